Background: an optimization exercise with open tools, aiming at a short achievable clock period and few clock cycles. Do not read the settings as production practice.
At most, simulation tests tie the RTL to the original design; equivalence was not proved.
Runs are listed by start time; runs that overlapped did not see each other's results, and the first one shown may already differ from the original design.
Not every run is shown, and edits may drop behaviour that the tests do not exercise.
The RTL of runs 2 and 3 was laid out without a check of its function.
The clock cells of runs 6 to 9 come from the design's own scripts or RTL, not from TritonCTS.
The clock port is modelled as an ideal driver, which makes a skipped or thinned clock tree look cheaper than it is; a real chip needs a root buffer or a tree.

==> design.v <==
module ALU(in1,
				in2, 
				op, 
				result);
	output reg [31:0] result;
	input [31:0] in1, in2;
	input [3:0] op;  
	always @(*) begin
		case(op)
			4'b0001 : begin  
				result = in1 & in2;
			end
			4'b0010 : begin  
				result = in1 | in2;
			end
			4'b0011 : begin  
				result = in1 ^ in2;
			end
			4'b0100 : begin  
				result = in1 + in2;
			end
			4'b0101 : begin 
				result = in1 - in2;
			end
			4'b0110 : begin  
				result = in1 >> in2[4:0];
			end
			4'b0111 : begin  
				result = in1 << in2[4:0];
			end
			4'b1000 : begin  
				result = $signed(in1) >>> in2[4:0];
			end
			4'b1001 : begin  
				result = in1 <<< in2[4:0];
			end
			4'b1010 : begin  
				result = in1 + in2;
			end
			4'b1011 : begin  
				result = {31'b0, $signed(in1) < $signed(in2)};
			end
			4'b1100 : begin  
				result = {31'b0, in1 < in2};
			end
			default : begin 
				result = 32'b0;
			end
		endcase
	end
endmodule
module BCompare(input [31:0] op1, input [31:0] op2, input BrUn, output reg BEQ, output reg BLT);
	always@(*)begin
		BEQ = 1'b0;
		BLT = 1'b0;
		if(~BrUn)begin 
			if(op1 == op2) begin
				BEQ = 1'b1;
			end
			if($signed(op1) < $signed(op2)) begin
				BLT = 1'b1;
			end
		end
		else begin
			if({1'b0, op1} == {1'b0, op2}) begin
				BEQ = 1'b1;
			end
			if({1'b0,op1} < {1'b0, op2}) begin
				BLT = 1'b1;
			end
		end
	end
endmodule
module ControlUnit(IWord, PCSelect, RegWEn, ImmSel, BrUn, BEQ, BLT, BSel, ASel, ALUOP, WBSel, MemRW);
input [31:0] IWord;
input BEQ, BLT;
output reg PCSelect, RegWEn, ImmSel, BSel, ASel, WBSel, MemRW, BrUn;
output reg [3:0] ALUOP;
always@(*) begin
	PCSelect = 1'b0;
	RegWEn = 1'b0;
	ImmSel = 1'b0;
	BSel = 1'b0;
	ASel = 1'b0;
	MemRW = 1'b0;
	WBSel = 1'b1;
	BrUn = 1'b0;
	ALUOP = 4'h4;
	case(IWord[6:0])
		7'b0110011: begin  
			PCSelect = 1'b0;
			RegWEn = 1'b1;
			ImmSel = 1'b0;
			BSel = 1'b0;
			ASel = 1'b0;
			MemRW = 1'b0;
			WBSel = 1'b1;
			BrUn = 1'b0;
			case(IWord[14:12])
				3'h0 : begin
					case(IWord[30])
						 1'b0 : begin  
							ALUOP = 4'h4;
						 end
						 1'b1 : begin  
							ALUOP = 4'h5;
						end
					endcase
				end
				3'h1 : begin  
					ALUOP = 4'h7;
				end
				3'h2 : begin  
					ALUOP = 4'hb;
				end
				3'h3 : begin  
					ALUOP = 4'hc;
				end
				3'h4 : begin  
					ALUOP = 4'h3;
				end
				3'h5 : begin 
					case(IWord[30]) 
						1'b1: begin  
							ALUOP = 4'h8;
						end
						1'b0:begin  
							ALUOP = 4'h6;
						end
					endcase
				end
				3'h6 : begin  
					ALUOP = 4'h2;
				end
				3'h7 : begin  
					ALUOP = 4'h1;
				end
			endcase
		end
		7'b0010011 : begin  
			PCSelect = 1'b0;
			RegWEn = 1'b1;
			ImmSel = 1'b1;
			BSel = 1'b1;
			ASel = 1'b0;
			MemRW = 1'b0;
			WBSel = 1'b1;
			BrUn = 1'b0;
			case(IWord[14:12])
					3'h0 : begin  
							ALUOP = 4'h4;
					end
					3'h1 : begin  
						ALUOP = 4'h7;
					end
					3'h2 : begin  
						ALUOP = 4'hb;
					end
					3'h3 : begin  
						ALUOP = 4'hc;
					end
					3'h4 : begin  
						ALUOP = 4'h3;
					end
					3'h5 : begin 
						case(IWord[30])
							1'b0 : begin
								ALUOP = 4'h6;
							end
							1'b1 : begin
								ALUOP = 4'h8;
							end
						endcase
					end
					3'h6 : begin  
						ALUOP = 4'h2;
					end
					3'h7 : begin  
						ALUOP = 4'h1;
					end
			endcase
		end
		7'b0000011 : begin  
			PCSelect = 1'b0;
			RegWEn = 1'b1;
			ImmSel = 1'b1;
			BSel = 1'b1;
			ASel = 1'b0;
			ALUOP = 4'h4;
			MemRW = 1'b0;
			WBSel = 1'b0;
			BrUn = 1'b0;
		end
		7'b0100011 : begin  
			PCSelect = 1'b0;
			RegWEn = 1'b0;
			ImmSel = 1'b1;
			BSel = 1'b1;
			ASel = 1'b0;
			ALUOP = 4'h4;
			MemRW = 1'b1;
			WBSel = 1'b1;
		end
		7'b1100011 : begin  
			RegWEn = 1'b0;
			ImmSel = 1'b1;
			case(IWord[14:12]) 
				3'h0 : begin
					BrUn = 1'b0;
					PCSelect = BEQ;
				end
				3'h1 : begin
					BrUn = 1'b0;
					PCSelect = ~BEQ;
				end
				3'h4 : begin
					BrUn = 1'b0;
					PCSelect = BLT;
				end
				3'h5 : begin
					BrUn = 1'b0;
					PCSelect = BEQ | ~BLT;
				end
				3'h6 : begin
					BrUn = 1'b1;
					PCSelect = BLT;
				end
				3'h7 : begin
					BrUn = 1'b1;
					PCSelect = BEQ | ~BLT;
				end
				default:
				;
			endcase
			BSel = 1'b1;
			ASel = 1'b1;
			ALUOP = 4'h4;
			MemRW = 1'b0;
			WBSel = 1'b1;
		end
		default:
		;
	endcase
end
endmodule
module ImmExtend(input [12:0] imm, output reg [31:0] extend);
	always @(*) begin
		extend = {{19{imm[12]}}, imm};
	end
endmodule
module PC(input PCSel, input [31:0] branchVal, input clk, input reset, output reg [31:0] PCVal);
	always @(posedge clk) begin
		if(reset) begin
			PCVal <= 32'b0;
		end
		else if(PCSel) begin
			PCVal <= branchVal;
		end
		else begin
			PCVal <= PCVal + 3'b100;
		end
	end
endmodule
module RegFile(rs1, rs2, rd, din, out1, out2, clk, reset, enable, rw);
reg [31:0] steve [31:0];
integer i;
input [4:0] rd, rs1, rs2;
input clk, reset, enable, rw;
input [31:0] din;
output reg [31:0] out1, out2;
	always @(posedge clk) begin
		if (enable) begin
			if(reset) begin
				for( i = 0; i <= 31; i = i + 1 ) begin 
					steve[i] <= 32'b0;	
				end
			end
			else if(rw && rd != 5'd0) begin
				steve[rd] <= din; 
			end
		end
	end
	always @(*) begin
		out1 = 32'b0;
		out2 = 32'b0;
		if(enable) begin
			out1 = (rs1 == 5'd0) ? 32'b0 : steve[rs1];
			out2 = (rs2 == 5'd0) ? 32'b0 : steve[rs2];
		end
	end
endmodule
module Datapath(input clk,
					input reset,
					output [31:0] imem_addr,
					input [31:0] imem_rdata,
					output [31:0] dmem_addr,
					output [31:0] dmem_wdata,
					output dmem_we,
					input [31:0] dmem_rdata,
					output wb_valid,
					output [4:0] wb_rd,
					output [31:0] wb_data);
reg [31:0] WB;
wire PCSelect, RegWEn, ImmSel, BrUn, BEQ, BLT, BSel, ASel, WBSel, MemRW;
wire [3:0] ALUOP;
wire [31:0] longImm, IWord, data1Val, data2Val, result, PCVal, DmemOut;
reg [31:0] alu1, alu2;
reg [12:0] imm;
reg [4:0] rs1, rs2, rd;
assign IWord = imem_rdata;
assign imem_addr = PCVal;
RegFile regs(IWord[19:15], IWord[24:20], IWord[11:7], WB, data1Val, data2Val, clk, reset, 1'b1 , RegWEn);
BCompare compare(data1Val, data2Val, BrUn, BEQ, BLT);
ControlUnit cu(IWord, PCSelect, RegWEn, ImmSel, BrUn, BEQ, BLT, BSel, ASel, ALUOP, WBSel, MemRW);
PC pc(PCSelect, WB, clk, reset, PCVal);
ImmExtend longBoi(imm, longImm);
ALU alu(alu1, alu2, ALUOP, result);
assign dmem_addr = result;
assign dmem_wdata = data2Val;
assign dmem_we = MemRW & ~reset;
assign DmemOut = dmem_rdata;
assign wb_valid = RegWEn & (rd != 5'd0) & ~reset;
assign wb_rd = rd;
assign wb_data = WB;
	always@(*) begin
		if(ASel) begin
			alu1 = PCVal;
		end
		else begin
			alu1 = data1Val;
		end
		if(BSel) begin
			alu2 = longImm;
		end
		else begin
			alu2 = data2Val;
		end
		if(WBSel) begin
			WB = result;
		end
		else begin
			WB = DmemOut;
		end
		if(IWord[6:0] == 7'b1100011)begin  
			imm = {IWord[31], IWord[7], IWord[30:25], IWord[11:8], 1'b0};
		end
		else if(IWord[6:0] == 7'b0100011)begin  
			imm = {IWord[31], IWord[31:25], IWord[11:7]};
		end
		else begin
			imm = {IWord[31], IWord[31:20]};
		end
		rs1 = IWord[19:15];
		rs2 = IWord[24:20];
		rd = IWord[11:7];
	end
endmodule
==> run.sh <==
#!/bin/bash
# synth_recipe.tcl (not shown) runs the flow's synth.tcl, then flattens the netlist and writes it again
# the make line also repeats each setting of config.mk as NAME=value (left out here)
make -C /OpenROAD-flow-scripts/flow DESIGN_CONFIG=/design/flow/config.mk WORK_HOME=/design/flow/orfs CLKGATE_MAP_FILE= SYNTH_SCRIPT=/design/flow/synth_recipe.tcl finish
==> config.mk <==
export PLATFORM = sky130hd
export DESIGN_NAME = Datapath
export DESIGN_NICKNAME = Datapath
export VERILOG_FILES = /design/flow/design.v
export SDC_FILE = /design/flow/constraint.sdc
export NUM_CORES = 4
export LEC_CHECK = 0
export CAP_MARGIN = 20
export CORE_MARGIN = 2
export CORE_UTILIZATION = 40
export PLACE_DENSITY = 0.6
export SLEW_MARGIN = 20
==> constraint.sdc <==
create_clock -name core_clock -period 14.0 [get_ports {clk}]
set_input_delay 2.8000 -clock core_clock [delete_from_list [all_inputs] [get_ports {clk}]]
set_output_delay 2.8000 -clock core_clock [all_outputs]
set_load 0.01 [all_outputs]
==> results of run 1 <==
[worst max-delay path, stage by stage]
cell and delay, ns:
clkdlybuf4s50_1 0.91, and2_2 0.55, nor2b_2 0.21, buf_4 0.22, a221oi_1 0.52, or4b_2 0.78
o21ai_0 0.80, ha_1 0.49, nor4_1 0.54, nand3_1 0.15, a21o_1 0.18, a21oi_1 0.43
o211ai_1 0.23, a211oi_1 0.32, mux2i_1 0.20, o21ai_0 0.19, o31ai_4 0.29, buf_4 0.28
inv_1 0.13, clkdlybuf4s50_1 0.50
[stage by stage]
| stage | hold WS [ns] | instances | cell area, µm² |
|---|---|---|---|
| floorplan | 0.5317 | 6107 | 67430 |
| global placement | 0.6351 | 8267 | 73000 |
| detailed placement | 0.6370 | 8267 | 73010 |
| CTS | 0.6458 | 8461 | 76400 |
| global route | 0.6807 | 8464 | 76410 |
| finish | 0.6563 | 8466 | 76420 |
[registers in the layout, summed over array words and instances, names as in the netlist]
register    flops
regs.steve   1024
pc.PCVal       32
[per-layer routing]
| metal | vias up | global-route usage |
|---|---|---|
| li1 | 23443 | - |
| met1 | 29335 | 0.4714 |
| met2 | 4299 | 0.5910 |
| met3 | 926 | 0.09687 |
| met4 | 38 | 0.2610 |
| met5 | - | 0 |
[final cells by class]
cell class | instances | area (µm²)
antenna | 5 | 12.51
sequential | 1056 | 31390
inverter | 167 | 631.9
fill | 15480 | 90810
clock inverter | 60 | 569.3
tap | 2204 | 2758
clock buffer | 134 | 2821
timing repair buffer | 553 | 4977
multi-input combinational | 4287 | 33260
[cell usage in the layout, fill, tap and decap left out, types with 27 or more instances in the layout]
| cell type | instances |
|---|---|
| buf_4 | 329 |
| nand2b_2 | 30 |
| clkinv_1 | 29 |
| mux2_2 | 97 |
| inv_1 | 154 |
| nor2_1 | 1001 |
| a21oi_1 | 313 |
| nand2_1 | 162 |
| nor3_1 | 272 |
| or4_1 | 27 |
| or3_1 | 41 |
| mux4_2 | 296 |
| o21ai_0 | 123 |
| a21o_1 | 38 |
| edfxtp_1 | 1024 |
| clkbuf_16 | 109 |
| mux2i_1 | 492 |
| o211ai_1 | 28 |
| nand2_2 | 33 |
| clkdlybuf4s50_1 | 193 |
| ha_1 | 130 |
| conb_1 | 32 |
| nor4_1 | 31 |
| o31ai_1 | 48 |
| a22oi_1 | 209 |
| nand3_1 | 75 |
| dfxtp_1 | 32 |
| a221o_1 | 38 |
| and2_1 | 27 |
| o22ai_1 | 58 |
| a211oi_1 | 152 |
[worst paths after layout]
kind,slack (ns),startpoint,endpoint,cells after the start
setup / recovery,0.41,imem_rdata[15],wb_data[29],20
hold / removal,0.66,pc.PCVal[1]$_SDFFE_PP0P_,pc.PCVal[1]$_SDFFE_PP0P_,2
setup reg to reg,7.05,regs.steve[30][18]$_SDFFCE_PN0P_,regs.steve[25][0]$_SDFFCE_PN0P_,17
hold reg to reg,0.66,pc.PCVal[1]$_SDFFE_PP0P_,pc.PCVal[1]$_SDFFE_PP0P_,2
[cells by family after synthesis]
family | share of synthesized area
simple gates | 0.1293
compound gates | 0.1341
flops | 0.4664
mux | 0.1884
buf+inv | 0.05218
fa+ha+maj | 0.02476
xor+xnor | 0.004814
other cells | 0.00005571
[Yosys cell counts (all sizes together), types with 41 or more instances]
cell | n | area (µm²)
a211oi | 156 | 1186
a21oi | 316 | 1585
a22oi | 209 | 1569
buf | 235 | 1524
clkbuf | 362 | 1359
edfxtp | 1024 | 30750
ha | 130 | 1627
inv | 165 | 621.8
mux2 | 97 | 1092
mux2i | 492 | 4925
mux4 | 296 | 6666
nand2 | 195 | 732.0
nand2b | 48 | 300.3
nand3 | 75 | 375.4
nor2 | 1014 | 3819
nor3 | 281 | 1436
o21ai | 131 | 655.6
o22ai | 64 | 400.4
o31ai | 56 | 425.4
or3 | 41 | 256.5
==> flow_metrics.tcl, run 1 <==
set metrics [dict create \
    clk_pin_slew_ns 0.08 \
    clock_path_buffers 3 \
    cts.sinks 1056 \
    totalWireLength_mm 336.8 \
    nets 6372 \
    cp.required_ns 11.20 \
    initial_core_util 0.4025 \
    syn_area_per_cell_um2 11.08 \
    period_share 0.9708 \
    worst_ep_arrival_time_ns 10.79 \
    cts_hold_buf 0 \
    maxCapViolCount 0 \
    drt.antenna.violating_nets 0 \
    grt_pass1_wl_mm 459.7 \
    cts_resized 0 \
    grt_max_degree 92 \
    hp-class "reg2reg" \
    fin_tns_setup_ns 0 \
    rsz0062_at_grt "false" \
    synth_seq_cells 1056 \
    dp_slack_ns 0.4886 \
    die-area_um2 171600 \
    dr_wl_met2_mm 150.0 \
    wl_per_cell_um 39.78 \
    die_h_um 414.2 \
    utilization 0.4570 \
    path_max_fanout 15 \
    grt_overflow 0 \
    drt_iter0_drc 9045 \
    drive_gt1_frac 0.1756 \
    dr.pass1.iters 6 \
    final.setup.worst_slack_ns 0.4086 \
    cts_max_level 3 \
    via_count 58041 \
    drt-met1-wl_mm 120.5 \
    async_flop_share 0 \
    via_per_inst 6.856 \
    dp_hpwl_mm 237.7 \
    ys.flop_type "edfxtp_1" \
    core_um2 167200 \
    drcViolationCount 0 \
    postCtsSetupRepairBufs 0 \
    slew_headroom 0.2151 \
    max_freq_mhz 73.58 \
    die_w_um 414.2 \
    fin_skew_ns 0.04647 \
    path_class "in2out" \
    cts_tree "yes" \
    routed-wl-met3_mm 38.20 \
    synth-edff-count 1024 \
    status "timing/DRC/antenna clean" \
    end_kind "output port" \
    yosys.cell_types.count 110 \
    maxSlewViolCount 0 \
    worstMarginPinSlew_ns 1.170 \
    grt_usage 0.3823 \
    clk_latency_ns 0.77 \
    gp_congestion 1.008 \
    setup_violations 0 \
    yosysWarnings 7 \
    ys_seq_area_frac 0.4664 \
    period_needed_ns 13.59 \
    cts_buffers 109 \
    cts-root-buf "clkbuf_16" \
    area_growth_pct 13.53 \
    grt_antenna_before_repair 30 \
    io_buffers 200 \
    grt_pass1_vias 55306 \
    synth_cells 6076 \
    maxUsedRoutingLayer "met5" \
    core.rowCount 150 \
    ios 201 \
    critPathLaunchType "input pin" \
    hold_viol_final 0 \
    syn_area_um2 67310 \
]
Testbench counts, summed over its fixed seeds: cycles 54,582.
Power of run 1 is not shown: the default activity estimate is doubtful for this run.
==> inputs of run 2 (changes only) <==
==> design.v (replaced) <==
module ALU(input [31:0] a, input [31:0] b, input sub, input f0, input arith,
           input [5:0] sel, output [31:0] result);
	wire [31:0] sum = a + (sub ? ~b : b) + {31'd0, sub};
	wire lt = f0 ? (a < b) : ($signed(a) < $signed(b));
	wire [31:0] sll = a << b[4:0];
	wire [32:0] sra = $signed({arith & a[31], a}) >>> b[4:0];
	wire [31:0] x = a ^ b;
	wire [31:0] oa = f0 ? (a & b) : (a | b);
	assign result = ({32{sel[0]}} & sum)
	              | ({32{sel[1]}} & sll)
	              | {31'd0, sel[2] & lt}
	              | ({32{sel[3]}} & x)
	              | ({32{sel[4]}} & sra[31:0])
	              | ({32{sel[5]}} & oa);
endmodule
module BCompare(input [31:0] a, input [31:0] b, input [2:0] f3, output taken);
	wire eq = (a == b);
	wire lt = f3[1] ? (a < b) : ($signed(a) < $signed(b));
	assign taken = f3[2] ? (lt ^ f3[0]) : (eq ^ f3[0]);
endmodule
module ControlUnit(input [31:0] IWord,
                   output wr, output ld, output st, output br,
                   output use1, output use2, output isimm, output sub, output bun,
                   output known, output kval, output f0, output arith,
                   output [5:0] sel);
	wire [6:0] opc = IWord[6:0];
	wire [2:0] f3 = IWord[14:12];
	wire is_r  = (opc == 7'b0110011);
	wire is_i  = (opc == 7'b0010011);
	wire is_ld = (opc == 7'b0000011);
	wire is_st = (opc == 7'b0100011);
	wire is_b  = (opc == 7'b1100011);
	wire is_op = is_r | is_i;
	wire rdnz  = (IWord[11:7] != 5'd0);
	wire same  = (IWord[19:15] == IWord[24:20]);
	wire rs2z  = (IWord[24:20] == 5'd0);
	assign wr   = (is_op | is_ld) & rdnz;
	assign ld   = is_ld;
	assign st   = is_st;
	assign br   = is_b & (f3[2] | ~f3[1]);
	assign use1 = is_op | is_ld | is_st | br;
	assign use2 = is_r | is_st | br;
	assign isimm = ~is_r;
	assign f0 = f3[0];
	assign arith = IWord[30];
	assign sub  = is_r & (f3 == 3'd0) & IWord[30];
	assign bun  = f3[1];
	assign known = same | (rs2z & f3[2] & f3[1]);
	assign kval  = (f3 == 3'd0) | (f3[2] & f3[0]);
	assign sel[0] = ~is_op | (f3 == 3'd0);
	assign sel[1] = is_op & (f3 == 3'd1);
	assign sel[2] = is_op & (f3[2:1] == 2'b01);
	assign sel[3] = is_op & (f3 == 3'd4);
	assign sel[4] = is_op & (f3 == 3'd5);
	assign sel[5] = is_op & (f3[2:1] == 2'b11);
endmodule
module ImmExtend(input [31:0] IWord, output [31:0] imm, output [31:0] bimm);
	wire st = (IWord[6:0] == 7'b0100011);
	assign imm  = {{20{IWord[31]}}, IWord[31:25], st ? IWord[11:7] : IWord[24:20]};
	assign bimm = {{20{IWord[31]}}, IWord[7], IWord[30:25], IWord[11:8], 1'b0};
endmodule
module PC(input [31:0] pc, output [31:0] pc4);
	assign pc4 = pc + 32'd4;
endmodule
module RegFile(input clk, input clr, input [4:0] rs1, input [4:0] rs2,
               input we, input [4:0] rd, input [31:0] din,
               output [31:0] out1, output [31:0] out2);
	reg [31:0] r [1:31];
	integer i;
	always @(posedge clk) begin
		if (clr) begin
			for (i = 1; i <= 31; i = i + 1)
				r[i] <= 32'd0;
		end else if (we && rd != 5'd0) begin
			r[rd] <= din;
		end
	end
	assign out1 = (rs1 == 5'd0) ? 32'd0 : r[rs1];
	assign out2 = (rs2 == 5'd0) ? 32'd0 : r[rs2];
endmodule
module Datapath(input clk,
					input reset,
					output [31:0] imem_addr,
					input [31:0] imem_rdata,
					output [31:0] dmem_addr,
					output [31:0] dmem_wdata,
					output dmem_we,
					input [31:0] dmem_rdata,
					output wb_valid,
					output [4:0] wb_rd,
					output [31:0] wb_data);
reg  [31:0] pc_f;
reg         valid_d;
reg  [31:0] ir_d, pc_d;
reg         f0_e, arith_e, valid_e, wr_e, ld_e, st_e, br_e, pred_e, sub_e, bun_e;
reg  [2:0]  bf3_e;
reg  [5:0]  sel_e;
reg  [4:0]  rd_e;
reg  [31:0] a_e, b_e, s_e, alt_e;
reg         wr_m, ld_m, st_m;
reg  [4:0]  rd_m;
reg  [31:0] res_m, sd_m;
reg         wr_w;
reg  [4:0]  rd_w;
reg  [31:0] data_w;
reg         reset_q;
wire        d_f0, d_arith, d_wr, d_ld, d_st, d_br, d_use1, d_use2, d_isimm, d_sub, d_bun, d_known, d_kval;
wire [5:0]  d_sel;
wire [31:0] d_imm, d_bimm;
wire [4:0]  rs1 = ir_d[19:15];
wire [4:0]  rs2 = ir_d[24:20];
wire [4:0]  rd  = ir_d[11:7];
ControlUnit cu(.IWord(ir_d), .wr(d_wr), .ld(d_ld), .st(d_st), .br(d_br),
               .use1(d_use1), .use2(d_use2), .isimm(d_isimm), .sub(d_sub),
               .bun(d_bun), .known(d_known), .kval(d_kval), .f0(d_f0), .arith(d_arith), .sel(d_sel));
ImmExtend ie(.IWord(ir_d), .imm(d_imm), .bimm(d_bimm));
wire [31:0] rf1, rf2;
RegFile regs(.clk(clk), .clr(reset_q), .rs1(rs1), .rs2(rs2),
             .we(wr_w), .rd(rd_w), .din(data_w), .out1(rf1), .out2(rf2));
wire [31:0] alu_res;
wire        taken;
wire [31:0] m_val = ld_m ? dmem_rdata : res_m;
wire e1 = wr_e & (rd_e == rs1);
wire m1 = wr_m & (rd_m == rs1);
wire w1 = wr_w & (rd_w == rs1);
wire e2 = wr_e & (rd_e == rs2);
wire m2 = wr_m & (rd_m == rs2);
wire w2 = wr_w & (rd_w == rs2);
wire [31:0] fwd1 = e1 ? alu_res : m1 ? m_val : w1 ? data_w : rf1;
wire [31:0] fwd2 = e2 ? alu_res : m2 ? m_val : w2 ? data_w : rf2;
wire stall = valid_d & ld_e & ((d_use1 & e1) | (d_use2 & e2));
wire d_pred = d_br & (d_known ? d_kval : d_bimm[31]);
wire [31:0] d_target = pc_d + d_bimm;
wire [31:0] d_pc4 = pc_d + 32'd4;
wire mispred = valid_e & br_e & (taken ^ pred_e);
wire d_go = valid_d & ~stall & ~mispred;
wire redirect_d = d_go & d_pred;
assign imem_addr = pc_f;
wire [31:0] f_pc4;
PC pcinc(.pc(pc_f), .pc4(f_pc4));
always @(posedge clk) begin
	reset_q <= reset;
	if (reset) begin
		pc_f <= 32'd0;
		valid_d <= 1'b0;
	end else if (mispred) begin
		pc_f <= alt_e;
		valid_d <= 1'b0;
	end else if (!stall) begin
		pc_f <= redirect_d ? d_target : f_pc4;
		valid_d <= ~redirect_d;
	end
	if (!stall) begin
		ir_d <= imem_rdata;
		pc_d <= pc_f;
	end
end
always @(posedge clk) begin
	if (reset) begin
		valid_e <= 1'b0;
		wr_e <= 1'b0;
		ld_e <= 1'b0;
		st_e <= 1'b0;
		br_e <= 1'b0;
	end else begin
		valid_e <= d_go;
		wr_e <= d_go & d_wr;
		ld_e <= d_go & d_ld;
		st_e <= d_go & d_st;
		br_e <= d_go & d_br;
	end
	pred_e <= d_pred;
	sub_e <= d_sub;
	f0_e <= d_f0;
	arith_e <= d_arith;
	bun_e <= d_bun;
	bf3_e <= ir_d[14:12];
	sel_e <= d_sel;
	rd_e <= rd;
	a_e <= fwd1;
	b_e <= d_isimm ? d_imm : fwd2;
	s_e <= fwd2;
	alt_e <= d_pred ? d_pc4 : d_target;
end
ALU alu(.a(a_e), .b(b_e), .sub(sub_e), .f0(f0_e), .arith(arith_e), .sel(sel_e), .result(alu_res));
BCompare bc(.a(a_e), .b(s_e), .f3(bf3_e), .taken(taken));
always @(posedge clk) begin
	if (reset) begin
		wr_m <= 1'b0;
		ld_m <= 1'b0;
		st_m <= 1'b0;
	end else begin
		wr_m <= wr_e;
		ld_m <= ld_e;
		st_m <= st_e;
	end
	rd_m <= rd_e;
	res_m <= alu_res;
	sd_m <= s_e;
end
assign dmem_addr = res_m;
assign dmem_wdata = sd_m;
assign dmem_we = st_m;
always @(posedge clk) begin
	if (reset)
		wr_w <= 1'b0;
	else
		wr_w <= wr_m;
	rd_w <= rd_m;
	data_w <= m_val;
end
assign wb_valid = wr_w;
assign wb_rd = rd_w;
assign wb_data = data_w;
endmodule
==> run 2 against run 1 <==
Compared with the run above:
- worst setup slack improved by 8.4 ns
- via count decreased by 7.5%
- flip-flop and latch count increased by 336
- non-clock buffer count decreased by 186
- critical path type is now reg2reg
==> flow_metrics.tcl, run 2 <==
set metrics [dict create \
    via_per_inst 6.135 \
    grt_antenna_before_repair 21 \
    period_share 0.3697 \
    utilization 0.4539 \
    hp-class "reg2reg" \
    cpMaxStageDelayCell "buf_4" \
    yosys.cell_types.count 103 \
    synth_seq_cells 1392 \
    cts_buffers 154 \
    path_max_fanout 88 \
    synth_top_area_frac 0.4163 \
    worstMarginPinSlew_ns 1.107 \
    max_stage_delay_ns 0.81 \
    cts_hold_buf 0 \
    cp.required_ns 14.74 \
    fin_tns_setup_ns 0 \
    gp_congestion 0.9423 \
    cts_resized 0 \
    cts-root-buf "clkbuf_16" \
    layout_commonest_cell "edfxtp_1" \
    cts.sinks 1392 \
    max_freq_mhz 193.2 \
    dr.pass1.iters 6 \
    die_h_um 447.0 \
    clk_latency_ns 0.84 \
    totalWireLength_mm 282.4 \
    via_count 53659 \
    top_register "regs.r" \
    area_growth_pct 12.77 \
    die-area_um2 199800 \
    ios 201 \
    grt_pass1_wl_mm 399.9 \
    fillers 17518 \
    yosysMostFrequentCell "edfxtp_1" \
    maxCapViolCount 0 \
    cts_max_level 4 \
    ys_seq_area_frac 0.4938 \
    layout_common_cells "1,088 x edfxtp_1, 1,005 x and2_1, 699 x mux4_2" \
    dp_hpwl_mm 176.3 \
    initial_core_util 0.4025 \
    core.rowCount 162 \
    slew_headroom 0.2607 \
    end_kind "flip-flop" \
    synth_common_cells "1,088 x edfxtp_1, 1,005 x and2_1, 699 x mux4_2" \
    drt.antenna.violating_nets 0 \
    critPathLaunchType "flip-flop" \
    postCtsSetupRepairBufs 0 \
    core_um2 195000 \
    synthTopCellsByArea "edfxtp_1 42%, mux4_2 20%, and2_1 8.0%" \
    nets 6246 \
    wl_per_cell_um 32.29 \
    die_w_um 447.0 \
    clock_path_buffers 3 \
    grt_pass1_vias 53718 \
    holdWs_ns 0.3591 \
    drt_iter0_drc 6862 \
    worst_ep_arrival_time_ns 5.91 \
    rsz0062_at_grt "false" \
    syn_area_per_cell_um2 13.19 \
    grt_max_degree 127 \
    grt_overflow 0 \
    fin_skew_ns 0.03316 \
    hold_viol_final 0 \
    crit_path_cell_trace "buf_4 -> buf_12 -> buf_4 -> mux4_2 -> mux4_2 -> mux2_2 -> a221oi_1 -> a211oi_1 -> a21o_1" \
    maxSlewViolCount 0 \
    drive_gt1_frac 0.2114 \
    synth_cells 5950 \
    path_class "reg2reg" \
    setup_violations 0 \
    ys.flop_type "edfxtp_1" \
    async_flop_share 0 \
    syn_area_um2 78480 \
    status "timing/DRC/antenna clean" \
    clk_pin_slew_ns 0.06 \
    grt_usage 0.2809 \
    synth_area_leader_cell "edfxtp_1" \
    io_buffers 200 \
    largest_register_ffs 1024 \
    drcViolationCount 0 \
    yosysWarnings 2 \
    cts_tree "yes" \
    period_needed_ns 5.176 \
    synth-edff-count 1088 \
]
[run 2: cell count changes after synthesis, sizes merged, moves of 64 or more]
cell,delta
o21ai,+76
dfxtp,+272
edfxtp,+64
xor2,+77
mux4,+405
nor3,-231
a22oi,-194
mux2i,-389
nor2,-754
and2,+977
buf,-81
a211oi,-102
a21oi,-105
[run 2: kinds of logic (layout without fill, tap and decap cells)]
family / count (synthesis) / in the layout / synth area share
xor+xnor: 144 / 144 / 0.01607
fa+ha+maj: 193 / 193 / 0.03096
mux: 881 / 881 / 0.2255
flops: 1392 / 1392 / 0.4938
buf+inv: 702 / 838 / 0.03684
compound gates: 795 / 795 / 0.06659
other cells: 1 / 37 / 0.00004778
simple gates: 1842 / 1842 / 0.1301
[run 2: area by class of cell]
class	instances	area (µm²)	share of cell area
well taps	2624	3283	0.03709
multi-input cells	3887	37250	0.4209
flip-flops and latches	1392	38800	0.4383
clock inverters	74	711.9	0.008044
diodes	5	12.51	0.0001414
repair buffers	367	3318	0.03749
clock buffers	212	4434	0.05010
inverters	185	701.9	0.007931
[run 2: final timing paths]
check	from	to	slack, ns	cells past startpoint
setup / recovery	flip-flop	a_e[1]$_DFF_P_	8.82	9
hold / removal	s_e[26]$_DFF_P_	sd_m[26]$_DFF_P_	0.36	0
setup reg to reg	flip-flop	a_e[1]$_DFF_P_	8.82	9
hold reg to reg	s_e[26]$_DFF_P_	sd_m[26]$_DFF_P_	0.36	0
[run 2: routing by layer]
metal,track usage,part of all wire,vias up
met4,0.1434,0.057,6
met3,0.06453,0.097,644
met2,0.4578,0.48,2910
met1,0.3499,0.37,27575
met5,0,0.00013,-
li1,-,-,22524
[run 2: per-stage QoR]
stage                     std cells  setup WS, ns  instance area [µm²]
final                          8746         8.824                88510
after detailed placement       8455         8.729                83350
after CTS                      8741         8.719                88490
after global placement         8454         8.739                83320
after global routing           8742         8.382                88500
after floorplan                5981         9.723                78600
[run 2: worst max-delay path: cells and delay by family, from the launching register on]
kind	cells	cell delay (ns)
buffers and inverters	3	2.09
muxes	3	1.48
AOI/OAI and AO/OA	3	0.63
DFF	1	0.57
Power of run 2 is not shown: the default activity estimate is doubtful for this run.
==> inputs of run 3 (changes only) <==
--- a/design.v
+++ b/design.v
@@ -64,14 +64,14 @@
 endmodule
 module RegFile(input clk, input clr, input [4:0] rs1, input [4:0] rs2,
-               input we, input [4:0] rd, input [31:0] din,
+               input [31:1] wen, input [31:0] din,
                output [31:0] out1, output [31:0] out2);
 	reg [31:0] r [1:31];
 	integer i;
 	always @(posedge clk) begin
-		if (clr) begin
-			for (i = 1; i <= 31; i = i + 1)
+		for (i = 1; i <= 31; i = i + 1) begin
+			if (clr)
 				r[i] <= 32'd0;
-		end else if (we && rd != 5'd0) begin
-			r[rd] <= din;
+			else if (wen[i])
+				r[i] <= din;
 		end
 	end
@@ -92,10 +92,15 @@
 reg  [31:0] pc_f;
 reg         valid_d;
-reg  [31:0] ir_d, pc_d;
-reg         f0_e, arith_e, valid_e, wr_e, ld_e, st_e, br_e, pred_e, sub_e, bun_e;
+reg  [31:0] ir_d, pc_d, bt_d;
+reg         bp_d, bh_d;
+reg  [1:0]  ctr_d;
+reg         known_e, hint_e;
+reg  [5:0]  bidx_e;
+reg  [1:0]  ctr_e;
+reg         tbad_e, f0_e, arith_e, valid_e, wr_e, ld_e, st_e, br_e, pred_e, sub_e, bun_e;
 reg  [2:0]  bf3_e;
 reg  [5:0]  sel_e;
 reg  [4:0]  rd_e;
-reg  [31:0] a_e, b_e, s_e, alt_e;
+reg  [31:0] a_e, b_e, s_e, alt_e, tgt_e;
 reg         wr_m, ld_m, st_m;
 reg  [4:0]  rd_m;
@@ -104,4 +109,6 @@
 reg  [4:0]  rd_w;
 reg  [31:0] data_w;
+reg  [31:1] wen_w;
+reg  [31:0] daddr_q, wbd_q;
 reg         reset_q;
 wire        d_f0, d_arith, d_wr, d_ld, d_st, d_br, d_use1, d_use2, d_isimm, d_sub, d_bun, d_known, d_kval;
@@ -117,5 +124,5 @@
 wire [31:0] rf1, rf2;
 RegFile regs(.clk(clk), .clr(reset_q), .rs1(rs1), .rs2(rs2),
-             .we(wr_w), .rd(rd_w), .din(data_w), .out1(rf1), .out2(rf2));
+             .wen(wen_w), .din(data_w), .out1(rf1), .out2(rf2));
 wire [31:0] alu_res;
 wire        taken;
@@ -130,11 +137,42 @@
 wire [31:0] fwd2 = e2 ? alu_res : m2 ? m_val : w2 ? data_w : rf2;
 wire stall = valid_d & ld_e & ((d_use1 & e1) | (d_use2 & e2));
-wire d_pred = d_br & (d_known ? d_kval : d_bimm[31]);
+wire d_pred = d_br & (d_known ? d_kval : d_bimm[31] ^ ctr_d[1]);
 wire [31:0] d_target = pc_d + d_bimm;
 wire [31:0] d_pc4 = pc_d + 32'd4;
-wire mispred = valid_e & br_e & (taken ^ pred_e);
+wire wrongdir = taken ^ pred_e;
+wire mispred = br_e & (wrongdir | tbad_e);
+wire [31:0] e_newpc = wrongdir ? alt_e : tgt_e;
 wire d_go = valid_d & ~stall & ~mispred;
-wire redirect_d = d_go & d_pred;
+wire redirect_d = d_go & (d_pred ^ bp_d);
 assign imem_addr = pc_f;
+localparam NB = 4;
+reg  [NB-1:0] bv;
+reg  [9:0]    btag [0:NB-1];
+reg  [31:0]   btgt [0:NB-1];
+reg  [NB-1:0] bknown, bhnt;
+reg  [1:0]    bptr;
+reg  [NB-1:0] bhit;
+reg  [31:0]   f_btgt;
+integer k;
+always @(*) begin
+	f_btgt = 32'd0;
+	for (k = 0; k < NB; k = k + 1) begin
+		bhit[k] = bv[k] & (btag[k] == pc_f[11:2]);
+		f_btgt = f_btgt | ({32{bhit[k]}} & btgt[k]);
+	end
+end
+wire f_bh = |bhit;
+reg  f_bk, f_bhint;
+always @(*) begin
+	f_bk = 1'b0;
+	f_bhint = 1'b0;
+	for (k = 0; k < NB; k = k + 1) begin
+		f_bk = f_bk | (bhit[k] & bknown[k]);
+		f_bhint = f_bhint | (bhit[k] & bhnt[k]);
+	end
+end
+reg  [1:0] bht [0:63];
+wire [1:0] f_ctr = bht[pc_f[7:2]];
+wire f_bp = f_bh & (f_bk | (f_bhint ^ f_ctr[1]));
 wire [31:0] f_pc4;
 PC pcinc(.pc(pc_f), .pc4(f_pc4));
@@ -145,8 +183,8 @@
 		valid_d <= 1'b0;
 	end else if (mispred) begin
-		pc_f <= alt_e;
+		pc_f <= e_newpc;
 		valid_d <= 1'b0;
 	end else if (!stall) begin
-		pc_f <= redirect_d ? d_target : f_pc4;
+		pc_f <= redirect_d ? (d_pred ? d_target : d_pc4) : f_bp ? f_btgt : f_pc4;
 		valid_d <= ~redirect_d;
 	end
@@ -154,4 +192,24 @@
 		ir_d <= imem_rdata;
 		pc_d <= pc_f;
+		bp_d <= f_bp;
+		bh_d <= f_bh;
+		bt_d <= f_btgt;
+		ctr_d <= f_ctr;
+	end
+end
+wire btb_ins = valid_d & ~stall & d_pred & ~bh_d;
+always @(posedge clk) begin
+	if (reset) begin
+		bv <= {NB{1'b0}};
+		bptr <= 2'd0;
+	end else if (btb_ins) begin
+		bv[bptr] <= 1'b1;
+		bptr <= bptr + 2'd1;
+	end
+	if (btb_ins) begin
+		btag[bptr] <= pc_d[11:2];
+		btgt[bptr] <= d_target;
+		bknown[bptr] <= d_known;
+		bhnt[bptr] <= d_bimm[31];
 	end
 end
@@ -171,4 +229,9 @@
 	end
 	pred_e <= d_pred;
+	known_e <= d_known;
+	hint_e <= d_bimm[31];
+	bidx_e <= pc_d[7:2];
+	ctr_e <= ctr_d;
+	tbad_e <= d_pred & bp_d & (bt_d != d_target);
 	sub_e <= d_sub;
 	f0_e <= d_f0;
@@ -182,4 +245,5 @@
 	s_e <= fwd2;
 	alt_e <= d_pred ? d_pc4 : d_target;
+	tgt_e <= d_target;
 end
 ALU alu(.a(a_e), .b(b_e), .sub(sub_e), .f0(f0_e), .arith(arith_e), .sel(sel_e), .result(alu_res));
@@ -197,19 +261,40 @@
 	rd_m <= rd_e;
 	res_m <= alu_res;
+	if (ld_e | st_e)
+		daddr_q <= alu_res;
 	sd_m <= s_e;
 end
-assign dmem_addr = res_m;
+wire agree = (taken == hint_e);
+always @(posedge clk) begin
+	if (reset) begin
+		for (k = 0; k < 64; k = k + 1)
+			bht[k] <= 2'd0;
+	end else if (br_e & ~known_e) begin
+		if (agree) begin
+			if (ctr_e != 2'd0) bht[bidx_e] <= ctr_e - 2'd1;
+		end else begin
+			if (ctr_e != 2'd3) bht[bidx_e] <= ctr_e + 2'd1;
+		end
+	end
+end
+assign dmem_addr = daddr_q;
 assign dmem_wdata = sd_m;
 assign dmem_we = st_m;
 always @(posedge clk) begin
-	if (reset)
+	if (reset) begin
 		wr_w <= 1'b0;
-	else
+		wen_w <= 31'd0;
+	end else begin
 		wr_w <= wr_m;
+		for (k = 1; k < 32; k = k + 1)
+			wen_w[k] <= wr_m & (rd_m == k);
+	end
 	rd_w <= rd_m;
 	data_w <= m_val;
+	if (wr_m)
+		wbd_q <= m_val;
 end
 assign wb_valid = wr_w;
 assign wb_rd = rd_w;
-assign wb_data = data_w;
-endmodule
+assign wb_data = wbd_q;
+endmodule
==> flow/run.sh (new file) <==
#!/bin/bash
cp standard.sh standard.sh.log
export SETUP_SLACK_MARGIN=${SETUP_SLACK_MARGIN_OVERRIDE:-10}
bash standard.sh > standard.log 2>&1
==> standard.sh (new file) <==
#!/bin/bash
# synth_recipe.tcl (not shown) runs the flow's synth.tcl, then flattens the netlist and writes it again
# the make line also repeats each setting of config.mk as NAME=value (left out here)
make -C /OpenROAD-flow-scripts/flow DESIGN_CONFIG=/design/flow/config.mk WORK_HOME=/design/flow/orfs CLKGATE_MAP_FILE= SYNTH_SCRIPT=/design/flow/synth_recipe.tcl "${@:-finish}"
--- a/config.mk
+++ b/config.mk
@@ -6,4 +6,5 @@
 export NUM_CORES = 4
 export LEC_CHECK = 0
+export ABC_CLOCK_PERIOD_IN_PS = 3500
 export CAP_MARGIN = 20
 export CORE_MARGIN = 2
removed: run.sh
==> run 3 against run 2 <==
Compared with the run above:
- final area grew 21%
- sequential share of layout area shrank 4.7 points
- routed wire length grew 50%
- register-to-register slack gained 0.96 ns
- still clean on timing, DRC and antenna
==> flow_metrics.tcl, run 3 <==
set metrics [dict create \
    cts_tree "yes" \
    die_h_um 480.3 \
    synthTopCellsByArea "dfxtp_1 30%, edfxtp_1 15%, mux2i_1 13%" \
    cp_top_family "flip-flops" \
    area_growth_pct 17.93 \
    cpMaxStageDelayCell "edfxtp_1" \
    layout_common_cells "1,352 x nor2_1, 1,214 x dfxtp_1, 1,135 x mux2i_1" \
    met3_usage 0.1202 \
    yosys.cell_types.count 91 \
    async_flop_share 0 \
    synth_seq_cells 1838 \
    setup_violations 0 \
    status "timing/DRC/antenna clean" \
    cts.sinks 1838 \
    clk_latency_ns 0.90 \
    core.rowCount 174 \
    ios 201 \
    period_share 0.3116 \
    io_buffers 200 \
    yosysWarnings 35 \
    drcViolationCount 0 \
    clock_path_buffers 3 \
    grtUsageMet2 0.5004 \
    cts_hold_buf 0 \
    synth_cells 9353 \
    ys.flop_type "dfxtp_1" \
    via_per_inst 6.702 \
    path_max_fanout 1 \
    crit_buf_inv 1 \
    die_w_um 480.3 \
    drive_gt1_frac 0.1706 \
    grt_pass1_vias 78154 \
    dr.pass1.iters 14 \
    synth_area_leader_cell "dfxtp_1" \
    grt_overflow 0 \
    dp_hpwl_mm 250.3 \
    cp.required_ns 11.20 \
    grt_pass1_wl_mm 582.9 \
    hold_viol_final 0 \
    maxCapViolCount 0 \
    via_count 83795 \
    period_needed_ns 4.362 \
    synth_top_area_frac 0.3022 \
    drt.antenna.violating_nets 0 \
    ys_seq_area_frac 0.4571 \
    largest_register_ffs 992 \
    synth-edff-count 468 \
    cts_max_level 4 \
    max_stage_delay_ns 0.51 \
    top_register "regs.r" \
    hp-class "reg2reg" \
    max_freq_mhz 229.3 \
    fin_tns_setup_ns 0 \
    grt_usage 0.3492 \
    layout_commonest_cell "nor2_1" \
    syn_area_per_cell_um2 9.702 \
    die-area_um2 230700 \
    slew_headroom 0.09245 \
    wl_per_cell_um 33.97 \
    largestRegisters "regs.r: 992 flops, bht: 128 flops, btgt: 128 flops" \
    crit_path_cell_trace "buf_2" \
    cts-root-buf "clkbuf_16" \
    gp_congestion 0.9664 \
    core_um2 225100 \
    end_kind "output port" \
    synth_common_cells "1,428 x nor2_1, 1,370 x dfxtp_1, 1,138 x mux2i_1" \
    grt_antenna_before_repair 15 \
    grt_max_degree 193 \
    cts_buffers 196 \
    maxSlewViolCount 0 \
    totalWireLength_mm 424.8 \
    yosysMostFrequentCell "nor2_1" \
    worst_ep_arrival_time_ns 1.56 \
    path_class "reg2out" \
    initial_core_util 0.4031 \
    rsz0062_at_grt "true" \
    critPathLaunchType "flip-flop" \
    syn_area_um2 90740 \
    drt_iter0_drc 15339 \
    nets 9594 \
    grt-busiest-layer "met2" \
    worstMarginPinSlew_ns 1.361 \
    fin_skew_ns 0.06686 \
    clk_pin_slew_ns 0.06 \
    met1_usage 0.4444 \
]
-- run 3: cell families after synthesis --
kind of cell	count (synthesis)	synth area share
mux	1304	0.1580
compound gates	1976	0.1538
simple gates	2775	0.1367
xor+xnor	224	0.02253
fa+ha+maj	199	0.02760
buf+inv	1037	0.04423
flops	1838	0.4571
-- run 3: worst reg2reg max path, stage by stage, from the launching register on --
cell      delay (ns)
dfxtp_4         0.40
ha_1            0.34
and4_4          0.27
and4bb_4        0.32
nand3_4         0.10
and3_4          0.18
a221o_2         0.46
or4_4           0.57
and2_4          0.20
mux2_4          0.31
a21oi_4         0.27
buf_6           0.20
buf_12          0.18
nor3_2          0.08
-- run 3: metal layers --
layer / up-vias / wire length [µm]
li1: 34205 / -
met1: 40514 / 155300
met2: 7059 / 172500
met3: 2003 / 61360
met4: 14 / 35440
met5: - / 191
-- run 3: path summary, 6_finish.rpt --
| path | cells after the start | slack (ns) | start | endpoint |
|---|---|---|---|---|
| max | 1 | 9.64 | wbd_q[31]$_DFFE_PP_ | wb_data[31] |
| min | 0 | 0.33 | s_e[19]$_DFF_P_ | sd_m[19]$_DFF_P_ |
| max reg2reg | 13 | 9.78 | a_e[23]$_DFF_P_ | bht[12][1]$_SDFFCE_PN0P_ |
| min reg2reg | 0 | 0.33 | s_e[19]$_DFF_P_ | sd_m[19]$_DFF_P_ |
-- run 3: final cells by class --
type,count,area [µm²]
inverter,197,744.5
timing repair buffer,610,5594
fill,20724,118100
clock buffer,285,5769
antenna,11,27.53
tap,2992,3744
clock inverter,84,1186
sequential,1838,41900
multi-input combinational,6486,48050
-- run 3: through the flow --
step                instances  setup WS [ns]  hold WS, ns  instance area, µm²    util
finish                  12503          9.638       0.3258              107000  0.4754
global route            12494          9.635       0.3380              107000  0.4753
CTS                     12412          9.608       0.3239              104500  0.4643
detailed placement      11933          8.352       0.3393               95620  0.4248
global placement        11932          8.371       0.3308               95600  0.4247
floorplan                9353          9.957       0.3233               90850       -
-- run 3: timing repair --
item                                    in CTS  in global routing
pin swaps                                   30                136
buffers inserted                           100                 68
gates cloned                                10                 11
endpoints found under the setup margin     772                881
resized for setup                          974                366
Power of run 3 is not shown: the default activity estimate is doubtful for this run.
==> inputs of run 4 (changes only) <==
--- a/design.v
+++ b/design.v
@@ -64,14 +64,14 @@
 endmodule
 module RegFile(input clk, input clr, input [4:0] rs1, input [4:0] rs2,
-               input [31:1] wen, input [31:0] din,
+               input we, input [4:0] rd, input [31:0] din,
                output [31:0] out1, output [31:0] out2);
 	reg [31:0] r [1:31];
 	integer i;
 	always @(posedge clk) begin
-		for (i = 1; i <= 31; i = i + 1) begin
-			if (clr)
+		if (clr) begin
+			for (i = 1; i <= 31; i = i + 1)
 				r[i] <= 32'd0;
-			else if (wen[i])
-				r[i] <= din;
+		end else if (we && rd != 5'd0) begin
+			r[rd] <= din;
 		end
 	end
@@ -109,6 +109,4 @@
 reg  [4:0]  rd_w;
 reg  [31:0] data_w;
-reg  [31:1] wen_w;
-reg  [31:0] daddr_q, wbd_q;
 reg         reset_q;
 wire        d_f0, d_arith, d_wr, d_ld, d_st, d_br, d_use1, d_use2, d_isimm, d_sub, d_bun, d_known, d_kval;
@@ -124,5 +122,5 @@
 wire [31:0] rf1, rf2;
 RegFile regs(.clk(clk), .clr(reset_q), .rs1(rs1), .rs2(rs2),
-             .wen(wen_w), .din(data_w), .out1(rf1), .out2(rf2));
+             .we(wr_w), .rd(rd_w), .din(data_w), .out1(rf1), .out2(rf2));
 wire [31:0] alu_res;
 wire        taken;
@@ -198,5 +196,5 @@
 	end
 end
-wire btb_ins = valid_d & ~stall & d_pred & ~bh_d;
+wire btb_ins = d_go & d_pred & ~bh_d;
 always @(posedge clk) begin
 	if (reset) begin
@@ -261,6 +259,4 @@
 	rd_m <= rd_e;
 	res_m <= alu_res;
-	if (ld_e | st_e)
-		daddr_q <= alu_res;
 	sd_m <= s_e;
 end
@@ -278,23 +274,17 @@
 	end
 end
-assign dmem_addr = daddr_q;
+assign dmem_addr = res_m;
 assign dmem_wdata = sd_m;
 assign dmem_we = st_m;
 always @(posedge clk) begin
-	if (reset) begin
+	if (reset)
 		wr_w <= 1'b0;
-		wen_w <= 31'd0;
-	end else begin
+	else
 		wr_w <= wr_m;
-		for (k = 1; k < 32; k = k + 1)
-			wen_w[k] <= wr_m & (rd_m == k);
-	end
 	rd_w <= rd_m;
 	data_w <= m_val;
-	if (wr_m)
-		wbd_q <= m_val;
 end
 assign wb_valid = wr_w;
 assign wb_rd = rd_w;
-assign wb_data = wbd_q;
-endmodule
+assign wb_data = data_w;
+endmodule
==> run 4 against run 3 <==
Compared with the run above:
- worst setup slack worse by 0.022 ns
- fmax down 0.51%
- critical path type is now reg2reg
- clock skew up 0.013 ns
- flip-flop and latch count down 53
- worst hold slack worse by 0.0079 ns
- via count down 18%
- still clean
- final area up 8.3%
- sequential share of layout area up 4.4 points
- area after synthesis up 4.1%
==> flow_metrics.tcl, run 4 <==
set metrics [dict create \
    grt_max_degree 88 \
    grt_antenna_before_repair 24 \
    syn_area_um2 94470 \
    cts.sinks 1785 \
    worst_ep_arrival_time_ns 4.92 \
    maxSlewViolCount 0 \
    multi_input_area_um2 44870 \
    path_max_fanout 8 \
    core_um2 235000 \
    maxCapViolCount 0 \
    drt.antenna.violating_nets 0 \
    ff_latch_area_um2 50540 \
    die-area_um2 240100 \
    initial_core_util 0.4021 \
    layout_commonest_cell "edfxtp_1" \
    synth_fa_ha_area_frac 0.02652 \
    grtUsageMet2 0.4365 \
    rsz0062_at_grt "true" \
    die_w_um 490.0 \
    met1_usage 0.4005 \
    synth_common_cells "1,428 x edfxtp_1, 1,004 x and2_1, 738 x mux4_2" \
    synth_top_area_frac 0.4539 \
    worstMarginPinSlew_ns 1.141 \
    ys_seq_area_frac 0.5296 \
    synth_xor_area_frac 0.02338 \
    layout_common_cells "1,428 x edfxtp_1, 1,000 x and2_1, 738 x mux4_2" \
    max_stage_delay_ns 0.61 \
    yosysMostFrequentCell "edfxtp_1" \
    via_per_inst 6.291 \
    synth_compound_area_frac 0.06769 \
    period_share 0.3132 \
    dp.cells 10105 \
    grt_overflow 0 \
    cpMaxStageDelayCell "or4_4" \
    wl_per_cell_um 33.46 \
    largestRegisters "regs.r: 1024 flops, bht: 128 flops, btgt: 128 flops" \
    end_kind "flip-flop" \
    hp-class "reg2reg" \
    cts_tree "yes" \
    grt_pass1_wl_mm 504.6 \
    dr.pass1.iters 8 \
    clk_latency_ns 0.88 \
    fillers 19607 \
    grt-busiest-layer "met2" \
    synth-edff-count 1428 \
    setup_violations 0 \
    status "timing/DRC/antenna clean" \
    clock_path_buffers 3 \
    final-instance-count-excl-fill 10908 \
    yosys.cell_types.count 90 \
    path_class "reg2reg" \
    drive_gt1_frac 0.3201 \
    hold_viol_final 0 \
    synth_cells 7135 \
    max_freq_mhz 228.1 \
    nets 7855 \
    gp_congestion 0.9534 \
    critPathLaunchType "flip-flop" \
    syn_area_per_cell_um2 13.24 \
    totalWireLength_mm 365.0 \
    synthMuxAreaShare 0.1965 \
    dp_hpwl_mm 200.1 \
    slew_headroom 0.2376 \
    synthTopCellsByArea "edfxtp_1 45%, mux4_2 18%, dfxtp_1 7.6%" \
    async_flop_share 0 \
    cts-root-buf "clkbuf_16" \
    cts_hold_buf 0 \
    fin_tns_setup_ns 0 \
    yosysWarnings 2 \
    clk_pin_slew_ns 0.06 \
    top_register "regs.r" \
    fin_skew_ns 0.08017 \
    synth_top_family_by_area "multiplexers" \
    crit_path_cell_trace "inv_1 -> ha_4 -> nand4_1 -> or4_4 -> nor4_4 -> o31ai_2 -> a31oi_4 -> buf_12 -> buf_8 -> xnor2_4 -> buf_12 -> xor2_4 -> buf_6 -> mux2_4 -> nand3_4 -> buf_6 -> o21ai_2" \
    die_h_um 490.0 \
    core.rowCount 178 \
    largest_register_ffs 1024 \
    utilization 0.4935 \
    cts_buffers 193 \
    drt_iter0_drc 9959 \
    grt_usage 0.2938 \
    io_buffers 200 \
    cts_max_level 4 \
    period_needed_ns 4.384 \
    via_count 68617 \
    grt_pass1_vias 66369 \
    area_growth_pct 22.73 \
    synth_seq_cells 1785 \
    synth-simple-area-share 0.1240 \
    met3_usage 0.09632 \
    drcViolationCount 0 \
    ys.flop_type "edfxtp_1" \
    cp.required_ns 14.54 \
    synth_area_leader_cell "edfxtp_1" \
    ios 201 \
]
run 4: cell types whose count changed after synthesis, sizes merged, moves of 798 or more:
cell    before   now
mux2i     1138   102
nor2      1430   394
dfxtp     1370   357
and2        37  1005
edfxtp     468  1428
a22oi      886    88
run 4: worst max-delay path: cells and delay by family, from the launching register on:
kind / cells / cell delay (ns)
fa+ha+maj: 1 / 0.26
buf+inv: 6 / 0.88
compound gates: 3 / 0.56
xor+xnor: 2 / 0.37
simple gates: 4 / 1.35
flops: 1 / 0.34
mux: 1 / 0.26
run 4: logic make-up (layout without fill, tap and decap cells):
family	Yosys count	in the layout
AOI/OAI and AO/OA	996	996
xor gates and xnor gates	249	250
adders and majority gates	199	199
buffers and inverters	792	1348
DFF	1785	1785
muxes	922	922
other	1	37
and+or+nand+nor	2191	2221
run 4: path summary, 6_finish.rpt:
kind	from	end	slack (ns)	cells past startpoint
setup / recovery	s_e[21]$_DFF_P_	bht[18][1]$_SDFFCE_PN0P_	9.62	17
hold / removal	s_e[14]$_DFF_P_	sd_m[14]$_DFF_P_	0.32	0
setup reg to reg	s_e[21]$_DFF_P_	bht[18][1]$_SDFFCE_PN0P_	9.62	17
hold reg to reg	s_e[14]$_DFF_P_	sd_m[14]$_DFF_P_	0.32	0
run 4: layout make-up:
cell class / count / area share
multi-input combinational: 4620 / 0.3870
timing repair inverter: 2 / 0.0002806
sequential: 1785 / 0.4359
clock inverter: 111 / 0.008827
timing repair buffer: 798 / 0.08198
antenna: 5 / 0.0001079
inverter: 190 / 0.006421
tap: 3150 / 0.03399
clock buffer: 247 / 0.04553
run 4: timing repair:
item / 4_1_cts / 5_1_grt
endpoints found under the setup margin: 913 / 761
gates cloned: 76 / 7
pin swaps: 89 / 110
gates resized for setup: 1527 / 269
setup buffers: 284 / 73
endpoints found under the hold margin: 0 / 0
run 4: per-stage QoR:
| step | hold slack, ns | setup slack (ns) | instance area [µm²] |
|---|---|---|---|
| 6_report | 0.3179 | 9.616 | 115900 |
| 5_1_grt | 0.3224 | 9.543 | 115900 |
| 4_1_cts | 0.3164 | 9.626 | 113900 |
| 3_5_place_dp | 0.3325 | 7.849 | 100400 |
| 3_3_place_gp | 0.3318 | 7.882 | 100400 |
| 2_1_floorplan | 0.3233 | 9.674 | 95020 |
run 4: routing by layer:
layer / routed length [µm] / up-vias
li1: - / 27863
met1: 139200 / 35346
met2: 160500 / 4616
met3: 49360 / 786
met4: 15860 / 6
met5: 90 / -
Testbench counts for the RTL of run 4, summed over its fixed seeds: cycles 58,953.
Power of run 4 is not shown: the default activity estimate is doubtful for this run.
==> inputs of run 5 (changes only) <==
--- a/design.v
+++ b/design.v
@@ -2,5 +2,6 @@
            input [5:0] sel, output [31:0] result);
 	wire [31:0] sum = a + (sub ? ~b : b) + {31'd0, sub};
-	wire lt = f0 ? (a < b) : ($signed(a) < $signed(b));
+	wire lt, eq;
+	LtTree cmp(.a(a), .b(b), .sgn(~f0), .lt(lt), .eq(eq));
 	wire [31:0] sll = a << b[4:0];
 	wire [32:0] sra = $signed({arith & a[31], a}) >>> b[4:0];
@@ -15,8 +16,39 @@
 endmodule
 module BCompare(input [31:0] a, input [31:0] b, input [2:0] f3, output taken);
-	wire eq = (a == b);
-	wire lt = f3[1] ? (a < b) : ($signed(a) < $signed(b));
+	wire eq, lt;
+	LtTree cmp(.a(a), .b(b), .sgn(~f3[1]), .lt(lt), .eq(eq));
 	assign taken = f3[2] ? (lt ^ f3[0]) : (eq ^ f3[0]);
 endmodule
+module LtTree(input [31:0] a, input [31:0] b, input sgn, output lt, output eq);
+	wire [31:0] aa = {a[31] ^ sgn, a[30:0]};
+	wire [31:0] bb = {b[31] ^ sgn, b[30:0]};
+	wire [31:0] g0 = ~aa & bb;
+	wire [31:0] e0 = ~(aa ^ bb);
+	wire [15:0] g1, e1;
+	wire [7:0]  g2, e2;
+	wire [3:0]  g3, e3;
+	wire [1:0]  g4, e4;
+	genvar i;
+	generate
+		for (i = 0; i < 16; i = i + 1) begin : l1
+			assign g1[i] = g0[2*i+1] | (e0[2*i+1] & g0[2*i]);
+			assign e1[i] = e0[2*i+1] & e0[2*i];
+		end
+		for (i = 0; i < 8; i = i + 1) begin : l2
+			assign g2[i] = g1[2*i+1] | (e1[2*i+1] & g1[2*i]);
+			assign e2[i] = e1[2*i+1] & e1[2*i];
+		end
+		for (i = 0; i < 4; i = i + 1) begin : l3
+			assign g3[i] = g2[2*i+1] | (e2[2*i+1] & g2[2*i]);
+			assign e3[i] = e2[2*i+1] & e2[2*i];
+		end
+		for (i = 0; i < 2; i = i + 1) begin : l4
+			assign g4[i] = g3[2*i+1] | (e3[2*i+1] & g3[2*i]);
+			assign e4[i] = e3[2*i+1] & e3[2*i];
+		end
+	endgenerate
+	assign lt = g4[1] | (e4[1] & g4[0]);
+	assign eq = e4[1] & e4[0];
+endmodule
 module ControlUnit(input [31:0] IWord,
                    output wr, output ld, output st, output br,
@@ -64,14 +96,14 @@
 endmodule
 module RegFile(input clk, input clr, input [4:0] rs1, input [4:0] rs2,
-               input we, input [4:0] rd, input [31:0] din,
+               input [31:1] wen, input [31:0] din,
                output [31:0] out1, output [31:0] out2);
 	reg [31:0] r [1:31];
 	integer i;
 	always @(posedge clk) begin
-		if (clr) begin
-			for (i = 1; i <= 31; i = i + 1)
+		for (i = 1; i <= 31; i = i + 1) begin
+			if (clr)
 				r[i] <= 32'd0;
-		end else if (we && rd != 5'd0) begin
-			r[rd] <= din;
+			else if (wen[i])
+				r[i] <= din;
 		end
 	end
@@ -91,7 +123,9 @@
 					output [31:0] wb_data);
 reg  [31:0] pc_f;
+reg  [31:2] pcx;
 reg         valid_d;
-reg  [31:0] ir_d, pc_d, bt_d;
+reg  [31:0] ir_d, pc_d;
 reg         bp_d, bh_d;
+reg  [12:1] bi_d;
 reg  [1:0]  ctr_d;
 reg         known_e, hint_e;
@@ -102,5 +136,5 @@
 reg  [5:0]  sel_e;
 reg  [4:0]  rd_e;
-reg  [31:0] a_e, b_e, s_e, alt_e, tgt_e;
+reg  [31:0] a_e, b_e, s_e, alt_e;
 reg         wr_m, ld_m, st_m;
 reg  [4:0]  rd_m;
@@ -109,4 +143,6 @@
 reg  [4:0]  rd_w;
 reg  [31:0] data_w;
+reg  [31:1] wen_w;
+reg  [31:0] daddr_q, wbd_q;
 reg         reset_q;
 wire        d_f0, d_arith, d_wr, d_ld, d_st, d_br, d_use1, d_use2, d_isimm, d_sub, d_bun, d_known, d_kval;
@@ -122,5 +158,5 @@
 wire [31:0] rf1, rf2;
 RegFile regs(.clk(clk), .clr(reset_q), .rs1(rs1), .rs2(rs2),
-             .we(wr_w), .rd(rd_w), .din(data_w), .out1(rf1), .out2(rf2));
+             .wen(wen_w), .din(data_w), .out1(rf1), .out2(rf2));
 wire [31:0] alu_res;
 wire        taken;
@@ -138,13 +174,17 @@
 wire [31:0] d_target = pc_d + d_bimm;
 wire [31:0] d_pc4 = pc_d + 32'd4;
-wire wrongdir = taken ^ pred_e;
-wire mispred = br_e & (wrongdir | tbad_e);
-wire [31:0] e_newpc = wrongdir ? alt_e : tgt_e;
+wire mispred = br_e & ((taken ^ pred_e) | tbad_e);
 wire d_go = valid_d & ~stall & ~mispred;
-wire redirect_d = d_go & (d_pred ^ bp_d);
+wire d_tbad = d_pred & bp_d & (bi_d != d_bimm[12:1]);
+wire [31:0] zs = a_e ^ b_e ^ {a_e[30:0] | b_e[30:0], 1'b0};
+wire e_sumz = ~|zs;
+wire d_fuse = e1 & wr_e & ~ld_e & sel_e[0] & ~sub_e & (rs2 == 5'd0) & (ir_d[14:13] == 2'b00);
+wire d_final = ~d_br ? 1'b0 : d_fuse ? (e_sumz ^ ir_d[12]) : d_pred;
+wire redirect_d = d_go & (d_final ^ bp_d);
 assign imem_addr = pc_f;
 localparam NB = 4;
 reg  [NB-1:0] bv;
-reg  [9:0]    btag [0:NB-1];
+reg  [31:2]   btag [0:NB-1];
+reg  [12:1]   bimm [0:NB-1];
 reg  [31:0]   btgt [0:NB-1];
 reg  [NB-1:0] bknown, bhnt;
@@ -152,10 +192,13 @@
 reg  [NB-1:0] bhit;
 reg  [31:0]   f_btgt;
+reg  [12:1]   f_bimm;
 integer k;
 always @(*) begin
 	f_btgt = 32'd0;
+	f_bimm = 12'd0;
 	for (k = 0; k < NB; k = k + 1) begin
-		bhit[k] = bv[k] & (btag[k] == pc_f[11:2]);
+		bhit[k] = bv[k] & (btag[k] == pcx);
 		f_btgt = f_btgt | ({32{bhit[k]}} & btgt[k]);
+		f_bimm = f_bimm | ({12{bhit[k]}} & bimm[k]);
 	end
 end
@@ -171,8 +214,9 @@
 end
 reg  [1:0] bht [0:63];
-wire [1:0] f_ctr = bht[pc_f[7:2]];
+wire [1:0] f_ctr = bht[pcx[7:2]];
 wire f_bp = f_bh & (f_bk | (f_bhint ^ f_ctr[1]));
 wire [31:0] f_pc4;
 PC pcinc(.pc(pc_f), .pc4(f_pc4));
+wire [31:0] f_next = redirect_d ? (bp_d ? d_pc4 : d_target) : f_bp ? f_btgt : f_pc4;
 always @(posedge clk) begin
 	reset_q <= reset;
@@ -181,10 +225,14 @@
 		valid_d <= 1'b0;
 	end else if (mispred) begin
-		pc_f <= e_newpc;
+		pc_f <= alt_e;
 		valid_d <= 1'b0;
 	end else if (!stall) begin
-		pc_f <= redirect_d ? (d_pred ? d_target : d_pc4) : f_bp ? f_btgt : f_pc4;
+		pc_f <= f_next;
 		valid_d <= ~redirect_d;
 	end
+	if (mispred)
+		pcx <= alt_e[31:2];
+	else if (!stall)
+		pcx <= f_next[31:2];
 	if (!stall) begin
 		ir_d <= imem_rdata;
@@ -192,22 +240,36 @@
 		bp_d <= f_bp;
 		bh_d <= f_bh;
-		bt_d <= f_btgt;
+		bi_d <= f_bimm;
 		ctr_d <= f_ctr;
 	end
 end
-wire btb_ins = d_go & d_pred & ~bh_d;
+wire btb_ins = valid_d & ~stall & d_final & ~bh_d;
+reg        ins_q;
+reg [31:2] ins_tag;
+reg [12:1] ins_imm;
+reg        ins_known, ins_hint;
+reg [31:0] ins_tgt;
 always @(posedge clk) begin
-	if (reset) begin
+	ins_q <= btb_ins;
+	ins_tag <= pc_d[31:2];
+	ins_imm <= d_bimm[12:1];
+	ins_tgt <= d_target;
+	ins_known <= d_known;
+	ins_hint <= d_bimm[31];
+end
+always @(posedge clk) begin
+	if (reset_q | (br_e & tbad_e)) begin
 		bv <= {NB{1'b0}};
 		bptr <= 2'd0;
-	end else if (btb_ins) begin
+	end else if (ins_q) begin
 		bv[bptr] <= 1'b1;
 		bptr <= bptr + 2'd1;
 	end
-	if (btb_ins) begin
-		btag[bptr] <= pc_d[11:2];
-		btgt[bptr] <= d_target;
-		bknown[bptr] <= d_known;
-		bhnt[bptr] <= d_bimm[31];
+	if (ins_q) begin
+		btag[bptr] <= ins_tag;
+		bimm[bptr] <= ins_imm;
+		btgt[bptr] <= ins_tgt;
+		bknown[bptr] <= ins_known;
+		bhnt[bptr] <= ins_hint;
 	end
 end
@@ -226,10 +288,10 @@
 		br_e <= d_go & d_br;
 	end
-	pred_e <= d_pred;
+	pred_e <= d_final;
 	known_e <= d_known;
 	hint_e <= d_bimm[31];
 	bidx_e <= pc_d[7:2];
 	ctr_e <= ctr_d;
-	tbad_e <= d_pred & bp_d & (bt_d != d_target);
+	tbad_e <= d_tbad;
 	sub_e <= d_sub;
 	f0_e <= d_f0;
@@ -242,6 +304,5 @@
 	b_e <= d_isimm ? d_imm : fwd2;
 	s_e <= fwd2;
-	alt_e <= d_pred ? d_pc4 : d_target;
-	tgt_e <= d_target;
+	alt_e <= d_tbad ? pc_d : d_pred ? d_pc4 : d_target;
 end
 ALU alu(.a(a_e), .b(b_e), .sub(sub_e), .f0(f0_e), .arith(arith_e), .sel(sel_e), .result(alu_res));
@@ -259,9 +320,10 @@
 	rd_m <= rd_e;
 	res_m <= alu_res;
+	daddr_q <= alu_res & {32{ld_e | st_e}};
 	sd_m <= s_e;
 end
 wire agree = (taken == hint_e);
 always @(posedge clk) begin
-	if (reset) begin
+	if (reset_q) begin
 		for (k = 0; k < 64; k = k + 1)
 			bht[k] <= 2'd0;
@@ -274,17 +336,22 @@
 	end
 end
-assign dmem_addr = res_m;
+assign dmem_addr = daddr_q;
 assign dmem_wdata = sd_m;
 assign dmem_we = st_m;
 always @(posedge clk) begin
-	if (reset)
+	if (reset) begin
 		wr_w <= 1'b0;
-	else
+		wen_w <= 31'd0;
+	end else begin
 		wr_w <= wr_m;
+		for (k = 1; k < 32; k = k + 1)
+			wen_w[k] <= wr_m & (rd_m == k);
+	end
 	rd_w <= rd_m;
 	data_w <= m_val;
+	wbd_q <= m_val & {32{wr_m}};
 end
 assign wb_valid = wr_w;
 assign wb_rd = rd_w;
-assign wb_data = data_w;
+assign wb_data = wbd_q;
 endmodule
--- a/config.mk
+++ b/config.mk
@@ -9,5 +9,5 @@
 export CAP_MARGIN = 20
 export CORE_MARGIN = 2
-export CORE_UTILIZATION = 40
-export PLACE_DENSITY = 0.6
+export CORE_UTILIZATION = 55
+export PLACE_DENSITY = 0.7
 export SLEW_MARGIN = 20
==> run 5 against run 4 <==
Compared with the run above:
- critical endpoint is now a_e[23]$_DFF_P_
- critical path depth decreased by 4
- core utilization increased by 15 points
- die area decreased by 26%
- global-route usage increased by 18 points
- worst hold slack improved by 0.024 ns
- register-to-register slack about the same
- synthesized cell count increased by 34%
- clock-buffer cell count increased by 39
- final cell count increased by 11%
- final area decreased by 4.3%
- sequential share of layout area decreased by 2.1 points
==> flow_metrics.tcl, run 5 <==
set metrics [dict create \
    grt_overflow 0 \
    synth_seq_cells 2006 \
    largestRegisters "regs.r: 992 flops, bht: 128 flops, btgt: 128 flops" \
    period_needed_ns 4.386 \
    startpoint "ir_d[15]$_DFFE_PN_" \
    ys_seq_area_frac 0.4788 \
    rsz0062_at_grt "true" \
    grt_pass1_vias 79115 \
    synth_area_leader_cell "dfxtp_1" \
    min-delay-start "ctr_d[0]$_DFFE_PN_" \
    synth-simple-area-share 0.1270 \
    via_count 86918 \
    dp_hpwl_mm 261.7 \
    syn_area_per_cell_um2 9.950 \
    max_freq_mhz 228.0 \
    die_h_um 420.1 \
    initial_core_util 0.5544 \
    async_flop_share 0 \
    end_kind "flip-flop" \
    path_class "reg2reg" \
    cts-root-buf "clkbuf_16" \
    regToRegStartpoint "ir_d[15]$_DFFE_PN_" \
    grt_antenna_before_repair 24 \
    cp.required_ns 14.75 \
    critPathLaunchType "flip-flop" \
    layout_common_cells "1,396 x nor2_1, 1,280 x dfxtp_1, 1,090 x mux2i_1" \
    worst_ep_arrival_time_ns 5.13 \
    largest_register_ffs 992 \
    slew_headroom 0.09576 \
    synthTopCellsByArea "dfxtp_1 31%, edfxtp_1 17%, mux2i_1 11%" \
    io_buffers 200 \
    gp_congestion 1.010 \
    synth_cells 9569 \
    drt_iter0_drc 18339 \
    area_growth_pct 16.53 \
    synth_compound_area_frac 0.1488 \
    multi_input_area_um2 47500 \
    ff_latch_area_um2 46010 \
    drt.antenna.violating_nets 0 \
    die-area_um2 176500 \
    core_um2 171700 \
    clk_pin_slew_ns 0.07 \
    ys.flop_type "dfxtp_1" \
    wl_per_cell_um 36.02 \
    yosysWarnings 35 \
    via_per_inst 7.163 \
    status "timing/DRC/antenna clean" \
    fillers 13707 \
    syn_area_um2 95210 \
    hold_viol_final 0 \
    period_share 0.3133 \
    grt_pass1_wl_mm 595.6 \
    path_max_fanout 22 \
    core.rowCount 152 \
    maxSlewViolCount 0 \
    totalWireLength_mm 437.1 \
    synth_top_area_frac 0.3078 \
    cts_buffers 202 \
    synthMuxAreaShare 0.1445 \
    clk_latency_ns 0.89 \
    hp-class "reg2reg" \
    synth_common_cells "1,464 x dfxtp_1, 1,456 x nor2_1, 1,093 x mux2i_1" \
    grt_max_degree 238 \
    yosysMostFrequentCell "dfxtp_1" \
    cts.sinks 2006 \
    synth_top_family_by_area "compound AO/OA/AOI/OAI gates" \
    yosys.cell_types.count 91 \
    cts_tree "yes" \
    grt_usage 0.4743 \
    cts_max_level 4 \
    die_w_um 420.1 \
    maxCapViolCount 0 \
    worstMarginPinSlew_ns 1.356 \
    synth_xor_area_frac 0.03367 \
    synth_fa_ha_area_frac 0.02644 \
    ios 201 \
    drive_gt1_frac 0.1627 \
    clock_path_buffers 3 \
    dr.pass1.iters 14 \
    fin_tns_setup_ns 0 \
    fin_skew_ns 0.09530 \
    synth-edff-count 542 \
    cts_hold_buf 0 \
    nets 9905 \
    setup_violations 0 \
    top_register "regs.r" \
    drcViolationCount 0 \
    layout_commonest_cell "nor2_1" \
    rrSetupSlack_ns 9.61 \
]
-- run 5: changes by cell type after synthesis, moves of 127 or more --
cell	change
mux4_2	-642
and2_1	-965
clkbuf_1	+205
nand4_1	+131
dfxtp_1	+1107
mux2i_1	+991
edfxtp_1	-886
a22oi_1	+638
xnor2_1	+127
nor2_1	+1064
-- run 5: final timing paths --
kind	endpoint	cells after the start
hold / removal	ctr_e[0]$_DFF_P_	0
setup / recovery	a_e[23]$_DFF_P_	13
hold reg to reg	ctr_e[0]$_DFF_P_	0
setup reg to reg	a_e[23]$_DFF_P_	13
-- run 5: kinds of logic (layout without fill, tap and decap cells) --
kind of cell,after synthesis,in the layout
flops,2006,2006
other cells,0,14
simple gates,2739,2741
fa+ha+maj,200,200
xor+xnor,366,366
mux,1247,1247
compound gates,1990,1990
buf+inv,1021,1260
-- run 5: layout make-up --
type | instances | area share
Antenna cell | 14 | 0.0003158
Tap cell | 2310 | 0.02605
Sequential cell | 2006 | 0.4147
Clock buffer | 286 | 0.05288
Inverter | 171 | 0.006326
Clock inverter | 89 | 0.01106
Timing Repair Buffer | 711 | 0.06040
Timing Repair inverter | 3 | 0.0002255
Multi-Input combinational cell | 6544 | 0.4281
-- run 5: through the flow --
step	setup WS [ns]	util	hold WS (ns)	cells	cell area [µm²]
2_1_floorplan	10.00	-	0.3233	9569	95250
3_3_place_gp	8.194	0.5781	0.3500	11465	99290
3_5_place_dp	8.114	0.5785	0.3387	11470	99350
4_1_cts	9.718	0.6329	0.3544	11978	108700
5_1_grt	9.725	0.6459	0.3618	12122	110900
6_report	9.614	0.6461	0.3418	12134	111000
-- run 5: what timing repair did --
| item | in CTS | in global routing |
|---|---|---|
| pin swaps | 34 | 62 |
| setup endpoints to repair | 629 | 499 |
| gates cloned | 9 | 9 |
| buffers inserted | 124 | 131 |
| gates resized for setup | 995 | 215 |
-- run 5: per-layer routing --
| layer | GRT usage | share of wire | vias up |
|---|---|---|---|
| li1 | - | - | 35013 |
| met1 | 0.6203 | 0.36 | 41480 |
| met2 | 0.6342 | 0.38 | 7945 |
| met3 | 0.2039 | 0.17 | 2444 |
| met4 | 0.3036 | 0.088 | 36 |
| met5 | 0.009447 | 0.0014 | - |
-- run 5: worst max-delay path, cell delays in order (launching register included) --
cell and delay, ns:
edfxtp_1 0.37, buf_4 0.27, nand2_2 0.41, nor2_4 0.03, buf_4 0.29, buf_4 0.39, a22o_1 0.30, a221oi_1 0.25
nand4_1 0.17, nor3_2 0.45, nor3_1 0.13, a211oi_2 0.56, a21oi_1 0.21, mux2_2 0.35
Testbench counts for the RTL of run 5, summed over its fixed seeds: cycles 58,268.
Power of run 5 is not shown: the default activity estimate is doubtful for this run.
==> inputs of run 6 (changes only) <==
==> flow/run.sh (replaced) <==
#!/bin/bash
cp standard.sh standard.sh.log
export SETUP_SLACK_MARGIN=10
export PRE_CTS_TCL="$PWD/flow/manual_cts.tcl"
export MCTS_SINKS=18
bash standard.sh > standard.log 2>&1
==> flow/manual_cts.tcl (new file) <==
# Two-level clock tree built here in place of TritonCTS (sourced as
# PRE_CTS_TCL; it replaces the clock_tree_synthesis command that ORFS's
# cts.tcl then calls, and the rest of cts.tcl runs unchanged).
# The clock port drives NROOT clkbuf_16 roots; each root drives the leaf
# clkbuf_16 of one part of the die; each leaf drives a cluster of nearby
# registers. Every register's clock goes through exactly two buffers, and the
# clusters are cut from the placement by recursive bisection so that they
# have equal sizes.
set ::mcts_nroot [expr {[info exists ::env(MCTS_NROOT)] ? $::env(MCTS_NROOT) : 4}]
set ::mcts_sinks [expr {[info exists ::env(MCTS_SINKS)] ? $::env(MCTS_SINKS) : 18}]
set ::mcts_leaf [expr {[info exists ::env(MCTS_LEAF)] ? $::env(MCTS_LEAF) : "sky130_fd_sc_hd__clkbuf_16"}]
set ::mcts_root "sky130_fd_sc_hd__clkbuf_16"

# items: list of {x y payload}; returns k groups of near-equal size
proc mcts_split {items k} {
  if {$k <= 1} { return [list $items] }
  set xs [lmap i $items {lindex $i 0}]
  set ys [lmap i $items {lindex $i 1}]
  set w [expr {[tcl::mathfunc::max {*}$xs] - [tcl::mathfunc::min {*}$xs]}]
  set h [expr {[tcl::mathfunc::max {*}$ys] - [tcl::mathfunc::min {*}$ys]}]
  set idx [expr {$w >= $h ? 0 : 1}]
  set sorted [lsort -integer -index $idx $items]
  set k1 [expr {$k / 2}]
  set n [llength $sorted]
  set n1 [expr {int(round(double($n) * $k1 / $k))}]
  return [concat [mcts_split [lrange $sorted 0 [expr {$n1 - 1}]] $k1] \
                 [mcts_split [lrange $sorted $n1 end] [expr {$k - $k1}]]]
}

proc mcts_centroid {items} {
  set sx 0; set sy 0
  foreach i $items { set sx [expr {$sx + [lindex $i 0]}]; set sy [expr {$sy + [lindex $i 1]}] }
  set n [llength $items]
  return [list [expr {int($sx / $n)}] [expr {int($sy / $n)}]]
}

proc mcts_place {inst xy} {
  set m [$inst getMaster]
  set x [expr {[lindex $xy 0] - [$m getWidth] / 2}]
  set y [expr {[lindex $xy 1] - [$m getHeight] / 2}]
  $inst setLocation $x $y
  $inst setPlacementStatus PLACED
}

rename clock_tree_synthesis __mcts_tritoncts
proc clock_tree_synthesis {args} {
  set db [ord::get_db]
  set block [ord::get_db_block]
  set port [$block findBTerm clk]
  set clk [$port getNet]
  set sinks {}
  foreach it [$clk getITerms] {
    set xy [$it getAvgXY]
    lappend sinks [list [lindex $xy 1] [lindex $xy 2] $it]
  }
  set n [llength $sinks]
  set nleaf [expr {int(ceil(double($n) / $::mcts_sinks))}]
  set nleaf [expr {(($nleaf + $::mcts_nroot - 1) / $::mcts_nroot) * $::mcts_nroot}]
  puts "manual CTS: $n sinks, $::mcts_nroot roots, $nleaf leaves"
  set lmaster [$db findMaster $::mcts_leaf]
  set rmaster [$db findMaster $::mcts_root]
  set parts [mcts_split $sinks $::mcts_nroot]
  set r 0
  foreach part $parts {
    set rnet [odb::dbNet_create $block "clknet_root_$r"]
    $rnet setSigType CLOCK
    set leaves {}
    set l 0
    foreach grp [mcts_split $part [expr {$nleaf / $::mcts_nroot}]] {
      set xy [mcts_centroid $grp]
      set inst [odb::dbInst_create $block $lmaster "clkbuf_leaf_${r}_$l"]
      mcts_place $inst $xy
      set lnet [odb::dbNet_create $block "clknet_leaf_${r}_$l"]
      $lnet setSigType CLOCK
      foreach s $grp {
        set it [lindex $s 2]
        $it disconnect
        $it connect $lnet
      }
      [$inst findITerm X] connect $lnet
      [$inst findITerm A] connect $rnet
      lappend leaves [list {*}$xy $inst]
      incr l
    }
    set rinst [odb::dbInst_create $block $rmaster "clkbuf_root_$r"]
    mcts_place $rinst [mcts_centroid $leaves]
    [$rinst findITerm X] connect $rnet
    [$rinst findITerm A] connect $clk
    incr r
  }
  set_propagated_clock [all_clocks]
}
==> run 6 against run 5 <==
Compared with the run above:
- still clean on timing, DRC and antenna
- first-iteration DRC count down 6.5%
- area after synthesis unchanged
- final area down 4.7%
- final cell count down 2.6%
- via count down 1.8%
- worst setup slack better by 0.082 ns
- critical endpoint is now b_e[28]$_DFF_P_
- largest cell class unchanged
- highest routed layer unchanged
==> flow_metrics.tcl, run 6 <==
set metrics [dict create \
    worstMarginPinSlew_ns 1.339 \
    cpMaxStageDelayCell "nor2_4" \
    synth_common_cells "1,464 x dfxtp_1, 1,456 x nor2_1, 1,093 x mux2i_1" \
    worst_ep_arrival_time_ns 4.94 \
    syn_area_um2 95210 \
    cp.required_ns 14.63 \
    hp-class "reg2reg" \
    min-delay-start "s_e[12]$_DFF_P_" \
    min_path_cells 0 \
    initial_core_util 0.5544 \
    die-area_um2 176500 \
    dp_hpwl_mm 261.7 \
    via_count 85348 \
    largest_register_ffs 992 \
    period_needed_ns 4.303 \
    syn_area_per_cell_um2 9.950 \
    async_flop_share 0 \
    fin_skew_ns 0.08785 \
    crit_buf_inv 3 \
    yosys.cell_types.count 91 \
    crit_path_cell_trace "buf_6 -> nand3b_1 -> buf_4 -> nor2_4 -> buf_4 -> a22oi_1 -> nand2_1 -> nor4_1 -> nor3_1 -> a211oi_2 -> a211o_1 -> a31oi_1" \
    gp_congestion 1.010 \
    maxCapViolCount 0 \
    rrSetupSlack_ns 9.70 \
    top_register "regs.r" \
    wl_per_cell_um 36.48 \
    period_share 0.3074 \
    grt_pass1_wl_mm 589.5 \
    grt_usage 0.4663 \
    dr.pass1.iters 13 \
    nets 9757 \
    path_class "reg2reg" \
    hold_path_end "sd_m[12]$_DFF_P_" \
    maxSlewViolCount 0 \
    layout_commonest_cell "nor2_1" \
    synth_area_leader_cell "dfxtp_1" \
    regToRegStartpoint "ir_d[24]$_DFFE_PN_" \
    rsz0062_at_grt "true" \
    end_kind "flip-flop" \
    cp_top_family "simple AND/OR/NAND/NOR gates" \
    totalWireLength_mm 430.9 \
    drive_gt1_frac 0.1371 \
    ios 201 \
    drt.antenna.violating_nets 0 \
    worstRegToRegCells 12 \
    slew_headroom 0.1077 \
    status "timing/DRC/antenna clean" \
    synth-edff-count 542 \
    max_freq_mhz 232.4 \
    layout_common_cells "1,395 x nor2_1, 1,323 x dfxtp_1, 1,086 x mux2i_1" \
    grt_overflow 0 \
    reg2reg_to "b_e[28]$_DFF_P_" \
    ys.flop_type "dfxtp_1" \
    hold_viol_final 0 \
    max_stage_delay_ns 0.62 \
    grt_max_degree 238 \
    via_per_inst 7.225 \
    crit_top_cell "buf_4" \
    synth_top_area_frac 0.3078 \
    fin_tns_setup_ns 0 \
    drcViolationCount 0 \
    path_max_fanout 29 \
    setup_violations 0 \
    clk_pin_slew_ns 0.11 \
    core.rowCount 152 \
    largestRegisters "regs.r: 992 flops, bht: 128 flops, btgt: 128 flops" \
    synth_cells 9569 \
    critPathLaunchType "flip-flop" \
    drt_iter0_drc 17139 \
    synth_seq_cells 2006 \
    fillers 14334 \
    die_h_um 420.1 \
    ys_seq_area_frac 0.4788 \
    core_um2 171700 \
    grt_pass1_vias 78070 \
    die_w_um 420.1 \
    yosysMostFrequentCell "dfxtp_1" \
    multi_input_area_um2 47640 \
    clk_latency_ns 0.73 \
    ff_latch_area_um2 45940 \
    yosysWarnings 35 \
    area_growth_pct 11.10 \
    grt_antenna_before_repair 23 \
    io_buffers 200 \
    synthTopCellsByArea "dfxtp_1 31%, edfxtp_1 17%, mux2i_1 11%" \
]
==> run 6: changes by cell type in the layout (fill, tap and decap cells not counted), moves of 27 or more <==
cell,before,now
dfxtp_2,106,68
o21ai_0,287,259
buf_6,140,59
buf_2,41,96
clkbuf_8,39,0
dfxtp_1,1280,1323
o21ai_1,14,41
clkbuf_16,213,120
buf_4,410,383
clkbuf_1,40,0
clkinv_2,31,0
==> run 6: kinds of logic (layout without fill, tap and decap cells) <==
kind of cell,count (synthesis),in the layout,synth area share
AND/OR/NAND/NOR,2739,2741,0.1270
flip-flops,2006,2006,0.4788
AO/OA/AOI/OAI,1990,1990,0.1488
multiplexers,1247,1247,0.1445
buffers and inverters,1021,939,0.04085
XOR/XNOR,366,366,0.03367
adder cells (fa/ha/maj),200,200,0.02644
other,0,14,0
==> run 6: how the worst max path moves through the flow <==
stage / slack [ns] / end / start / cells after the start
CTS: 9.95 / imem_addr[2] / pc_f[2]$_SDFFE_PP0N_ / 2
finish: 9.70 / b_e[28]$_DFF_P_ / ir_d[24]$_DFFE_PN_ / 12
detailed placement: 8.11 / pc_f[16]$_SDFFE_PP0N_ / b_e[4]$_DFF_P_ / 15
global placement: 8.19 / pc_f[16]$_SDFFE_PP0N_ / b_e[4]$_DFF_P_ / 15
global route: 9.93 / a_e[30]$_DFF_P_ / ir_d[17]$_DFFE_PN_ / 13
floorplan: 10.00 / pcx[31]$_DFFE_PN_ / b_e[0]$_DFF_P_ / 16
==> run 6: routing by layer <==
| metal | global-route usage | wire length, µm |
|---|---|---|
| met5 | 0.005279 | 462 |
| met4 | 0.2856 | 37220 |
| met3 | 0.1878 | 70860 |
| met2 | 0.6301 | 165500 |
| met1 | 0.6177 | 156800 |
==> run 6: metrics by stage <==
step                        util  instance area (µm²)  std cells  hold slack [ns]  setup WS, ns
after floorplan                -                95250       9569           0.3233         10.00
after global placement    0.5781                99290      11465           0.3500         8.194
after detailed placement  0.5785                99350      11470           0.3387         8.114
after CTS                 0.6065               104200      11710           0.3358         9.951
after global routing      0.6157               105700      11799           0.3452         9.934
final                     0.6160               105800      11813           0.3313         9.697
==> run 6: final cells by class <==
cell class | instances | area share
diodes | 14 | 0.0003312
plain buffers | 116 | 0.02744
inverters | 171 | 0.006435
multi-input cells | 6544 | 0.4504
flip-flops and latches | 2006 | 0.4343
well taps | 2310 | 0.02732
repair buffers | 651 | 0.05368
repair inverters | 1 | 0.00007097
==> run 6: timing repair <==
item                                    CTS  global route
setup buffers                           115            83
hold buffers                              0             0
pin swaps                                35            38
endpoints found under the setup margin  626           341
cloned                                    9             4
gates resized for setup                 928           194
==> run 6: worst register-to-register path, cell delays in order, from the launching register on <==
cell,delay [ns]
edfxtp_1,0.39
buf_6,0.32
nand3b_1,0.22
buf_4,0.20
nor2_4,0.63
buf_4,0.63
a22oi_1,0.22
nand2_1,0.09
nor4_1,0.08
nor3_1,0.62
a211oi_2,0.25
a211o_1,0.41
a31oi_1,0.23
Power of run 6 is not shown: the default activity estimate is doubtful for this run.
==> inputs of run 7 (changes only) <==
--- a/design.v
+++ b/design.v
@@ -95,7 +95,7 @@
 	assign pc4 = pc + 32'd4;
 endmodule
-module RegFile(input clk, input clr, input [4:0] rs1, input [4:0] rs2,
+module RegFile(input clk, input clr, input [31:1] sel1, input [31:1] sel2,
                input [31:1] wen, input [31:0] din,
-               output [31:0] out1, output [31:0] out2);
+               output reg [31:0] out1, output reg [31:0] out2);
 	reg [31:0] r [1:31];
 	integer i;
@@ -108,6 +108,12 @@
 		end
 	end
-	assign out1 = (rs1 == 5'd0) ? 32'd0 : r[rs1];
-	assign out2 = (rs2 == 5'd0) ? 32'd0 : r[rs2];
+	always @(*) begin
+		out1 = 32'd0;
+		out2 = 32'd0;
+		for (i = 1; i <= 31; i = i + 1) begin
+			out1 = out1 | ({32{sel1[i]}} & r[i]);
+			out2 = out2 | ({32{sel2[i]}} & r[i]);
+		end
+	end
 endmodule
 module Datapath(input clk,
@@ -126,4 +132,5 @@
 reg         valid_d;
 reg  [31:0] ir_d, pc_d;
+reg  [31:1] oh1_d, oh2_d;
 reg         bp_d, bh_d;
 reg  [12:1] bi_d;
@@ -146,16 +153,19 @@
 reg  [31:0] daddr_q, wbd_q;
 reg         reset_q;
-wire        d_f0, d_arith, d_wr, d_ld, d_st, d_br, d_use1, d_use2, d_isimm, d_sub, d_bun, d_known, d_kval;
-wire [5:0]  d_sel;
+reg         d_f0, d_arith, d_wr, d_ld, d_st, d_br, d_use1, d_use2, d_isimm, d_sub, d_bun, d_known, d_kval, d_fz;
+reg  [5:0]  d_sel;
 wire [31:0] d_imm, d_bimm;
 wire [4:0]  rs1 = ir_d[19:15];
 wire [4:0]  rs2 = ir_d[24:20];
 wire [4:0]  rd  = ir_d[11:7];
-ControlUnit cu(.IWord(ir_d), .wr(d_wr), .ld(d_ld), .st(d_st), .br(d_br),
-               .use1(d_use1), .use2(d_use2), .isimm(d_isimm), .sub(d_sub),
-               .bun(d_bun), .known(d_known), .kval(d_kval), .f0(d_f0), .arith(d_arith), .sel(d_sel));
+wire        f_f0, f_arith, f_wr, f_ld, f_st, f_br, f_use1, f_use2, f_isimm, f_sub, f_bun, f_known, f_kval;
+wire [5:0]  f_sel;
+ControlUnit cu(.IWord(imem_rdata), .wr(f_wr), .ld(f_ld), .st(f_st), .br(f_br),
+               .use1(f_use1), .use2(f_use2), .isimm(f_isimm), .sub(f_sub),
+               .bun(f_bun), .known(f_known), .kval(f_kval), .f0(f_f0), .arith(f_arith), .sel(f_sel));
+wire        f_fz = (imem_rdata[24:20] == 5'd0) & (imem_rdata[14:13] == 2'b00);
 ImmExtend ie(.IWord(ir_d), .imm(d_imm), .bimm(d_bimm));
 wire [31:0] rf1, rf2;
-RegFile regs(.clk(clk), .clr(reset_q), .rs1(rs1), .rs2(rs2),
+RegFile regs(.clk(clk), .clr(reset_q), .sel1(oh1_d), .sel2(oh2_d),
              .wen(wen_w), .din(data_w), .out1(rf1), .out2(rf2));
 wire [31:0] alu_res;
@@ -168,6 +178,6 @@
 wire m2 = wr_m & (rd_m == rs2);
 wire w2 = wr_w & (rd_w == rs2);
-wire [31:0] fwd1 = e1 ? alu_res : m1 ? m_val : w1 ? data_w : rf1;
-wire [31:0] fwd2 = e2 ? alu_res : m2 ? m_val : w2 ? data_w : rf2;
+wire [31:0] o1 = m1 ? m_val : w1 ? data_w : rf1;
+wire [31:0] o2 = m2 ? m_val : w2 ? data_w : rf2;
 wire stall = valid_d & ld_e & ((d_use1 & e1) | (d_use2 & e2));
 wire d_pred = d_br & (d_known ? d_kval : d_bimm[31] ^ ctr_d[1]);
@@ -179,5 +189,5 @@
 wire [31:0] zs = a_e ^ b_e ^ {a_e[30:0] | b_e[30:0], 1'b0};
 wire e_sumz = ~|zs;
-wire d_fuse = e1 & wr_e & ~ld_e & sel_e[0] & ~sub_e & (rs2 == 5'd0) & (ir_d[14:13] == 2'b00);
+wire d_fuse = e1 & wr_e & ~ld_e & sel_e[0] & ~sub_e & d_fz;
 wire d_final = ~d_br ? 1'b0 : d_fuse ? (e_sumz ^ ir_d[12]) : d_pred;
 wire redirect_d = d_go & (d_final ^ bp_d);
@@ -237,4 +247,23 @@
 	if (!stall) begin
 		ir_d <= imem_rdata;
+		d_f0 <= f_f0;
+		d_arith <= f_arith;
+		d_wr <= f_wr;
+		d_ld <= f_ld;
+		d_st <= f_st;
+		d_br <= f_br;
+		d_use1 <= f_use1;
+		d_use2 <= f_use2;
+		d_isimm <= f_isimm;
+		d_sub <= f_sub;
+		d_bun <= f_bun;
+		d_known <= f_known;
+		d_kval <= f_kval;
+		d_fz <= f_fz;
+		d_sel <= f_sel;
+		for (k = 1; k < 32; k = k + 1) begin
+			oh1_d[k] <= (imem_rdata[19:15] == k);
+			oh2_d[k] <= (imem_rdata[24:20] == k);
+		end
 		pc_d <= pc_f;
 		bp_d <= f_bp;
@@ -301,7 +330,7 @@
 	sel_e <= d_sel;
 	rd_e <= rd;
-	a_e <= fwd1;
-	b_e <= d_isimm ? d_imm : fwd2;
-	s_e <= fwd2;
+	a_e <= e1 ? alu_res : o1;
+	b_e <= (e2 & ~d_isimm) ? alu_res : d_isimm ? d_imm : o2;
+	s_e <= e2 ? alu_res : o2;
 	alt_e <= d_tbad ? pc_d : d_pred ? d_pc4 : d_target;
 end
@@ -324,14 +353,17 @@
 end
 wire agree = (taken == hint_e);
+reg        upd_q;
+reg  [5:0] upd_idx;
+reg  [1:0] upd_val;
 always @(posedge clk) begin
+	upd_q <= ~reset & br_e & ~known_e;
+	upd_idx <= bidx_e;
+	upd_val <= agree ? (ctr_e == 2'd0 ? 2'd0 : ctr_e - 2'd1)
+	                 : (ctr_e == 2'd3 ? 2'd3 : ctr_e + 2'd1);
 	if (reset_q) begin
 		for (k = 0; k < 64; k = k + 1)
 			bht[k] <= 2'd0;
-	end else if (br_e & ~known_e) begin
-		if (agree) begin
-			if (ctr_e != 2'd0) bht[bidx_e] <= ctr_e - 2'd1;
-		end else begin
-			if (ctr_e != 2'd3) bht[bidx_e] <= ctr_e + 2'd1;
-		end
+	end else if (upd_q) begin
+		bht[upd_idx] <= upd_val;
 	end
 end
==> run 7 against run 6 <==
Compared with the run above:
- now fails the layout checks on capacitance limit
- area after synthesis increased by 3.1%
- routed wire length decreased by 3.0%
- first-iteration DRC count increased by 1.7%
- flip-flop and latch count increased by 88
- critical path type unchanged
==> flow_metrics.tcl, run 7 <==
set metrics [dict create \
    status "finished with violations" \
    so.violations "capacitance limit" \
    yosysMostFrequentCell "dfxtp_1" \
    synth_cells 9537 \
    ys.flop_type "dfxtp_1" \
    grt_overflow 0 \
    grt_usage 0.4365 \
    drt.antenna.violating_nets 0 \
    synth-edff-count 621 \
    synthTopCellsByArea "dfxtp_1 30%, edfxtp_1 19%, mux2i_1 11%" \
    drcViolationCount 0 \
    core_um2 177800 \
    area_growth_pct 8.631 \
    die-area_um2 181900 \
    path_class "reg2reg" \
    top_register "regs.r" \
    fin_tns_setup_ns 0 \
    crit_path_cell_trace "buf_4 -> a22o_1 -> a221oi_1 -> nand4_1 -> nor3_1 -> a211oi_1 -> a211oi_1 -> a21oi_1 -> a21bo_2" \
    critPathLaunchType "flip-flop" \
    setup_violations 0 \
    end_kind "flip-flop" \
    synth_fa_ha_area_frac 0.02584 \
    ff_latch_area_um2 48570 \
    syn_area_um2 98190 \
    drive_gt1_frac 0.1114 \
    synth_seq_cells 2094 \
    maxCapViolCount 1 \
    synth_top_area_frac 0.3003 \
    slew_headroom 0.02121 \
    grt_pass1_vias 77833 \
    nets 9586 \
    die_h_um 426.5 \
    synth_common_cells "1,473 x dfxtp_1, 1,408 x nor2_1, 1,071 x mux2i_1" \
    fin_skew_ns 0.03883 \
    period_needed_ns 4.304 \
    largestRegisters "regs.r: 992 flops, bht: 128 flops, btgt: 128 flops" \
    grt_antenna_before_repair 52 \
    async_flop_share 0 \
    hold_viol_final 0 \
    layout_common_cells "1,400 x nor2_1, 1,312 x dfxtp_1, 1,069 x mux2i_1" \
    dp_hpwl_mm 246.9 \
    cts_hold_buf 0 \
    drt_iter0_drc 17430 \
    largest_register_ffs 992 \
    max_stage_delay_ns 1.28 \
    fillers 14771 \
    layout_commonest_cell "nor2_1" \
    synth_compound_area_frac 0.1518 \
    dr.pass1.iters 11 \
    via_count 86096 \
    initial_core_util 0.5521 \
    synthMuxAreaShare 0.1374 \
    die_w_um 426.5 \
    syn_area_per_cell_um2 10.30 \
    final_area_um2 106700 \
    wl_per_cell_um 35.71 \
    synth_top_family_by_area "compound AO/OA/AOI/OAI gates" \
    cpMaxStageDelayCell "edfxtp_1" \
    rsz0062_at_grt "true" \
    cp.required_ns 14.62 \
    clk_latency_ns 0.70 \
    ios 201 \
    yosysWarnings 3 \
    clk_pin_slew_ns 0.08 \
    io_buffers 200 \
    hp-class "reg2reg" \
    gp_congestion 0.9990 \
    path_max_fanout 23 \
    core.rowCount 155 \
    grt_pass1_wl_mm 576.6 \
    worst_ep_arrival_time_ns 4.93 \
    period_share 0.3074 \
    max_freq_mhz 232.4 \
    synth_xor_area_frac 0.03228 \
    placed_area_um2 101700 \
    utilization 0.5998 \
    maxSlewViolCount 0 \
    synth_area_leader_cell "dfxtp_1" \
    totalWireLength_mm 417.9 \
    crit_top_cell "a211oi_1" \
    ys_seq_area_frac 0.4902 \
    yosys.cell_types.count 94 \
    grt_max_degree 207 \
    worstMarginPinSlew_ns 1.459 \
    via_per_inst 7.356 \
    multi_input_area_um2 46990 \
    synth-simple-area-share 0.1228 \
]
## run 7: changes by cell type in the layout (fill, tap and decap cells not counted), sizes merged, moves of 41 or more
cell,delta
o21ai,-96
xnor2,-63
edfxtp,+79
nor3,-41
and3,+114
a22oi,-345
a22o,+173
nand2,-96
nand3,-43
a221oi,+172
nor2,-48
a211oi,+65
xor2,+58
buf,-152
## run 7: critical path, delay by kind of cell (launching register included)
family | cells | cell delay [ns]
DFF | 1 | 1.28
buffers and inverters | 1 | 0.72
and+or+nand+nor | 2 | 0.27
AOI/OAI and AO/OA | 6 | 1.96
## run 7: layer usage
layer | vias up | wire length [µm] | GRT usage
met5 | - | 711 | 0.01376
met4 | 45 | 36480 | 0.2690
met3 | 2430 | 66380 | 0.1776
met2 | 7772 | 165600 | 0.6064
met1 | 41198 | 148700 | 0.5620
li1 | 34651 | - | -
## run 7: area by class of cell
cell class / instances / area share
multi-input combinational: 6431 / 0.4405
buffer: 124 / 0.02909
antenna: 31 / 0.0007273
inverter: 171 / 0.006287
sequential: 2094 / 0.4554
timing repair buffer: 498 / 0.04035
tap: 2355 / 0.02762
## run 7: repair_timing
action	in CTS	in global routing
buffers inserted	58	21
hold endpoints to repair	0	0
gates cloned	7	7
gates resized for setup	828	108
endpoints found under the setup margin	500	211
pin swaps	9	13
## run 7: stage by stage
step | hold WS, ns | setup slack [ns] | std cells
2_1_floorplan | 0.3233 | 9.985 | 9537
3_3_place_gp | 0.3237 | 8.665 | 11452
3_5_place_dp | 0.3269 | 8.614 | 11453
4_1_cts | 0.3411 | 9.982 | 11642
6_report | 0.3449 | 9.696 | 11704
5_1_grt | 0.3495 | 9.973 | 11679
## run 7: path summary, 6_finish.rpt
| kind | startpoint | end | slack (ns) | cells after the start |
|---|---|---|---|---|
| worst min-delay path | ir_d[14]$_DFFE_PN_ | bf3_e[2]$_DFF_P_ | 0.34 | 0 |
| worst max-delay path | oh2_d[10]$_DFFE_PN_ | b_e[18]$_DFF_P_ | 9.70 | 9 |
| worst min register to register | ir_d[14]$_DFFE_PN_ | bf3_e[2]$_DFF_P_ | 0.34 | 0 |
| worst max register to register | oh2_d[10]$_DFFE_PN_ | b_e[18]$_DFF_P_ | 9.70 | 9 |
## run 7: kinds of logic (layout without fill, tap and decap cells)
group | Yosys count | after routing
multiplexers | 1223 | 1225
AND/OR/NAND/NOR | 2661 | 2663
adder cells (fa/ha/maj) | 202 | 202
AO/OA/AOI/OAI | 1980 | 1980
flip-flops | 2094 | 2094
other | 0 | 31
XOR/XNOR | 361 | 361
buffers and inverters | 1016 | 793
Testbench counts for the RTL of run 7, summed over its fixed seeds: cycles 58,268.
Power of run 7 is not shown: the default activity estimate is doubtful for this run.
==> inputs of run 8 (changes only) <==
--- a/design.v
+++ b/design.v
@@ -153,4 +153,6 @@
 reg  [31:0] daddr_q, wbd_q;
 reg         reset_q;
+wire        stall;
+integer k;
 reg         d_f0, d_arith, d_wr, d_ld, d_st, d_br, d_use1, d_use2, d_isimm, d_sub, d_bun, d_known, d_kval, d_fz;
 reg  [5:0]  d_sel;
@@ -161,8 +163,16 @@
 wire        f_f0, f_arith, f_wr, f_ld, f_st, f_br, f_use1, f_use2, f_isimm, f_sub, f_bun, f_known, f_kval;
 wire [5:0]  f_sel;
-ControlUnit cu(.IWord(imem_rdata), .wr(f_wr), .ld(f_ld), .st(f_st), .br(f_br),
+wire [31:0] fw = stall ? ir_d : imem_rdata;
+ControlUnit cu(.IWord(fw), .wr(f_wr), .ld(f_ld), .st(f_st), .br(f_br),
                .use1(f_use1), .use2(f_use2), .isimm(f_isimm), .sub(f_sub),
                .bun(f_bun), .known(f_known), .kval(f_kval), .f0(f_f0), .arith(f_arith), .sel(f_sel));
-wire        f_fz = (imem_rdata[24:20] == 5'd0) & (imem_rdata[14:13] == 2'b00);
+reg  [31:1] f_oh1, f_oh2;
+always @(*) begin
+	for (k = 1; k < 32; k = k + 1) begin
+		f_oh1[k] = (fw[19:15] == k);
+		f_oh2[k] = (fw[24:20] == k);
+	end
+end
+wire        f_fz = (fw[24:20] == 5'd0) & (fw[14:13] == 2'b00);
 ImmExtend ie(.IWord(ir_d), .imm(d_imm), .bimm(d_bimm));
 wire [31:0] rf1, rf2;
@@ -180,5 +190,5 @@
 wire [31:0] o1 = m1 ? m_val : w1 ? data_w : rf1;
 wire [31:0] o2 = m2 ? m_val : w2 ? data_w : rf2;
-wire stall = valid_d & ld_e & ((d_use1 & e1) | (d_use2 & e2));
+assign stall = valid_d & ld_e & ((d_use1 & e1) | (d_use2 & e2));
 wire d_pred = d_br & (d_known ? d_kval : d_bimm[31] ^ ctr_d[1]);
 wire [31:0] d_target = pc_d + d_bimm;
@@ -203,5 +213,4 @@
 reg  [31:0]   f_btgt;
 reg  [12:1]   f_bimm;
-integer k;
 always @(*) begin
 	f_btgt = 32'd0;
@@ -245,31 +254,27 @@
 	else if (!stall)
 		pcx <= f_next[31:2];
-	if (!stall) begin
-		ir_d <= imem_rdata;
-		d_f0 <= f_f0;
-		d_arith <= f_arith;
-		d_wr <= f_wr;
-		d_ld <= f_ld;
-		d_st <= f_st;
-		d_br <= f_br;
-		d_use1 <= f_use1;
-		d_use2 <= f_use2;
-		d_isimm <= f_isimm;
-		d_sub <= f_sub;
-		d_bun <= f_bun;
-		d_known <= f_known;
-		d_kval <= f_kval;
-		d_fz <= f_fz;
-		d_sel <= f_sel;
-		for (k = 1; k < 32; k = k + 1) begin
-			oh1_d[k] <= (imem_rdata[19:15] == k);
-			oh2_d[k] <= (imem_rdata[24:20] == k);
-		end
-		pc_d <= pc_f;
-		bp_d <= f_bp;
-		bh_d <= f_bh;
-		bi_d <= f_bimm;
-		ctr_d <= f_ctr;
-	end
+	ir_d <= fw;
+	d_f0 <= f_f0;
+	d_arith <= f_arith;
+	d_wr <= f_wr;
+	d_ld <= f_ld;
+	d_st <= f_st;
+	d_br <= f_br;
+	d_use1 <= f_use1;
+	d_use2 <= f_use2;
+	d_isimm <= f_isimm;
+	d_sub <= f_sub;
+	d_bun <= f_bun;
+	d_known <= f_known;
+	d_kval <= f_kval;
+	d_fz <= f_fz;
+	d_sel <= f_sel;
+	oh1_d <= f_oh1;
+	oh2_d <= f_oh2;
+	pc_d <= ({32{~stall}} & pc_f) | ({32{stall}} & pc_d);
+	bp_d <= (~stall & f_bp) | (stall & bp_d);
+	bh_d <= (~stall & f_bh) | (stall & bh_d);
+	bi_d <= ({12{~stall}} & f_bimm) | ({12{stall}} & bi_d);
+	ctr_d <= ({2{~stall}} & f_ctr) | ({2{stall}} & ctr_d);
 end
 wire btb_ins = valid_d & ~stall & d_final & ~bh_d;
==> flow/run.sh (replaced) <==
#!/bin/bash
cp standard.sh standard.sh.log
export SETUP_SLACK_MARGIN=10.5
export PRE_CTS_TCL="$PWD/flow/manual_cts.tcl"
export MCTS_SINKS=18
bash standard.sh > standard.log 2>&1
--- a/config.mk
+++ b/config.mk
@@ -7,7 +7,7 @@
 export LEC_CHECK = 0
 export ABC_CLOCK_PERIOD_IN_PS = 3500
-export CAP_MARGIN = 20
+export CAP_MARGIN = 35
 export CORE_MARGIN = 2
-export CORE_UTILIZATION = 55
-export PLACE_DENSITY = 0.7
-export SLEW_MARGIN = 20
+export CORE_UTILIZATION = 45
+export PLACE_DENSITY = 0.62
+export SLEW_MARGIN = 30
==> run 8 against run 7 <==
Compared with the run above:
- now clean on timing, DRC and antenna
- register-to-register slack better by 0.46 ns
- flip-flop and latch count unchanged
- core utilization down 6.6 points
- sequential share of layout area down 3.9 points
- largest cell class is now multi-input combinational cells
- first-iteration DRC count down 4.7%
- final area up 7.6%
- global-route usage down 4.8 points
- fmax up 5.5%
- routed wire length up 9.3%
- critical path type is now reg2out
- via count up 1.3%
- final cell count up 7.4%
- area after synthesis down 0.65%
==> flow_metrics.tcl, run 8 <==
set metrics [dict create \
    worstMarginPinSlew_ns 1.126 \
    final.setup.worst_slack_ns 9.920 \
    crit_buf_inv 1 \
    dr.pass1.iters 14 \
    core_um2 215000 \
    syn_area_um2 97550 \
    clk_latency_ns 0.73 \
    layout_common_cells "1,433 x nor2_1, 1,275 x dfxtp_1, 1,042 x mux2i_1" \
    via_count 87240 \
    die_w_um 469.6 \
    grt_usage 0.3889 \
    period_needed_ns 4.080 \
    max_freq_mhz 245.1 \
    synth_area_leader_cell "dfxtp_1" \
    grt_antenna_before_repair 36 \
    path_class "reg2out" \
    async_flop_share 0 \
    maxCapViolCount 0 \
    multi_input_area_um2 50720 \
    synth_cells 9605 \
    crit_path_cell_trace "buf_6" \
    synth-edff-count 516 \
    max_stage_delay_ns 0.43 \
    largestRegisters "regs.r: 992 flops, bht: 128 flops, btgt: 128 flops" \
    fin_tns_setup_ns 0 \
    nets 9977 \
    layout_commonest_cell "nor2_1" \
    fillers 18601 \
    ys.flop_type "dfxtp_1" \
    end_kind "output port" \
    totalWireLength_mm 456.6 \
    grt_pass1_vias 80152 \
    synthTopCellsByArea "dfxtp_1 32%, edfxtp_1 16%, mux2i_1 11%" \
    yosysMostFrequentCell "dfxtp_1" \
    wl_per_cell_um 36.33 \
    largest_register_ffs 992 \
    drcViolationCount 0 \
    cp.required_ns 11.20 \
    die_h_um 469.6 \
    dp_slack_ns 8.785 \
    holdWs_ns 0.3297 \
    drt.antenna.violating_nets 0 \
    cts_hold_buf 0 \
    via_per_inst 6.941 \
    core.rowCount 170 \
    io_buffers 200 \
    die-area_um2 220500 \
    fin_skew_ns 0.05020 \
    drt_iter0_drc 16609 \
    hp-class "reg2reg" \
    yosysWarnings 3 \
    hold_viol_final 0 \
    path_max_fanout 1 \
    cp_top_family "flip-flops" \
    yosys.cell_types.count 96 \
    grt_max_degree 220 \
    synth_seq_cells 2094 \
    synth_top_area_frac 0.3238 \
    drive_gt1_frac 0.1970 \
    ios 201 \
    period_share 0.2915 \
    critPathLaunchType "flip-flop" \
    initial_core_util 0.4536 \
    status "timing/DRC/antenna clean" \
    synth_common_cells "1,578 x dfxtp_1, 1,455 x nor2_1, 1,077 x mux2i_1" \
    maxSlewViolCount 0 \
    worst_ep_arrival_time_ns 1.28 \
    gp_congestion 1.042 \
    clk_pin_slew_ns 0.08 \
    ff_latch_area_um2 47780 \
    top_register "regs.r" \
    setup_violations 0 \
    syn_area_per_cell_um2 10.16 \
    grt_pass1_wl_mm 623.1 \
    slew_headroom 0.2491 \
    cpMaxStageDelayCell "dfxtp_4" \
    dp_hpwl_mm 268.2 \
    area_growth_pct 17.70 \
    ys_seq_area_frac 0.4827 \
    grt_overflow 0 \
    rsz0062_at_grt "true" \
]
-- run 8: final timing paths --
check                    from               end  slack (ns)  depth (start not counted)
max reg2reg   a_e[18]$_DFF_P_  pcx[5]$_DFFE_PN_       10.16                         18
max          wbd_q[9]$_DFF_P_        wb_data[9]        9.92                          1
min reg2reg  d_sel[0]$_DFF_P_  sel_e[0]$_DFF_P_        0.33                          0
min          d_sel[0]$_DFF_P_  sel_e[0]$_DFF_P_        0.33                          0
-- run 8: stage by stage --
stage	area [µm²]	instances	utilization
after global routing	114800	12552	0.5337
after CTS	111700	12419	0.5196
final	114800	12568	0.5339
after detailed placement	102900	12014	0.4783
after floorplan	97970	9605	-
after global placement	102000	11973	0.4742
-- run 8: cell type report --
type,count,area share
multi-input combinational,6471,0.4418
sequential,2094,0.4161
timing repair buffer,829,0.07673
tap,2838,0.03093
buffer,124,0.02703
inverter,190,0.006898
antenna,21,0.0004577
timing repair inverter,1,0.00007628
-- run 8: per-layer routing --
metal | GRT usage | part of all wire
met1 | 0.5027 | 0.37
met2 | 0.5523 | 0.40
met3 | 0.1345 | 0.14
met4 | 0.2445 | 0.083
met5 | 0.008436 | 0.0021
-- run 8: logic make-up (layout without fill, tap and decap cells) --
group / after synthesis / in the layout / synth area share
and+or+nand+nor: 2719 / 2727 / 0.1262
DFF: 2094 / 2094 / 0.4827
AOI/OAI and AO/OA: 1957 / 1958 / 0.1530
muxes: 1230 / 1230 / 0.1391
buffers and inverters: 1049 / 1144 / 0.04088
xor gates and xnor gates: 354 / 354 / 0.03213
adders and majority gates: 202 / 202 / 0.02601
other: 0 / 21 / 0
-- run 8: timing repair --
item | in CTS | in global routing
pin swaps | 133 | 196
buffers inserted | 250 | 109
gates cloned | 31 | 8
endpoints found under the hold margin | 0 | 0
setup endpoints to repair | 628 | 523
gates resized for setup | 1391 | 401
Testbench counts for the RTL of run 8, summed over its fixed seeds: cycles 58,268.
Power of run 8 is not shown: the default activity estimate is doubtful for this run.
==> inputs of run 9 (changes only) <==
--- a/flow/run.sh
+++ b/flow/run.sh
@@ -4,3 +4,4 @@
 export PRE_CTS_TCL="$PWD/flow/manual_cts.tcl"
 export MCTS_SINKS=18
+export MCTS_MID=4
 bash standard.sh > standard.log 2>&1
--- a/flow/manual_cts.tcl
+++ b/flow/manual_cts.tcl
@@ -2,7 +2,8 @@
 # PRE_CTS_TCL; it replaces the clock_tree_synthesis command that ORFS's
 # cts.tcl then calls, and the rest of cts.tcl runs unchanged).
-# The clock port drives NROOT clkbuf_16 roots; each root drives the leaf
+# The clock port drives NROOT clkbuf_16 roots; each root drives MCTS_MID
+# middle clkbuf_16 (if MCTS_MID > 1), which drive the leaf
 # clkbuf_16 of one part of the die; each leaf drives a cluster of nearby
-# registers. Every register's clock goes through exactly two buffers, and the
+# registers. Every register's clock goes through the same number of buffers, and the
 # clusters are cut from the placement by recursive bisection so that they
 # have equal sizes.
@@ -11,4 +12,5 @@
 set ::mcts_leaf [expr {[info exists ::env(MCTS_LEAF)] ? $::env(MCTS_LEAF) : "sky130_fd_sc_hd__clkbuf_16"}]
 set ::mcts_root "sky130_fd_sc_hd__clkbuf_16"
+set ::mcts_mid [expr {[info exists ::env(MCTS_MID)] ? $::env(MCTS_MID) : 1}]
 
 # items: list of {x y payload}; returns k groups of near-equal size
@@ -56,33 +58,56 @@
   set n [llength $sinks]
   set nleaf [expr {int(ceil(double($n) / $::mcts_sinks))}]
-  set nleaf [expr {(($nleaf + $::mcts_nroot - 1) / $::mcts_nroot) * $::mcts_nroot}]
+  set q [expr {$::mcts_nroot * $::mcts_mid}]
+  set nleaf [expr {(($nleaf + $q - 1) / $q) * $q}]
   puts "manual CTS: $n sinks, $::mcts_nroot roots, $nleaf leaves"
   set lmaster [$db findMaster $::mcts_leaf]
   set rmaster [$db findMaster $::mcts_root]
   set parts [mcts_split $sinks $::mcts_nroot]
+  set nmid $::mcts_mid
   set r 0
   foreach part $parts {
     set rnet [odb::dbNet_create $block "clknet_root_$r"]
     $rnet setSigType CLOCK
-    set leaves {}
-    set l 0
-    foreach grp [mcts_split $part [expr {$nleaf / $::mcts_nroot}]] {
-      set xy [mcts_centroid $grp]
-      set inst [odb::dbInst_create $block $lmaster "clkbuf_leaf_${r}_$l"]
-      mcts_place $inst $xy
-      set lnet [odb::dbNet_create $block "clknet_leaf_${r}_$l"]
-      $lnet setSigType CLOCK
-      foreach s $grp {
-        set it [lindex $s 2]
-        $it disconnect
-        $it connect $lnet
+    set mids {}
+    set m 0
+    foreach mpart [mcts_split $part $nmid] {
+      if {$nmid > 1} {
+        set mnet [odb::dbNet_create $block "clknet_mid_${r}_$m"]
+        $mnet setSigType CLOCK
+      } else {
+        set mnet $rnet
       }
-      [$inst findITerm X] connect $lnet
-      [$inst findITerm A] connect $rnet
-      lappend leaves [list {*}$xy $inst]
-      incr l
+      set leaves {}
+      set l 0
+      foreach grp [mcts_split $mpart [expr {$nleaf / $::mcts_nroot / $nmid}]] {
+        set xy [mcts_centroid $grp]
+        set inst [odb::dbInst_create $block $lmaster "clkbuf_leaf_${r}_${m}_$l"]
+        mcts_place $inst $xy
+        set lnet [odb::dbNet_create $block "clknet_leaf_${r}_${m}_$l"]
+        $lnet setSigType CLOCK
+        foreach s $grp {
+          set it [lindex $s 2]
+          $it disconnect
+          $it connect $lnet
+        }
+        [$inst findITerm X] connect $lnet
+        [$inst findITerm A] connect $mnet
+        lappend leaves [list {*}$xy $inst]
+        incr l
+      }
+      if {$nmid > 1} {
+        set minst [odb::dbInst_create $block $rmaster "clkbuf_mid_${r}_$m"]
+        set mxy [mcts_centroid $leaves]
+        mcts_place $minst $mxy
+        [$minst findITerm X] connect $mnet
+        [$minst findITerm A] connect $rnet
+        lappend mids [list {*}$mxy $minst]
+      } else {
+        set mids [concat $mids $leaves]
+      }
+      incr m
     }
     set rinst [odb::dbInst_create $block $rmaster "clkbuf_root_$r"]
-    mcts_place $rinst [mcts_centroid $leaves]
+    mcts_place $rinst [mcts_centroid $mids]
     [$rinst findITerm X] connect $rnet
     [$rinst findITerm A] connect $clk
==> run 9 against run 8 <==
Compared with the run above:
- still clean on timing, DRC and antenna
- final area rose by 0.22%
- flip-flop and latch count did not move
- final cell count rose by 0.25%
- core utilization rose by 0.12 points
- area after synthesis did not move
- routed wire length rose by 0.34%
- fmax rose by 2.3%
- critical path depth rose by 1
- sequential share of layout area fell by 0.10 points
- critical endpoint is now imem_addr[19]
==> flow_metrics.tcl, run 9 <==
set metrics [dict create \
    die_w_um 469.6 \
    area_growth_pct 17.96 \
    dp_hpwl_mm 268.2 \
    rsz0062_at_grt "true" \
    synth_common_cells "1,578 x dfxtp_1, 1,455 x nor2_1, 1,077 x mux2i_1" \
    grt_usage 0.3905 \
    ios 201 \
    synth_cells 9605 \
    reg2reg_to "daddr_q[31]$_DFF_P_" \
    drcViolationCount 0 \
    hold_viol_final 0 \
    drt.antenna.violating_nets 0 \
    yosysMostFrequentCell "dfxtp_1" \
    max_freq_mhz 250.7 \
    fillers 18599 \
    rrSetupSlack_ns 10.15 \
    initial_core_util 0.4536 \
    gp_congestion 1.042 \
    synth_top_area_frac 0.3238 \
    layout_common_cells "1,430 x nor2_1, 1,283 x dfxtp_1, 1,048 x mux2i_1" \
    via_per_inst 6.946 \
    core.rowCount 170 \
    largestRegisters "regs.r: 992 flops, bht: 128 flops, btgt: 128 flops" \
    drive_gt1_frac 0.1965 \
    die_h_um 469.6 \
    drt_iter0_drc 16605 \
    synth_seq_cells 2094 \
    totalWireLength_mm 458.1 \
    via_count 87515 \
    grt_max_degree 220 \
    min-delay-start "d_sel[0]$_DFF_P_" \
    path_max_fanout 2 \
    fin_tns_setup_ns 0 \
    die-area_um2 220500 \
    synth-edff-count 516 \
    syn_area_per_cell_um2 10.16 \
    regToRegStartpoint "b_e[3]$_DFF_P_" \
    synthTopCellsByArea "dfxtp_1 32%, edfxtp_1 16%, mux2i_1 11%" \
    min_path_cells 0 \
    fin_skew_ns 0.07934 \
    status "timing/DRC/antenna clean" \
    core_um2 215000 \
    yosysWarnings 3 \
    yosys.cell_types.count 96 \
    cp.required_ns 11.20 \
    dr.pass1.iters 12 \
    ff_latch_area_um2 47760 \
    maxCapViolCount 0 \
    async_flop_share 0 \
    hold_path_end "sel_e[0]$_DFF_P_" \
    ys_seq_area_frac 0.4827 \
    top_register "regs.r" \
    path_class "reg2out" \
    setup_violations 0 \
    synth_area_leader_cell "dfxtp_1" \
    grt_pass1_vias 80636 \
    period_needed_ns 3.989 \
    clk_pin_slew_ns 0.08 \
    worstRegToRegCells 17 \
    layout_commonest_cell "nor2_1" \
    multi_input_area_um2 50470 \
    hp-class "reg2reg" \
    slew_headroom 0.2402 \
    period_share 0.2849 \
    clk_latency_ns 0.66 \
    critPathLaunchType "flip-flop" \
    worst_ep_arrival_time_ns 1.19 \
    syn_area_um2 97550 \
    worstMarginPinSlew_ns 1.140 \
    grt_pass1_wl_mm 625.4 \
    nets 10010 \
    io_buffers 200 \
    largest_register_ffs 992 \
    end_kind "output port" \
    wl_per_cell_um 36.36 \
    grt_antenna_before_repair 33 \
    maxSlewViolCount 0 \
    ys.flop_type "dfxtp_1" \
    grt_overflow 0 \
]
[run 9: area by class of cell]
class                           count  area share
Antenna cell                       19   0.0004132
Buffer                            148     0.03218
Inverter                          190    0.006763
Multi-Input combinational cell   6472      0.4386
Sequential cell                  2094      0.4151
Tap cell                         2838     0.03086
Timing Repair Buffer              837     0.07601
Timing Repair inverter              1  0.00007611
[run 9: through the flow]
step	instances	hold slack, ns	util	cell area, µm²	setup slack, ns
2_1_floorplan	9605	0.3096	-	97970	10.31
5_1_grt	12585	0.3377	0.5349	115000	10.02
6_report	12599	0.3312	0.5351	115100	10.01
3_3_place_gp	11973	0.3139	0.4742	102000	8.756
3_5_place_dp	12014	0.3186	0.4783	102900	8.785
4_1_cts	12459	0.3318	0.5228	112400	10.02
[run 9: cell families after synthesis]
| family | Yosys count | share of synthesized area |
|---|---|---|
| AOI/OAI and AO/OA | 1957 | 0.1530 |
| xor gates and xnor gates | 354 | 0.03213 |
| adders and majority gates | 202 | 0.02601 |
| buffers and inverters | 1049 | 0.04088 |
| DFF | 2094 | 0.4827 |
| muxes | 1230 | 0.1391 |
| and+or+nand+nor | 2719 | 0.1262 |
[run 9: layer usage]
layer / up-vias / part of all wire / GRT usage
met3: 2150 / 0.15 / 0.1439
met4: 33 / 0.085 / 0.2485
met1: 42438 / 0.37 / 0.4996
met2: 7404 / 0.40 / 0.5532
met5: - / 0.0011 / 0.001730
li1: 35490 / - / -
[run 9: worst max-delay path: stages (launching register included)]
cell     delay, ns
dfxtp_2       0.32
buf_6         0.13
buf_6         0.12
[run 9: worst max-delay path by stage]
stage | start | to | slack [ns]
finish | pc_f[19]$_SDFFE_PP0N_ | imem_addr[19] | 10.01
global placement | a_e[22]$_DFF_P_ | pcx[10]$_DFFE_PN_ | 8.76
detailed placement | a_e[22]$_DFF_P_ | pcx[10]$_DFFE_PN_ | 8.78
CTS | pc_f[19]$_SDFFE_PP0N_ | imem_addr[19] | 10.02
floorplan | dmem_rdata[5] | b_e[5]$_DFF_P_ | 10.31
global route | pc_f[19]$_SDFFE_PP0N_ | imem_addr[19] | 10.02
[run 9: timing repair]
action | in CTS | in global routing
hold buffers | 0 | 0
buffers inserted | 265 | 107
gates resized for setup | 1447 | 326
pin swaps | 184 | 169
endpoints found under the setup margin | 632 | 533
gates cloned | 32 | 5
Power of run 9 is not shown: the default activity estimate is doubtful for this run.

==> what the ideal ports hide <==
No port has a modelled driver above. Below, the same layouts with a new extraction and two added sets of constraints. Step 1: set_driving_cell puts a clkbuf_16 on clk and a buf_2 on each other input, an assumption about the parent block. Step 2 times the ports against the registers' clock, not the clock port: input delays grow and output delays shrink by t, the midpoint of the rising clock arrivals with the driver on. Slacks: no drivers / after step 1 / after step 2; pairs: no drivers / after step 1.
| run | shift t [ns] | slack for setup (ns) | worst register clock-pin slew, ns |
|---|---|---|---|
| run 1 | 0.826 | 0.409 / 0.356 / 0.356 | 0.08 / 0.08 |
| run 2 | 0.916 | 8.824 / 8.791 / 8.824 | 0.07 / 0.07 |
| run 3 | 0.961 | 9.638 / 9.539 / 8.839 | 0.07 / 0.07 |
| run 4 | 0.932 | 9.616 / 9.586 / 8.787 | 0.07 / 0.07 |
| run 5 | 0.933 | 9.614 / 9.614 / 9.220 | 0.07 / 0.07 |
| run 6 | 0.888 | 9.697 / 9.697 / 9.331 | 0.11 / 0.11 |
| run 7 | 0.885 | 9.696 / 9.696 / 9.338 | 0.10 / 0.10 |
| run 8 | 0.925 | 9.920 / 9.696 / 9.571 | 0.10 / 0.10 |
| run 9 | 0.837 | 10.011 / 9.791 / 9.723 | 0.10 / 0.10 |
For run 4, which loses most, drivers alone change the setup slack by -0.030 ns; drivers and shift together by -0.829 ns.
